From an optimization exercise on the open Yosys and OpenROAD flow, aimed at small area, a short achievable clock period and few clock cycles per item; shortcuts taken in it are not production practice.
Only simulation tests tie the RTL to the original design; equivalence was not proved.
Runs are listed by start time; runs that overlapped did not see each other's results, and the first one shown may already differ from the original design.
The series may have gaps, and a smaller design here may also do less where the tests do not look.
No activity file was given, so power comes from the tool's default toggle rates.

==> design.v <==
module cla(A, B, c_in, sum, G, P);
    input [7:0] A, B;
    input c_in;
    output [7:0] sum;
    output G, P;
    wire g_0, p_0;
    and g0 (g_0, A[0], B[0]);
    or p0 (p_0, A[0], B[0]);
    wire g_1, p_1;
    and g1( g_1, A[1], B[1]);
    or p1( p_1, A[1], B[1]);
    wire g_2, p_2;
    and g2( g_2, A[2], B[2]);
    or p2( p_2, A[2], B[2]);
    wire g_3, p_3;
    and g3( g_3, A[3], B[3]);
    or p3( p_3, A[3], B[3]);
    wire g_4, p_4;
    and g4( g_4, A[4], B[4]);
    or p4( p_4, A[4], B[4]);
    wire g_5, p_5;
    and g5( g_5, A[5], B[5]);
    or p5( p_5, A[5], B[5]);
    wire g_6, p_6;
    and g6( g_6, A[6], B[6]);
    or p6( p_6, A[6], B[6]);
    wire g_7, p_7;
    and g7( g_7, A[7], B[7]);
    or p7( p_7, A[7], B[7]);
    wire c_1;  
    wire w1;
    and and1 (w1, p_0, c_in);
    or or1 (c_1, g_0, w1);
    wire c_2;  
    wire w21, w22, t21;
    and and2_1 (w21, p_1, w1);  
    and and2_2 (w22, p_1, g_0);  
    or or2_1 (t21, w21, w22);
    or or2_2 (c_2, g_1, t21);
    wire c_3;  
    wire w31, w32, w33, t31, t32;
    and and3_1 (w31, p_2, w21);  
    and and3_2 (w32, p_2, w22);  
    and and3_3 (w33, p_2, g_1);  
    or or3_1 (t31, w31, w32);
    or or3_2 (t32, w33, t31);
    or or3_3 (c_3, g_2, t32);
    wire c_4;  
    wire w41, w42, w43, w44, t41, t42, t43;
    and and4_1 (w41, p_3, w31);  
    and and4_2 (w42, p_3, w32);  
    and and4_3 (w43, p_3, w33);  
    and and4_4 (w44, p_3, g_2);  
    or or4_1 (t41, w41, w42);
    or or4_2 (t42, w43, t41);
    or or4_3 (t43, w44, t42);
    or or4_4 (c_4, g_3, t43);
    wire c_5;  
    wire w51, w52, w53, w54, w55, t51, t52, t53, t54;
    and and5_1 (w51, p_4, w41);  
    and and5_2 (w52, p_4, w42);  
    and and5_3 (w53, p_4, w43);  
    and and5_4 (w54, p_4, w44);  
    and and5_5 (w55, p_4, g_3);  
    or or5_1 (t51, w51, w52);
    or or5_2 (t52, w53, t51);
    or or5_3 (t53, w54, t52);
    or or5_4 (t54, w55, t53);
    or or5_5 (c_5, g_4, t54);
    wire c_6;  
    wire w61, w62, w63, w64, w65, w66, t61, t62, t63, t64, t65;
    and and6_1 (w61, p_5, w51);  
    and and6_2 (w62, p_5, w52);  
    and and6_3 (w63, p_5, w53);  
    and and6_4 (w64, p_5, w54);  
    and and6_5 (w65, p_5, w55);  
    and and6_6 (w66, p_5, g_4);  
    or or6_1 (t61, w61, w62);
    or or6_2 (t62, w63, t61);
    or or6_3 (t63, w64, t62);
    or or6_4 (t64, w65, t63);
    or or6_5 (t65, w66, t64);
    or or6_6 (c_6, g_5, t65);
    wire c_7;  
    wire w71, w72, w73, w74, w75, w76, w77, t71, t72, t73, t74, t75, t76;
    and and7_1 (w71, p_6, w61);  
    and and7_2 (w72, p_6, w62);  
    and and7_3 (w73, p_6, w63);  
    and and7_4 (w74, p_6, w64);  
    and and7_5 (w75, p_6, w65);  
    and and7_6 (w76, p_6, w66);  
    and and7_7 (w77, p_6, g_5);  
    or or7_1 (t71, w71, w72);
    or or7_2 (t72, w73, t71);
    or or7_3 (t73, w74, t72);
    or or7_4 (t74, w75, t73);
    or or7_5 (t75, w76, t74);
    or or7_6 (t76, w77, t75);
    or or7_7 (c_7, g_6, t76);
    wire ptemp1, ptemp2, ptemp3, ptemp4, ptemp5, ptemp6, ptemp7;
    and and_p1 (ptemp1, p_1, p_0);
    and and_p2 (ptemp2, p_2, ptemp1);
    and and_p3 (ptemp3, p_3, ptemp2);
    and and_p4 (ptemp4, p_4, ptemp3);
    and and_p5 (ptemp5, p_5, ptemp4);
    and and_p6 (ptemp6, p_6, ptemp5);
    and and_p7 (P, p_7, ptemp6);
    wire gand1, gand2, gand3, gand4, gand5, gand6, gand7;
    wire intermediate1, intermediate2, intermediate3, intermediate4, intermediate5, intermediate6;
    and and_g1 (gand1, p_7, g_6);  
    and and_g2_1 (intermediate1, p_7, p_6);
    and and_g2_2 (gand2, g_5, intermediate1);  
    and and_g3_1 (intermediate2, p_5, intermediate1);
    and and_g3_2 (gand3, g_4, intermediate2);  
    and and_g4_1 (intermediate3, p_4, intermediate2);
    and and_g4_2 (gand4, g_3, intermediate3);  
    and and_g5_1 (intermediate4, p_3, intermediate3);
    and and_g5_2 (gand5, g_2, intermediate4);  
    and and_g6_1 (intermediate5, p_2, intermediate4);
    and and_g6_2 (gand6, g_1, intermediate5);  
    and and_g7_1 (intermediate6, p_1, intermediate5);
    and and_g7_2 (gand7, g_0, intermediate6);  
    wire gor1, gor2, gor3, gor4, gor5, gor6, gor7;
    or or_g1 (gor1, gand1, g_7);
    or or_g2 (gor2, gand2, gor1);
    or or_g3 (gor3, gand3, gor2);
    or or_g4 (gor4, gand4, gor3);
    or or_g5 (gor5, gand5, gor4);
    or or_g6 (gor6, gand6, gor5);
    or or_g7 (G, gand7, gor6);
    wire x_0, x_1, x_2, x_3, x_4, x_5, x_6, x_7;
    xor xor0_1 (x_0, A[0], B[0]);
    xor xor0_2 (sum[0], c_in, x_0);
    xor xor1_1 (x_1, A[1], B[1]);
    xor xor1_2 (sum[1], c_1, x_1);
    xor xor2_1 (x_2, A[2], B[2]);
    xor xor2_2 (sum[2], c_2, x_2);
    xor xor3_1 (x_3, A[3], B[3]);
    xor xor3_2 (sum[3], c_3, x_3);
    xor xor4_1 (x_4, A[4], B[4]);
    xor xor4_2 (sum[4], c_4, x_4);
    xor xor5_1 (x_5, A[5], B[5]);
    xor xor5_2 (sum[5], c_5, x_5);
    xor xor6_1 (x_6, A[6], B[6]);
    xor xor6_2 (sum[6], c_6, x_6);
    xor xor7_1 (x_7, A[7], B[7]);
    xor xor7_2 (sum[7], c_7, x_7);
endmodule
module alu_adder(data_operandA, data_operandB, c_0, data_result);
    input [31:0] data_operandA, data_operandB;
    input c_0;
    output [31:0] data_result;
    wire G_0, P_0, G_1, P_1, G_2, P_2, G_3, P_3;
    wire c_8, c_16, c_24, c_32;
    cla block_0 (data_operandA[7:0], data_operandB[7:0], c_0, data_result[7:0], G_0, P_0);
    wire w0;
    and and8 (w0, P_0, c_0);
    or or8 (c_8, G_0, w0);
    cla block_1 (data_operandA[15:8], data_operandB[15:8], c_8, data_result[15:8], G_1, P_1);
    wire w11, w12, t11;
    and and16_1 (w11, P_1, w0);
    and and16_2 (w12, P_1, G_0);
    or or16_1 (t11, w11, w12);
    or or16_2 (c_16, G_1, t11);
    cla block_2 (data_operandA[23:16], data_operandB[23:16], c_16, data_result[23:16], G_2, P_2);
    wire w21, w22, w23, t21, t22;
    and and24_1 (w21, P_2, w11);
    and and24_2 (w22, P_2, w12);
    and and24_3 (w23, P_2, G_1);
    or or24_1 (t21, w21, w22);
    or or24_2 (t22, w23, t21);
    or or24_3 (c_24, G_2, t22);
    cla block_3 (data_operandA[31:24], data_operandB[31:24], c_24, data_result[31:24], G_3, P_3);
    wire w31, w32, w33, w34, t31, t32, t33;
    wire c_out;
    and and32_1 (w31, P_3, w21);
    and and32_2 (w32, P_3, w22);
    and and32_3 (w33, P_3, w23);
    and and32_4 (w34, P_3, G_2);
    or or32_1 (t31, w31, w32);
    or or32_2 (t32, w33, t31);
    or or32_3 (t33, w34, t32);
    or or32_4 (c_out, G_3, t33);
endmodule
module right_rotate(in, out, rotate_amt);
    input [31:0] in;
    input [4:0] rotate_amt;
    output [31:0] out;
    wire [31:0] r1, r2, r4, r8, r16;
    wire [31:0] mux1, mux2, mux3, mux4;
    rotate_16 first_rotate(.in(in), .out(r16));
    assign mux1 = rotate_amt[4] ? r16 : in;
    rotate_8 second_rotate(.in(mux1), .out(r8));
    assign mux2 = rotate_amt[3] ? r8 : mux1;
    rotate_4 third_rotate(.in(mux2), .out(r4));
    assign mux3 = rotate_amt[2] ? r4 : mux2;
    rotate_2 fourth_rotate(.in(mux3), .out(r2));
    assign mux4 = rotate_amt[1] ? r2 : mux3;
    rotate_1 fifth_rotate(.in(mux4), .out(r1));
    assign out = rotate_amt[0] ? r1 : mux4;
endmodule
module rotate_1(in, out);
    input[31:0] in;
    output[31:0] out;
    wire [30:0] body;
    assign body = in[31:1];
    assign out[30:0] = body;
    assign out[31] = in[0];
endmodule
module rotate_2(in, out);
    input[31:0] in;
    output[31:0] out;
    wire [31:0] r1;
    rotate_1 first (in, r1);
    rotate_1 second (r1, out);
endmodule
module rotate_4(in, out);
    input [31:0] in;
    output [31:0] out;
    wire [31:0] r2;
    rotate_2 first (in, r2);
    rotate_2 second (r2, out);
endmodule
module rotate_8(in, out);
    input [31:0] in;
    output [31:0] out;
    wire [31:0] r4;
    rotate_4 first (in, r4);
    rotate_4 second (r4, out);
endmodule
module rotate_16(in, out);
    input [31:0] in;
    output [31:0] out;
    wire [31:0] r8;
    rotate_8 first (in, r8);
    rotate_8 second (r8, out);
endmodule
module alu(data_operandA, data_operandB, ctrl_ALUopcode,
			ctrl_shiftamt, data_result, isNotEqual, isLessThan, overflow);
	input [31:0] data_operandA, data_operandB;
	input [4:0] ctrl_ALUopcode, ctrl_shiftamt;
	output [31:0] data_result;
	output isNotEqual, isLessThan, overflow;
	wire signed[31:0] inner_A, inner_B;
	reg signed[31:0] inner_result;
	reg inner_cout;
	assign inner_A = data_operandA;
	assign inner_B = data_operandB;
	assign isNotEqual = data_operandA != data_operandB;
	assign isLessThan = data_operandA < data_operandB;
	assign overflow = inner_cout != inner_result[31];
	wire [31:0] rotr_result;
	right_rotate ROTR (inner_A, rotr_result, ctrl_shiftamt);
	assign data_result = (ctrl_ALUopcode == 5'b01001) ? rotr_result : inner_result;
	always @(*)
		begin
			case (ctrl_ALUopcode)
				0 : {inner_cout, inner_result} = inner_A + inner_B;      
				1 : {inner_cout, inner_result} = inner_A - inner_B;	     
				2 : begin 
						inner_result = inner_A & inner_B;  			     
						inner_cout = inner_result[31];
					end
				3 : begin 
						inner_result = inner_A | inner_B;  			     
						inner_cout = inner_result[31];
					end
				4 : begin 
						inner_result = inner_A << ctrl_shiftamt;		 
						inner_cout = inner_result[31];
					end
				5 : begin 
						inner_result = inner_A >>> ctrl_shiftamt;	     
						inner_cout = inner_result[31];
					end
				8 : begin
						inner_result = inner_A ^ inner_B;                
						inner_cout = inner_result[31];
					end
				9 : begin
						inner_result = rotr_result;                      
						inner_cout = inner_result[31];
					end
				10 : begin
						inner_result = data_operandA + data_operandB;	 
					 	inner_cout = inner_result[31];
					 end
				11 : begin
						inner_result = inner_A >> ctrl_shiftamt;	     
					 	inner_cout = inner_result[31];
					 end
				default : begin
						inner_result = 32'b0;                            
						inner_cout = 1'b0;
					 end
			endcase
		end
endmodule
module control (instruction, opcode, rd, rs, rt, shamt, ALUop, imm);
    input [31:0] instruction;
    output [4:0] opcode, rd, rs, rt, shamt, ALUop;
    output [31:0] imm;
    wire [4:0] opcode;
    assign opcode = instruction[31:27];
    wire r_type, i_type, ji_type, jii_type;
    assign r_type = ~opcode[4] && ~opcode[3] && ~opcode[2] && ~opcode[1] && ~opcode[0];
    assign i_type = (~opcode[4] && ~opcode[3] && opcode[2] && ~opcode[1] && opcode[0]) ||
                    (~opcode[4] && ~opcode[3] && opcode[2] && opcode[1] && opcode[0]) ||
                    (~opcode[4] && opcode[3] && ~opcode[2] && ~opcode[1] && ~opcode[0]) ||
                    (~opcode[4] && ~opcode[3] && ~opcode[2] && opcode[1] && ~opcode[0]) || 
                    (~opcode[4] && ~opcode[3] && opcode[2] && opcode[1] && ~opcode[0]);
    assign ji_type = (~opcode[4] && ~opcode[3] && ~opcode[2] && ~opcode[1] && opcode[0]) ||
                     (~opcode[4] && ~opcode[3] && ~opcode[2] && opcode[1] && opcode[0]) ||
                     (opcode[4] && ~opcode[3] && opcode[2] && opcode[1] && ~opcode[0]) ||
                     (opcode[4] && ~opcode[3] && opcode[2] && ~opcode[1] && opcode[0]);
    assign jii_type = ~opcode[4] && ~opcode[3] && opcode[2] && ~opcode[1] && ~opcode[0];
    wire [31:0] i_imm;  
    assign i_imm[16:0] = instruction[16:0];
    wire sign;
    assign sign = i_imm[16];
    wire [15:0] ones, zeros;
    assign ones = 15'b111111111111111;
    assign zeros = 15'b0;
    assign i_imm[31:17] = sign ? ones : zeros;
    wire [31:0] ji_imm;
    wire [26:0] target;
    assign target = instruction[26:0];  
    assign ji_imm[26:0] = target;
    assign ji_imm[31:27] = 5'b0;
    assign imm = i_type ? i_imm : ji_imm;
    wire is_sw, is_lw, is_bne, is_blt, is_bex, is_setx, is_jal;
    assign is_sw = opcode == 5'b00111;
    assign is_lw = opcode == 5'b01000;
    assign is_bne = opcode == 5'b00010;
    assign is_blt = opcode == 5'b00110;
    assign is_bex = opcode == 5'b10110;
    assign is_setx = opcode == 5'b10101;
    assign is_jal = opcode == 5'b00011;
    wire is_rotr, is_sla;
    assign is_rotr = opcode == 5'b11101;
    assign is_sla = ALUop == 5'b01011;
    wire [4:0] shamt_if_rotr;
    assign shamt_if_rotr = is_rotr ? imm : instruction[11:7];
    assign shamt = is_sla ? rt : shamt_if_rotr;
    wire [4:0] ALUop_if_I, ALUop_if_branch;
    assign ALUop_if_I = (i_type) ? 5'b00000 : instruction[6:2];
    assign ALUop_if_branch = (is_blt || is_bne || is_bex) ? 5'b00001 : ALUop_if_I;
    assign ALUop = is_rotr ? 5'b01001 : ALUop_if_branch;
    wire [4:0] rd_if_setx;
    assign rd_if_setx = is_setx ? 5'b11110 : instruction[26:22];
    assign rd = is_jal ? 5'b11111 : rd_if_setx;
    wire [4:0] rs_if_bne_or_blt;
    assign rs_if_bne_or_blt = (is_bne || is_blt || (opcode == 5'b00100)) ? instruction[26:22] : instruction[21:17];
    assign rs = is_bex ? 5'b11110 : rs_if_bne_or_blt;
    wire [4:0] rt_if_I_not_addi, rt_if_bex;
    assign rt_if_I_not_addi = (is_lw || is_bne || is_blt) ? instruction[21:17] : instruction[16:12];
    assign rt_if_bex = is_bex ? 5'b0 : rt_if_I_not_addi;
    assign rt = is_sw ? instruction[26:22] : rt_if_bex;
endmodule
module dffe_ref (q, d, clk, en, clr);
   input d, clk, en, clr;
   wire clr;
   output q;
   reg q;
   always @(posedge clk or posedge clr) begin
       if (clr) begin
           q <= 1'b0;
       end else if (en) begin
           q <= d;
       end
   end
endmodule
module register (clock, ctrl_reset, input_enable, input_data, output_data);
    input clock, ctrl_reset, input_enable;
    input [31:0] input_data;
	output [31:0] output_data;
    dffe_ref dff0(output_data[0], input_data[0], clock, input_enable, ctrl_reset);
    dffe_ref dff1(output_data[1], input_data[1], clock, input_enable, ctrl_reset);
    dffe_ref dff2(output_data[2], input_data[2], clock, input_enable, ctrl_reset);
    dffe_ref dff3(output_data[3], input_data[3], clock, input_enable, ctrl_reset);
    dffe_ref dff4(output_data[4], input_data[4], clock, input_enable, ctrl_reset);
    dffe_ref dff5(output_data[5], input_data[5], clock, input_enable, ctrl_reset);
    dffe_ref dff6(output_data[6], input_data[6], clock, input_enable, ctrl_reset);
    dffe_ref dff7(output_data[7], input_data[7], clock, input_enable, ctrl_reset);
    dffe_ref dff8(output_data[8], input_data[8], clock, input_enable, ctrl_reset);
    dffe_ref dff9(output_data[9], input_data[9], clock, input_enable, ctrl_reset);
    dffe_ref dff10(output_data[10], input_data[10], clock, input_enable, ctrl_reset);
    dffe_ref dff11(output_data[11], input_data[11], clock, input_enable, ctrl_reset);
    dffe_ref dff12(output_data[12], input_data[12], clock, input_enable, ctrl_reset);
    dffe_ref dff13(output_data[13], input_data[13], clock, input_enable, ctrl_reset);
    dffe_ref dff14(output_data[14], input_data[14], clock, input_enable, ctrl_reset);
    dffe_ref dff15(output_data[15], input_data[15], clock, input_enable, ctrl_reset);
    dffe_ref dff16(output_data[16], input_data[16], clock, input_enable, ctrl_reset);
    dffe_ref dff17(output_data[17], input_data[17], clock, input_enable, ctrl_reset);
    dffe_ref dff18(output_data[18], input_data[18], clock, input_enable, ctrl_reset);
    dffe_ref dff19(output_data[19], input_data[19], clock, input_enable, ctrl_reset);
    dffe_ref dff20(output_data[20], input_data[20], clock, input_enable, ctrl_reset);
    dffe_ref dff21(output_data[21], input_data[21], clock, input_enable, ctrl_reset);
    dffe_ref dff22(output_data[22], input_data[22], clock, input_enable, ctrl_reset);
    dffe_ref dff23(output_data[23], input_data[23], clock, input_enable, ctrl_reset);
    dffe_ref dff24(output_data[24], input_data[24], clock, input_enable, ctrl_reset);
    dffe_ref dff25(output_data[25], input_data[25], clock, input_enable, ctrl_reset);
    dffe_ref dff26(output_data[26], input_data[26], clock, input_enable, ctrl_reset);
    dffe_ref dff27(output_data[27], input_data[27], clock, input_enable, ctrl_reset);
    dffe_ref dff28(output_data[28], input_data[28], clock, input_enable, ctrl_reset);
    dffe_ref dff29(output_data[29], input_data[29], clock, input_enable, ctrl_reset);
    dffe_ref dff30(output_data[30], input_data[30], clock, input_enable, ctrl_reset);
    dffe_ref dff31(output_data[31], input_data[31], clock, input_enable, ctrl_reset);
endmodule
module decoder (out, select, enable);
    input [4:0] select;
    input enable;
    output [31:0] out;
    wire [31:0] en;
    assign en[0] = enable;
    assign en[1] = 1'b0;
    assign en[2] = 1'b0;
    assign en[3] = 1'b0;
    assign en[4] = 1'b0;
    assign en[5] = 1'b0;
    assign en[6] = 1'b0;
    assign en[7] = 1'b0;
    assign en[8] = 1'b0;
    assign en[9] = 1'b0;
    assign en[10] = 1'b0;
    assign en[11] = 1'b0;
    assign en[12] = 1'b0;
    assign en[13] = 1'b0;
    assign en[14] = 1'b0;
    assign en[15] = 1'b0;
    assign en[16] = 1'b0;
    assign en[17] = 1'b0;
    assign en[18] = 1'b0;
    assign en[19] = 1'b0;
    assign en[20] = 1'b0;
    assign en[21] = 1'b0;
    assign en[22] = 1'b0;
    assign en[23] = 1'b0;
    assign en[24] = 1'b0;
    assign en[25] = 1'b0;
    assign en[26] = 1'b0;
    assign en[27] = 1'b0;
    assign en[28] = 1'b0;
    assign en[29] = 1'b0;
    assign en[30] = 1'b0;
    assign en[31] = 1'b0;
    assign out = en << select;
endmodule
module fd_latch(
    in_ir, in_pc,
    out_ir, out_pc,
    clock, ctrl_reset, input_enable);
    input clock, ctrl_reset, input_enable;
    input [31:0] in_ir, in_pc;
    output [31:0] out_ir, out_pc;
    register pc (clock, ctrl_reset, input_enable, in_pc, out_pc);
    register ir (clock, ctrl_reset, input_enable, in_ir, out_ir);
endmodule
module dx_latch(
    in_A, in_B, in_ir, in_pc,
    out_A, out_B, out_ir, out_pc,
    clock, ctrl_reset, input_enable);
    input clock, ctrl_reset, input_enable;
    input [31:0] in_A, in_B, in_ir, in_pc;
    output [31:0] out_A, out_B, out_ir, out_pc;
    register pc (clock, ctrl_reset, input_enable, in_pc, out_pc);
    register A (clock, ctrl_reset, input_enable, in_A, out_A);
    register B (clock, ctrl_reset, input_enable, in_B, out_B);    
    register ir (clock, ctrl_reset, input_enable, in_ir, out_ir);
endmodule
module xm_latch(
    in_O, in_B, in_ir, 
    out_O, out_B, out_ir, 
    clock, ctrl_reset, input_enable);
    input clock, ctrl_reset, input_enable;
    input [31:0] in_O, in_B, in_ir;
    output [31:0] out_O, out_B, out_ir;
    register O (clock, ctrl_reset, input_enable, in_O, out_O);
    register B (clock, ctrl_reset, input_enable, in_B, out_B);    
    register ir (clock, ctrl_reset, input_enable, in_ir, out_ir);
endmodule
module mw_latch(
    in_O, in_D, in_ir, 
    out_O, out_D, out_ir, 
    clock, ctrl_reset, input_enable);
    input clock, ctrl_reset, input_enable;
    input [31:0] in_O, in_D, in_ir;
    output [31:0] out_O, out_D, out_ir;
    register O (clock, ctrl_reset, input_enable, in_O, out_O);
    register D (clock, ctrl_reset, input_enable, in_D, out_D);    
    register ir (clock, ctrl_reset, input_enable, in_ir, out_ir);
endmodule
module regfile (
	clock,
	ctrl_writeEnable, ctrl_reset, ctrl_writeReg,
	ctrl_readRegA, ctrl_readRegB, data_writeReg,
	data_readRegA, data_readRegB
);
	input clock, ctrl_writeEnable, ctrl_reset;
	input [4:0] ctrl_writeReg, ctrl_readRegA, ctrl_readRegB;
	input [31:0] data_writeReg;
	output [31:0] data_readRegA, data_readRegB;
	wire [31:0] reg_in_enable;
	wire reg0_in_enable, reg1_in_enable, reg2_in_enable, reg3_in_enable, reg4_in_enable, reg5_in_enable, reg6_in_enable, reg7_in_enable, reg8_in_enable, reg9_in_enable, reg10_in_enable, reg11_in_enable, reg12_in_enable, reg13_in_enable, reg14_in_enable, reg15_in_enable, reg16_in_enable, reg17_in_enable, reg18_in_enable, reg19_in_enable, reg20_in_enable, reg21_in_enable, reg22_in_enable, reg23_in_enable, reg24_in_enable, reg25_in_enable, reg26_in_enable, reg27_in_enable, reg28_in_enable, reg29_in_enable, reg30_in_enable, reg31_in_enable;
	decoder decode_writeReg (reg_in_enable, ctrl_writeReg, ctrl_writeEnable);
	and and0(reg0_in_enable, ctrl_writeEnable, reg_in_enable[0]);
	and and1(reg1_in_enable, ctrl_writeEnable, reg_in_enable[1]);
	and and2(reg2_in_enable, ctrl_writeEnable, reg_in_enable[2]);
	and and3(reg3_in_enable, ctrl_writeEnable, reg_in_enable[3]);
	and and4(reg4_in_enable, ctrl_writeEnable, reg_in_enable[4]);
	and and5(reg5_in_enable, ctrl_writeEnable, reg_in_enable[5]);
	and and6(reg6_in_enable, ctrl_writeEnable, reg_in_enable[6]);
	and and7(reg7_in_enable, ctrl_writeEnable, reg_in_enable[7]);
	and and8(reg8_in_enable, ctrl_writeEnable, reg_in_enable[8]);
	and and9(reg9_in_enable, ctrl_writeEnable, reg_in_enable[9]);
	and and10(reg10_in_enable, ctrl_writeEnable, reg_in_enable[10]);
	and and11(reg11_in_enable, ctrl_writeEnable, reg_in_enable[11]);
	and and12(reg12_in_enable, ctrl_writeEnable, reg_in_enable[12]);
	and and13(reg13_in_enable, ctrl_writeEnable, reg_in_enable[13]);
	and and14(reg14_in_enable, ctrl_writeEnable, reg_in_enable[14]);
	and and15(reg15_in_enable, ctrl_writeEnable, reg_in_enable[15]);
	and and16(reg16_in_enable, ctrl_writeEnable, reg_in_enable[16]);
	and and17(reg17_in_enable, ctrl_writeEnable, reg_in_enable[17]);
	and and18(reg18_in_enable, ctrl_writeEnable, reg_in_enable[18]);
	and and19(reg19_in_enable, ctrl_writeEnable, reg_in_enable[19]);
	and and20(reg20_in_enable, ctrl_writeEnable, reg_in_enable[20]);
	and and21(reg21_in_enable, ctrl_writeEnable, reg_in_enable[21]);
	and and22(reg22_in_enable, ctrl_writeEnable, reg_in_enable[22]);
	and and23(reg23_in_enable, ctrl_writeEnable, reg_in_enable[23]);
	and and24(reg24_in_enable, ctrl_writeEnable, reg_in_enable[24]);
	and and25(reg25_in_enable, ctrl_writeEnable, reg_in_enable[25]);
	and and26(reg26_in_enable, ctrl_writeEnable, reg_in_enable[26]);
	and and27(reg27_in_enable, ctrl_writeEnable, reg_in_enable[27]);
	and and28(reg28_in_enable, ctrl_writeEnable, reg_in_enable[28]);
	and and29(reg29_in_enable, ctrl_writeEnable, reg_in_enable[29]);
	and and30(reg30_in_enable, ctrl_writeEnable, reg_in_enable[30]);
	and and31(reg31_in_enable, ctrl_writeEnable, reg_in_enable[31]);	
	wire reg_clock;
	assign reg_clock = clock;  
	wire [31:0] reg0_result, reg1_result, reg2_result, reg3_result, reg4_result, reg5_result, reg6_result, reg7_result, reg8_result, reg9_result, reg10_result, reg11_result, reg12_result, reg13_result, reg14_result, reg15_result, reg16_result, reg17_result, reg18_result, reg19_result, reg20_result, reg21_result, reg22_result, reg23_result, reg24_result, reg25_result, reg26_result, reg27_result, reg28_result, reg29_result, reg30_result, reg31_result;
	register reg0(reg_clock, ctrl_reset, 1'b0, data_writeReg, reg0_result);
	register reg1(reg_clock, ctrl_reset, reg1_in_enable, data_writeReg, reg1_result);
	register reg2(reg_clock, ctrl_reset, reg2_in_enable, data_writeReg, reg2_result);
	register reg3(reg_clock, ctrl_reset, reg3_in_enable, data_writeReg, reg3_result);
	register reg4(reg_clock, ctrl_reset, reg4_in_enable, data_writeReg, reg4_result);
	register reg5(reg_clock, ctrl_reset, reg5_in_enable, data_writeReg, reg5_result);
	register reg6(reg_clock, ctrl_reset, reg6_in_enable, data_writeReg, reg6_result);
	register reg7(reg_clock, ctrl_reset, reg7_in_enable, data_writeReg, reg7_result);
	register reg8(reg_clock, ctrl_reset, reg8_in_enable, data_writeReg, reg8_result);
	register reg9(reg_clock, ctrl_reset, reg9_in_enable, data_writeReg, reg9_result);
	register reg10(reg_clock, ctrl_reset, reg10_in_enable, data_writeReg, reg10_result);
	register reg11(reg_clock, ctrl_reset, reg11_in_enable, data_writeReg, reg11_result);
	register reg12(reg_clock, ctrl_reset, reg12_in_enable, data_writeReg, reg12_result);
	register reg13(reg_clock, ctrl_reset, reg13_in_enable, data_writeReg, reg13_result);
	register reg14(reg_clock, ctrl_reset, reg14_in_enable, data_writeReg, reg14_result);
	register reg15(reg_clock, ctrl_reset, reg15_in_enable, data_writeReg, reg15_result);
	register reg16(reg_clock, ctrl_reset, reg16_in_enable, data_writeReg, reg16_result);
	register reg17(reg_clock, ctrl_reset, reg17_in_enable, data_writeReg, reg17_result);
	register reg18(reg_clock, ctrl_reset, reg18_in_enable, data_writeReg, reg18_result);
	register reg19(reg_clock, ctrl_reset, reg19_in_enable, data_writeReg, reg19_result);
	register reg20(reg_clock, ctrl_reset, reg20_in_enable, data_writeReg, reg20_result);
	register reg21(reg_clock, ctrl_reset, reg21_in_enable, data_writeReg, reg21_result);
	register reg22(reg_clock, ctrl_reset, reg22_in_enable, data_writeReg, reg22_result);
	register reg23(reg_clock, ctrl_reset, reg23_in_enable, data_writeReg, reg23_result);
	register reg24(reg_clock, ctrl_reset, reg24_in_enable, data_writeReg, reg24_result);
	register reg25(reg_clock, ctrl_reset, reg25_in_enable, data_writeReg, reg25_result);
	register reg26(reg_clock, ctrl_reset, reg26_in_enable, data_writeReg, reg26_result);
	register reg27(reg_clock, ctrl_reset, reg27_in_enable, data_writeReg, reg27_result);
	register reg28(reg_clock, ctrl_reset, reg28_in_enable, data_writeReg, reg28_result);
	register reg29(reg_clock, ctrl_reset, reg29_in_enable, data_writeReg, reg29_result);
	register reg30(reg_clock, ctrl_reset, reg30_in_enable, data_writeReg, reg30_result);
	register reg31(reg_clock, ctrl_reset, reg31_in_enable, data_writeReg, reg31_result);
	wire [1023:0] all_regs;
	assign all_regs = {reg31_result, reg30_result, reg29_result, reg28_result, reg27_result, reg26_result, reg25_result, reg24_result, reg23_result, reg22_result, reg21_result, reg20_result, reg19_result, reg18_result, reg17_result, reg16_result, reg15_result, reg14_result, reg13_result, reg12_result, reg11_result, reg10_result, reg9_result, reg8_result, reg7_result, reg6_result, reg5_result, reg4_result, reg3_result, reg2_result, reg1_result, reg0_result};
	wire [31:0] raw_readRegA, raw_readRegB;
	assign raw_readRegA = all_regs[ctrl_readRegA*32 +: 32];
	assign raw_readRegB = all_regs[ctrl_readRegB*32 +: 32];
	assign data_readRegA = (ctrl_writeEnable && (ctrl_writeReg == ctrl_readRegA) && (ctrl_readRegA != 5'b00000))
	                       ? data_writeReg : raw_readRegA;
	assign data_readRegB = (ctrl_writeEnable && (ctrl_writeReg == ctrl_readRegB) && (ctrl_readRegB != 5'b00000))
	                       ? data_writeReg : raw_readRegB;
endmodule
module processor(
    clock,                           
    reset,                           
    address_imem,                    
    q_imem,                          
    address_dmem,                    
    data,                            
    wren,                            
    q_dmem,                          
    ctrl_writeEnable,                
    ctrl_writeReg,                   
    ctrl_readRegA,                   
    ctrl_readRegB,                   
    data_writeReg,                   
    data_readRegA,                   
    data_readRegB,                   
    hashOutput,                      
    isHashDone                       
	);
	input clock, reset;
    output [31:0] address_imem;
	input [31:0] q_imem;
	output [31:0] address_dmem, data;
	output wren;
	input [31:0] q_dmem;
	output ctrl_writeEnable;
	output [4:0] ctrl_writeReg, ctrl_readRegA, ctrl_readRegB;
	output [31:0] data_writeReg;
	input [31:0] data_readRegA, data_readRegB;
    output [255:0] hashOutput;
    output isHashDone;
    wire stall;
    wire input_enable;
    assign input_enable = 1'b1;
    wire [31:0] nop;
    assign nop = 32'b0;
    wire [31:0] in_pc, out_pc;
    register pc (clock, reset, input_enable, in_pc, out_pc);
    wire [31:0] fd_in_ir, fd_in_pc;
    wire [31:0] fd_out_ir, fd_out_pc;
    fd_latch fd (fd_in_ir, fd_in_pc, fd_out_ir, fd_out_pc, clock, reset, input_enable);
    wire [31:0] dx_in_A, dx_in_B, dx_in_ir, dx_in_pc;
    wire [31:0] dx_out_A, dx_out_B, dx_out_ir, dx_out_pc;
    dx_latch dx (dx_in_A, dx_in_B, dx_in_ir, dx_in_pc, 
                 dx_out_A, dx_out_B, dx_out_ir, dx_out_pc,
                 clock, reset, input_enable);
    wire [31:0] xm_in_O, xm_in_B, xm_in_ir;
    wire [31:0] xm_out_O, xm_out_B, xm_out_ir;
    xm_latch xm (xm_in_O, xm_in_B, xm_in_ir, 
                 xm_out_O, xm_out_B, xm_out_ir, 
                 clock, reset, input_enable);
    wire [31:0] mw_in_O, mw_in_D, mw_in_ir;
    wire [31:0] mw_out_O, mw_out_D, mw_out_ir;
    mw_latch mw (mw_in_O, mw_in_D, mw_in_ir, 
                 mw_out_O, mw_out_D, mw_out_ir, 
                 clock, reset, input_enable);
    wire [4:0] d_opcode, d_rd, d_rs, d_rt, d_shamt, d_ALUop;
    wire [31:0] d_imm;
    control decode_control(fd_out_ir, d_opcode, d_rd, d_rs, d_rt, d_shamt, d_ALUop, d_imm);
    wire [4:0] x_opcode, x_rd, x_rs, x_rt, x_shamt, x_ALUop;
    wire [31:0] x_imm;
    control execute_control(dx_out_ir, x_opcode, x_rd, x_rs, x_rt, x_shamt, x_ALUop, x_imm);
    wire [4:0] m_opcode, m_rd, m_rs, m_rt, m_shamt, m_ALUop;
    wire [31:0] m_imm;
    control memory_control(xm_out_ir, m_opcode, m_rd, m_rs, m_rt, m_shamt, m_ALUop, m_imm);
    wire [4:0] w_opcode, w_rd, w_rs, w_rt, w_shamt, w_ALUop;
    wire [31:0] w_imm;
    control writeback_control(mw_out_ir, w_opcode, w_rd, w_rs, w_rt, w_shamt, w_ALUop, w_imm);
    wire h_ctrl_reset, h_input_enable;
    assign h_ctrl_reset = reset;
    assign h_input_enable = 1'b1;
    wire [31:0] h0_in, h1_in, h2_in, h3_in, h4_in, h5_in, h6_in, h7_in;
    wire [31:0] h0_out, h1_out, h2_out, h3_out, h4_out, h5_out, h6_out, h7_out;
    register h_0 (clock, h_ctrl_reset, h_input_enable, h0_in, h0_out);
    register h_1 (clock, h_ctrl_reset, h_input_enable, h1_in, h1_out);
    register h_2 (clock, h_ctrl_reset, h_input_enable, h2_in, h2_out);
    register h_3 (clock, h_ctrl_reset, h_input_enable, h3_in, h3_out);
    register h_4 (clock, h_ctrl_reset, h_input_enable, h4_in, h4_out);
    register h_5 (clock, h_ctrl_reset, h_input_enable, h5_in, h5_out);
    register h_6 (clock, h_ctrl_reset, h_input_enable, h6_in, h6_out);
    register h_7 (clock, h_ctrl_reset, h_input_enable, h7_in, h7_out);
    assign h0_in = (m_opcode == 5'b11110 && m_rd == 5'b00000) ? xm_out_O : h0_out;
    assign h1_in = (m_opcode == 5'b11110 && m_rd == 5'b00001) ? xm_out_O : h1_out;
    assign h2_in = (m_opcode == 5'b11110 && m_rd == 5'b00010) ? xm_out_O : h2_out;
    assign h3_in = (m_opcode == 5'b11110 && m_rd == 5'b00011) ? xm_out_O : h3_out;
    assign h4_in = (m_opcode == 5'b11110 && m_rd == 5'b00100) ? xm_out_O : h4_out;
    assign h5_in = (m_opcode == 5'b11110 && m_rd == 5'b00101) ? xm_out_O : h5_out;
    assign h6_in = (m_opcode == 5'b11110 && m_rd == 5'b00110) ? xm_out_O : h6_out;
    assign h7_in = (m_opcode == 5'b11110 && m_rd == 5'b00111) ? xm_out_O : h7_out;
    assign hashOutput[31:0] = h7_out;
    assign hashOutput[63:32] = h6_out;
    assign hashOutput[95:64] = h5_out;
    assign hashOutput[127:96] = h4_out;
    assign hashOutput[159:128] = h3_out;
    assign hashOutput[191:160] = h2_out;
    assign hashOutput[223:192] = h1_out;
    assign hashOutput[255:224] = h0_out;
    assign isHashDone = (m_opcode == 5'b11111) ? 1'b1 : 1'b0;
    wire [31:0] pc_select_1, pc_select_2;
    wire [31:0] new_pc;
    wire pc_jump;
    assign pc_jump = pc_branch || pc_imm || pc_rd;
    assign pc_select_1 = pc_branch ? pc_plus_imm : pc_plus_1;
    assign pc_select_2 = pc_imm ? x_imm : pc_select_1;
    assign new_pc = pc_rd ? ALU_in_A : pc_select_2;
    assign in_pc = stall ? out_pc : new_pc;
    wire [31:0] pc_plus_1, new_pc_plus_1;
    wire [31:0] one;
    assign one = 32'b00000000000000000000000000000001;
    alu_adder pc_add_1 (out_pc, one, 1'b0, pc_plus_1);
    alu_adder new_pc_add_1 (new_pc, one, 1'b0, new_pc_plus_1);
    assign address_imem = in_pc;
    assign fd_in_pc = pc_jump ? new_pc_plus_1 : (stall ? fd_out_pc : pc_plus_1);
    wire [31:0] fd_stall;
    assign fd_stall = stall ? fd_out_ir : q_imem;
    assign fd_in_ir = pc_jump ? nop : fd_stall;
    assign ctrl_readRegA = d_rs;
    assign ctrl_readRegB = d_rt;
    assign dx_in_A = (stall || pc_jump) ? 32'b0 : data_readRegA;
    assign dx_in_B = (stall || pc_jump) ? 32'b0 : data_readRegB;
    assign dx_in_pc = fd_out_pc;
    assign dx_in_ir = (stall || pc_jump) ? nop : fd_out_ir;
    wire [31:0] ALU_in_A, ALU_in_B;
    wire xm_no_bypass, mw_no_bypass;
    assign xm_no_bypass = ~((m_opcode == 5'b00000) || (m_opcode == 5'b00101) || (m_opcode == 5'b01000) ||
                            (m_opcode == 5'b00011) || (m_opcode == 5'b10101) || (m_opcode == 5'b11101));
    assign mw_no_bypass = ~((w_opcode == 5'b00000) || (w_opcode == 5'b00101) || (w_opcode == 5'b01000) ||
                            (w_opcode == 5'b00011) || (w_opcode == 5'b10101) || (w_opcode == 5'b11101));
    wire [31:0] A_bypass_1, A_bypass_2;
    wire A_xm_bypass, A_mw_bypass, A_no_bypass;
    assign A_xm_bypass = x_rs == m_rd;
    assign A_mw_bypass = x_rs == w_rd;
    assign A_bypass_1 = (A_xm_bypass && ~xm_no_bypass)      
                        ? xm_out_O : data_writeReg;         
    assign A_bypass_2 = ((A_xm_bypass && ~xm_no_bypass) ||  
                        (A_mw_bypass && ~mw_no_bypass))     
                        ? A_bypass_1 : dx_out_A;  
    assign ALU_in_A = (x_rs == 5'b00000) ? dx_out_A : A_bypass_2;
    wire [31:0] B_choice, B_bypass_1, B_bypass_2;
    wire B_xm_bypass, B_mw_bypass, B_no_bypass;
    assign B_xm_bypass = x_rt == m_rd; 
    assign B_mw_bypass = x_rt == w_rd;
    assign B_bypass_1 = (B_xm_bypass && ~xm_no_bypass)      
                        ? xm_out_O : data_writeReg;         
    assign B_bypass_2 = ((B_xm_bypass && ~xm_no_bypass) ||  
                        (B_mw_bypass && ~mw_no_bypass))     
                        ? B_bypass_1 : dx_out_B;  
    assign B_choice = (x_rt == 5'b00000) ? dx_out_B : B_bypass_2;
    assign ALU_in_B = ((x_opcode == 5'b00101) ||  
                      (x_opcode == 5'b00111) ||   
                      (x_opcode == 5'b01000))     
                      ? x_imm : B_choice;         
    wire isNotEqual, isLessThan, alu_overflow;
    wire [31:0] alu_out;
    alu ALU (ALU_in_A, ALU_in_B, x_ALUop, x_shamt, alu_out, isNotEqual, isLessThan, alu_overflow);
    wire overflow, is_add, is_sub, is_addi;
    assign is_add = (x_opcode == 5'b00000) && (x_ALUop == 5'b00000);
    assign is_sub = (x_opcode == 5'b00000) && (x_ALUop == 5'b00001);
    assign is_addi = (x_opcode == 5'b00101);
    assign overflow = alu_overflow && (is_add || is_sub || is_addi);
    wire [31:0] rstatus_val;
    assign rstatus_val = is_sub ? 32'd3 : (is_addi ? 32'd2 : 32'd1);
    wire [31:0] overflow_inst;  
    assign overflow_inst[31:27] = x_opcode; 
    assign overflow_inst[26:22] = 5'b11110;  
    assign overflow_inst[21:0] = dx_out_ir[21:0];
    assign xm_in_ir = overflow ? overflow_inst : dx_out_ir;
    wire [31:0] xm_in_O_if_jal, xm_in_O_if_setx;
    assign xm_in_O_if_jal = (x_opcode == 5'b00011) ? dx_out_pc : alu_out;
    wire [31:0] xm_in_O_if_swhash;
    assign xm_in_O_if_setx = (x_opcode == 5'b10101) ? x_imm : xm_in_O_if_jal;
    assign xm_in_O_if_swhash = (x_opcode == 5'b11110) ? ALU_in_A : xm_in_O_if_setx;  
    assign xm_in_O = overflow ? rstatus_val : xm_in_O_if_swhash;
    assign xm_in_B = B_choice;
    wire [31:0] pc_plus_imm;
    alu_adder pc_add_imm (dx_out_pc, x_imm, 1'b0, pc_plus_imm);  
    wire pc_branch, pc_imm, pc_rd;
    assign pc_branch = ((x_opcode == 5'b00010) && isNotEqual) ||  
                       ((x_opcode == 5'b00110) && isLessThan);    
    assign pc_imm = (x_opcode == 5'b00001) ||                     
                    (x_opcode == 5'b00011) ||                     
                    ((x_opcode == 5'b10110) && isNotEqual);       
    assign pc_rd = (x_opcode == 5'b00100);                        
    assign address_dmem = xm_out_O;
    assign wren = (m_opcode == 5'b00111) ? 1'b1 : 1'b0;  
    wire mem_bypass_select;                               
    assign mem_bypass_select = (m_opcode == 5'b00111) &&  
                               (w_opcode == 5'b01000) &&  
                               (m_rd == w_rd) &&          
                               (w_rd != 5'b00000);        
    wire mem_no_bypass;  
    assign mem_no_bypass = ((w_opcode == 5'b00111) ||  
                           (w_opcode == 5'b00010) ||   
                           (w_opcode == 5'b00110) ||   
                           (w_opcode == 5'b00100)) &&  
                           (m_rd == w_rd);
    assign data = (mem_bypass_select && ~mem_no_bypass) ? data_writeReg : xm_out_B;
    assign mw_in_O = xm_out_O;
    assign mw_in_D = q_dmem;
    assign mw_in_ir = xm_out_ir;
    assign ctrl_writeReg = w_rd;
    assign data_writeReg = (w_opcode == 5'b01000) ? q_dmem : mw_out_O;
    assign ctrl_writeEnable = (w_opcode == 5'b00000) ||  
                              (w_opcode == 5'b00101) ||  
                              (w_opcode == 5'b01000) ||  
                              (w_opcode == 5'b00011) ||  
                              (w_opcode == 5'b10101) ||  
                              (w_opcode == 5'b11101);    
    assign stall = ((x_opcode == 5'b01000) && ((d_rs == x_rd) || ((d_rt == x_rd) && (d_opcode != 5'b00111))));
endmodule
module sha_cpu (
    input          clock,
    input          reset,
    output [11:0]  address_imem,
    input  [31:0]  q_imem,
    output [11:0]  address_dmem,
    output [31:0]  data,
    output         wren,
    input  [31:0]  q_dmem,
    output [255:0] hashOutput,
    output         isHashDone
);
    wire        rwe;
    wire [4:0]  rd, rs1, rs2;
    wire [31:0] rData, regA, regB;
    wire [31:0] instAddr, memAddr;
    processor CPU(.clock(clock), .reset(reset),
        .address_imem(instAddr), .q_imem(q_imem),
        .ctrl_writeEnable(rwe), .ctrl_writeReg(rd),
        .ctrl_readRegA(rs1), .ctrl_readRegB(rs2),
        .data_writeReg(rData), .data_readRegA(regA), .data_readRegB(regB),
        .wren(wren), .address_dmem(memAddr),
        .data(data), .q_dmem(q_dmem),
        .hashOutput(hashOutput), .isHashDone(isHashDone));
    regfile RegisterFile(.clock(clock),
        .ctrl_writeEnable(rwe), .ctrl_reset(reset),
        .ctrl_writeReg(rd),
        .ctrl_readRegA(rs1), .ctrl_readRegB(rs2),
        .data_writeReg(rData), .data_readRegA(regA), .data_readRegB(regB));
    assign address_imem = instAddr[11:0];
    assign address_dmem = memAddr[11:0];
endmodule
==> run.sh <==
#!/bin/bash
# synth_recipe.tcl (not shown) runs the flow's synth.tcl, then flattens the netlist and writes it again
# the make line also repeats each setting of config.mk as NAME=value (left out here)
make -C /OpenROAD-flow-scripts/flow DESIGN_CONFIG=/design/flow/config.mk WORK_HOME=/design/flow/orfs CLKGATE_MAP_FILE= SYNTH_SCRIPT=/design/flow/synth_recipe.tcl finish
==> config.mk <==
export PLATFORM = sky130hd
export DESIGN_NAME = sha_cpu
export DESIGN_NICKNAME = sha_cpu
export VERILOG_FILES = /design/flow/design.v
export SDC_FILE = /design/flow/constraint.sdc
export NUM_CORES = 4
export LEC_CHECK = 0
export CAP_MARGIN = 20
export CORE_MARGIN = 2
export CORE_UTILIZATION = 40
export SLEW_MARGIN = 20
==> constraint.sdc <==
create_clock -name core_clock -period 12.0 [get_ports {clock}]
set_input_delay 2.4000 -clock core_clock [delete_from_list [all_inputs] [get_ports {clock}]]
set_output_delay 2.4000 -clock core_clock [all_outputs]
set_load 0.01 [all_outputs]
==> results of run 1 <==
## metal layers
metal | share of wire | wire (um) | vias to the layer above
li1 | - | - | 42124
met1 | 0.38 | 212000 | 48931
met2 | 0.42 | 234000 | 6681
met3 | 0.097 | 53600 | 1712
met4 | 0.095 | 52100 | 14
met5 | 0.00013 | 72 | -
## worst register-to-register path, delay by kind of cell (launching register included)
kind | cells | cell delay, ns
simple gates | 12 | 3.33
flops | 1 | 0.40
compound gates | 9 | 2.87
fa+ha+maj | 8 | 1.91
buf+inv | 10 | 1.95
## through the flow
stage | util | cell area [sq um] | worst slack, ns
3_5_place_dp | 0.429 | 104000 | 0.948
6_report | 0.456 | 111000 | 0.288
3_3_place_gp | 0.428 | 104000 | 0.940
2_1_floorplan | - | 97300 | -12.40
5_1_grt | 0.456 | 111000 | 0.0167
4_1_cts | 0.455 | 110000 | 0.445
## kinds of logic after synthesis
logic type               synth area share
XOR/XNOR                          0.00702
multiplexers                       0.0501
flip-flops                          0.408
buffers and inverters              0.0732
adder cells (fa/ha/maj)            0.0286
AO/OA/AOI/OAI                       0.210
AND/OR/NAND/NOR                     0.223
## placed cells by master (no fill, tap or decap), drive strengths merged, types with 25 or more instances in the layout
| cell type | instances |
|---|---|
| a221oi | 57 |
| nand2b | 26 |
| a21o | 25 |
| nand2 | 2890 |
| mux2i | 116 |
| clkinv | 52 |
| o211ai | 72 |
| clkbuf | 256 |
| clkdlybuf4s50 | 379 |
| a21oi | 903 |
| xnor2 | 57 |
| nor3 | 92 |
| mux2 | 308 |
| and2 | 58 |
| o21a | 36 |
| a2111oi | 50 |
| or2 | 26 |
| o21ai | 862 |
| a311oi | 282 |
| o22ai | 53 |
| diode | 35 |
| dfrtp | 1588 |
| nand4 | 25 |
| nor4 | 36 |
| a32oi | 58 |
| nand3 | 901 |
| a22oi | 75 |
| o221ai | 37 |
| nor2 | 864 |
| a211oi | 253 |
| buf | 505 |
| a31oi | 225 |
| inv | 214 |
| ha | 213 |
| and3 | 139 |
| a22o | 38 |
## how the worst max path moves through the flow
stage | endpoint | slack, ns | start | depth (start not counted)
final | address_imem[3] | 0.29 | CPU.dx.ir.dff30.q | 27
after detailed placement | address_imem[11] | 0.95 | q_dmem[25] | 21
after global placement | address_imem[11] | 0.94 | q_dmem[25] | 21
after CTS | address_imem[11] | 0.44 | CPU.dx.ir.dff31.q | 28
after floorplan | CPU.dx.A.dff0.q | -12.40 | reset | 1
after global routing | address_imem[3] | 0.02 | CPU.dx.ir.dff27.q | 27
## final cells by class
| class | instances | area share |
|---|---|---|
| diodes | 35 | 0.000792 |
| clock buffers | 256 | 0.0482 |
| clock inverters | 84 | 0.0103 |
| inverters | 206 | 0.00702 |
| multi-input cells | 9068 | 0.466 |
| flip-flops and latches | 1588 | 0.359 |
| well taps | 3202 | 0.0362 |
| repair buffers | 884 | 0.0716 |
## what timing repair did
item,CTS,global route
setup buffers,0,4
hold endpoints to repair,0,0
setup endpoints to repair,0,5
resized for setup,0,1
==> results.sh, run 1 <==
export IMPL_tightest_slew_ns=1.40
export IMPL_dp_cells=14943
export IMPL_yosysTopAreaCell="dfrtp_1"
export IMPL_io_buffers=379
export IMPL_grt_max_degree=168
export IMPL_gp_congestion=1.11
export IMPL_slowest_delay_ns=0.66
export IMPL_hp_start="CPU.fd.pc.dff27.q"
export IMPL_synth_avg_cell_area_sq_um=7.95
export IMPL_nets=12217
export IMPL_reg2reg_from="CPU.dx.ir.dff30.q"
export IMPL_track_usage=0.432
export IMPL_yosysSeqAreaShare=0.408
export IMPL_synth_area_top_cells="dfrtp_1 41%, nand2_1 11%, a21oi_1 4.6%, nand3_1 4.6%, o21ai_0 4.4%"
export IMPL_path_buf_inv=9
export IMPL_clock_sinks=1588
export IMPL_hold_buffers=0
export IMPL_vias=99462
export IMPL_drive_above_1_share=0.114
export IMPL_routedWlPerCell_um=36.0
export IMPL_met2_usage=0.636
export IMPL_syn_cell_area_sq_um=97300
export IMPL_first_global_vias=93173
export IMPL_cp_required_ns=9.60
export IMPL_synthDistinctLibCells=109
export IMPL_synth_common_cells="2,883 x nand2_1, 1,588 x dfrtp_1, 932 x clkbuf_1, 901 x a21oi_1, 901 x nand3_1"
export IMPL_synth_top_flop_cell="dfrtp_1"
export IMPL_antenna_found_initial=57
export IMPL_cts_buffers=184
export IMPL_clockBufferDepth=3
export IMPL_r2r_slack_ns=1.35
export IMPL_cap_violations=0
export IMPL_finalMaxSlewViolations=0
export IMPL_hold_end="CPU.dx.pc.dff27.q"
export IMPL_cp_top_family="compound AO/OA/AOI/OAI gates"
export IMPL_drt_wl_total_mm=551
export IMPL_min_path_cells=0
export IMPL_clk_transition_reported_paths_ns=0.06
export IMPL_cp_end_kind="output pin"
export IMPL_cts_tree="done"
export IMPL_timing_final_crit_share=0.976
export IMPL_yosysMostFrequentCell="nand2_1"
export IMPL_die_area_sq_um=247000
export IMPL_grtUsageMet3=0.101
export IMPL_core_region_area_sq_um=243000
export IMPL_setup_viol=0
export IMPL_synth_seq_cells=1588
export IMPL_register_area_sq_um=39700
export IMPL_rr_worst_depth=39
export IMPL_syn_nets=12520
export IMPL_area_delta_synth_final_pct=13.7
export IMPL_first_iter_violations=13546
export IMPL_yosys_warnings=2
export IMPL_met1_usage=0.545
export IMPL_busiest_layer="met2"
export IMPL_clock_skew_final_ns=0.122
export IMPL_min_period_ns=11.71
export IMPL_die_w_um=497
export IMPL_overflow=0
export IMPL_post_dp_hpwl_mm=386
export IMPL_die_y_um=497
export IMPL_detail_route_first_pass_iterations=7
export IMPL_initial_utilization=0.401
export IMPL_cts_root_buf="clkbuf_16"
export IMPL_status="finished clean"
export IMPL_core_rowCount=181
export IMPL_worstSkewPairLatency_ns=0.92
export IMPL_via_per_inst=6.49
export IMPL_path_class="reg2out"
export IMPL_synthArstFlopShare=1.00
export IMPL_worstSetupStartpointType="flip-flop"
export IMPL_final_cells=15323
export IMPL_hold_class="reg2reg"
export IMPL_htreeDepth=4
export IMPL_crit_arrival_ns=9.31
export IMPL_final_fill_count=23598
export IMPL_setup_tns_ns=0
export IMPL_ios=380
export IMPL_multi_input_area_sq_um=51600
export IMPL_clock_fmax_mhz=85.4
export IMPL_rsz0062_at_grt="false"
export IMPL_remaining_drc_errors=0
export IMPL_slew_headroom=0.0650
export IMPL_timing_rr_end="CPU.fd.pc.dff31.q"
export IMPL_ant_nets=0
export IMPL_crit_fanout=25
export IMPL_cp_slowest_cell="a31oi_1"
export IMPL_cpMostUsedCell="buf_4"
export IMPL_synth_top_area_frac=0.408
export IMPL_hold_viol=0
export IMPL_synthCells=12235
export IMPL_whs_ns=0.344
export IMPL_grt_first_pass_wirelength_mm=759
export IMPL_synth_edf_count=0
Testbench counts, summed over its fixed seeds: cycles 136,260, items 18.
Power of run 1 is not shown: the default activity estimate is doubtful for this run.
==> run 2, diff against run 1 <==
==> design.v (replaced) <==
module alu (
    input  [31:0] A,
    input  [31:0] B,
    input         cin,
    input         r_and,
    input         r_or,
    input         r_xor,
    input         r_sh,
    input  [4:0]  rot,
    input  [4:0]  msk,
    input         shl,
    input         shr,
    input         sar,
    output [31:0] sum,    
    output [31:0] oth     
);
    wire [32:0] s0 = {A, 1'b1} + {B, cin};
    assign sum = s0[32:1];
    wire [63:0] aa = {A, A} >> rot;
    wire [31:0] r = aa[31:0];
    wire [31:0] mr = 32'hffffffff >> msk;
    wire [31:0] ml = 32'hffffffff << msk;
    wire [31:0] keep = shr ? mr : (shl ? ml : 32'hffffffff);
    wire [31:0] sh = (r & keep) | (~keep & {32{sar & A[31]}});
    assign oth = ({32{r_and}} & (A & B)) |
                 ({32{r_or}}  & (A | B)) |
                 ({32{r_xor}} & (A ^ B)) |
                 ({32{r_sh}}  & sh);
endmodule
module regfile (
    input             clock,
    input             clear,
    input             we,
    input      [4:0]  wdest,
    input      [31:0] wdata,
    input      [31:1] sa,      
    input      [4:0]  rb,
    input             fb,      
    output     [31:0] da,
    output     [31:0] db
);
    wire [31:0] q [0:31];
    assign q[0] = 32'b0;
    wire [31:0] wd = clear ? 32'b0 : wdata;
    genvar i;
    generate
        for (i = 1; i < 32; i = i + 1) begin : r
            reg [31:0] d;
            always @(posedge clock)
                if (clear | (we & (wdest == i))) d <= wd;
            assign q[i] = d;
        end
    endgenerate
    reg [31:0] ta, tb;
    integer k;
    always @(*) begin
        ta = 32'b0;
        tb = 32'b0;
        for (k = 1; k < 32; k = k + 1) begin
            ta = ta | (q[k] & {32{sa[k]}});
            tb = tb | (q[k] & {32{(rb == k) & ~fb}});
        end
    end
    assign da = ta;
    assign db = tb;
endmodule
module sha_cpu (
    input          clock,
    input          reset,
    output [11:0]  address_imem,
    input  [31:0]  q_imem,
    output [11:0]  address_dmem,
    output [31:0]  data,
    output         wren,
    input  [31:0]  q_dmem,
    output [255:0] hashOutput,
    output         isHashDone
);
    localparam OP_R    = 5'b00000, OP_J    = 5'b00001, OP_BNE  = 5'b00010,
               OP_JAL  = 5'b00011, OP_JR   = 5'b00100, OP_ADDI = 5'b00101,
               OP_BLT  = 5'b00110, OP_SW   = 5'b00111, OP_LW   = 5'b01000,
               OP_SETX = 5'b10101, OP_BEX  = 5'b10110, OP_ROTR = 5'b11101,
               OP_SWH  = 5'b11110, OP_HD   = 5'b11111;
    reg  [11:0] pc;           
    reg         btb_v;        
    reg  [11:0] btb_pc, btb_tg;
    reg         f_valid;      
    reg         f_btb;        
    reg  [11:0] f_pc;
    reg         d_valid;      
    reg  [1:0]  d_cnt;        
    reg  [31:0] d_ir;
    reg  [4:0]  d_ia, d_ib;   
    reg  [11:0] d_alt;        
    reg         d_pt;         
    reg  [11:0] d_pc, d_tgt;  
    reg         d_new;        
    reg         d_fix;        
    reg  [31:1] d_sa;         
    reg         x_valid;      
    reg  [31:0] x_a, x_b;
    reg         x_ba, x_bb;   
    reg         x_la, x_lb;   
    reg         x_sub, x_radd, x_rand, x_ror, x_rxor, x_rsh;
    reg  [4:0]  x_rot, x_msk;
    reg         x_shl, x_shr, x_sar;
    reg  [4:0]  x_dst;
    reg         x_wr, x_ld, x_ovf;
    reg  [1:0]  x_code;
    reg         x_bne, x_blt, x_bex, x_jr, x_pt;
    reg  [11:0] x_alt;
    reg         x_swh;
    reg  [2:0]  x_hidx;
    reg         x_sw;
    reg  [11:0] x_sa;         
    reg         w_we, w_ld, w_ovc;  
    reg         w_a31, w_b31, w_s31;    
    reg  [1:0]  w_code;
    reg         wt_a, wt_b;   
    reg  [4:0]  w_dst;
    reg  [31:0] w_sum, w_oth;    
    reg         w_isadd;
    reg  [11:0] w_alt;
    reg  [11:0] m_addr;       
    reg  [31:0] m_data;
    reg         m_wren;
    reg         qv;           
    reg  [11:0] qa;
    reg  [31:0] qd;
    reg         done, hd_pend;
    wire [31:0] w_val = w_isadd ? w_sum : w_oth;
    wire ovf_w = w_ovc & (w_a31 == w_b31) & (w_s31 != w_a31);
    wire [31:0] wdata = w_ld ? q_dmem : (ovf_w ? {30'b0, w_code} : w_val);
    wire [31:0] rf_a, rf_b;
    regfile RF (.clock(clock), .clear(reset),
                .we(w_we | ovf_w), .wdest(ovf_w ? 5'd30 : w_dst), .wdata(wdata),
                .sa(d_sa), .rb(d_ib), .fb(wt_b), .da(rf_a), .db(rf_b));
    wire [31:0] Ab = x_ba ? w_val : x_a;    
    wire [31:0] Bb = x_bb ? w_val : x_b;
    wire [31:0] A = x_la ? q_dmem : Ab;
    wire [31:0] B = x_lb ? q_dmem : (Bb ^ {32{x_sub}});
    wire [31:0] alu_sum, alu_oth;
    alu ALU (.A(A), .B(B), .cin(x_sub),
             .r_and(x_rand), .r_or(x_ror), .r_xor(x_rxor), .r_sh(x_rsh),
             .rot(x_rot), .msk(x_msk), .shl(x_shl), .shr(x_shr), .sar(x_sar),
             .sum(alu_sum), .oth(alu_oth));
    wire wflush = ovf_w;
    wire br_ne = Ab != Bb;
    wire br_lt = Ab < Bb;
    wire ldconf = x_ld & qv & (qa == m_addr);    
    wire xflush = x_valid & ((((x_bne | x_bex) & br_ne) ^ ((x_bne | x_bex) & x_pt)) |
                             ((x_blt & br_lt) ^ (x_blt & x_pt)) | x_jr | ldconf);
    wire flush = wflush | xflush;
    wire [11:0] redirect = wflush ? w_alt : (x_jr ? Ab[11:0] : x_alt);
    wire x_live = x_valid & ~wflush;
    wire [4:0] f_op = q_imem[31:27];
    wire [4:0] f_rd = q_imem[26:22];
    wire [4:0] f_rs = q_imem[21:17];
    wire [4:0] f_rt = q_imem[16:12];
    wire [4:0] f_fn = q_imem[6:2];
    wire f_isr  = f_op == OP_R;
    wire f_j    = f_op == OP_J;
    wire f_jal  = f_op == OP_JAL;
    wire f_bne  = f_op == OP_BNE;
    wire f_blt  = f_op == OP_BLT;
    wire f_jr   = f_op == OP_JR;
    wire f_bex  = f_op == OP_BEX;
    wire f_sw   = f_op == OP_SW;
    wire f_lw   = f_op == OP_LW;
    wire [4:0] f_ia = (f_bne | f_blt | f_jr) ? f_rd : (f_bex ? 5'd30 : f_rs);
    wire [4:0] f_ib = f_isr ? f_rt : ((f_bne | f_blt) ? f_rs : f_rd);
    wire f_mem = f_lw | f_sw;                       
    wire [4:0] d_op = d_ir[31:27];
    wire d_isr  = d_op == OP_R;
    wire d_addi = d_op == OP_ADDI;
    wire d_lw   = d_op == OP_LW;
    wire d_sw   = d_op == OP_SW;
    wire d_jal  = d_op == OP_JAL;
    wire d_setx = d_op == OP_SETX;
    wire d_rotr = d_op == OP_ROTR;
    wire [4:0] d_fn = d_ir[6:2];
    wire [4:0] d_dst = d_jal ? 5'd31 : (d_setx ? 5'd30 : d_ir[26:22]);
    wire d_wr  = (d_isr | d_addi | d_lw | d_jal | d_setx | d_rotr) & (d_dst != 5'd0);
    wire d_ovf = d_addi | (d_isr & (d_fn == 5'd0 || d_fn == 5'd1));
    wire dw  = d_valid & d_wr;
    wire dl  = dw & d_lw;
    wire e_rd = d_dst == f_rd;
    wire e_rs = d_dst == f_rs;
    wire e_rt = d_dst == f_rt;
    wire e_30 = d_dst == 5'd30;
    wire xl_rs = x_valid & x_ld & x_wr & (x_dst == f_rs);
    wire g2 = dl & f_mem & e_rs;
    wire g1 = (dl & (((f_bne | f_blt | f_jr) & e_rd) | ((f_bne | f_blt) & e_rs) | (f_bex & e_30) |
                     (f_isr & (f_fn == 5'd1) & e_rt))) |
              (dw & f_mem & e_rs) | (f_mem & xl_rs);
    wire [1:0] g = g2 ? 2'd2 : (g1 ? 2'd1 : 2'd0);
    wire fixD = d_valid & d_new & d_fix & ~flush;
    wire fv = f_valid & ~fixD;
    wire [1:0] cnt_n = flush ? 2'd0 :
                       (fv ? g : ((d_cnt != 2'd0) ? d_cnt - 2'd1 : 2'd0));
    wire hold = ~flush & (fv ? g1 : d_cnt[1]);
    wire pt = f_j | f_jal | ((f_bne | f_blt) & q_imem[16]);
    wire [11:0] f_pc1 = f_pc + 12'd1;
    wire [11:0] tgt = (f_j | f_jal | f_bex) ? q_imem[11:0] : (f_pc1 + q_imem[11:0]);
    wire hit = btb_v & (btb_pc == pc);
    always @(posedge clock or posedge reset)
        if (reset) begin
            pc <= 12'd5;
            f_valid <= 1'b0;
            f_btb <= 1'b0;
            btb_v <= 1'b0;
        end else begin
            pc <= flush ? redirect :
                  fixD  ? (d_pt ? d_tgt : d_pc + 12'd1) :
                  hold  ? pc :
                  hit   ? btb_tg : pc + 12'd1;
            f_valid <= ~flush & ~fixD & ~hold;
            f_btb <= hit;
            if (fixD & d_pt) btb_v <= 1'b1;
        end
    always @(posedge clock) begin
        f_pc <= pc;
        if (fixD & d_pt) begin
            btb_pc <= d_pc;
            btb_tg <= d_tgt;
        end
    end
    assign address_imem = pc;
    wire d_go = d_valid & (d_cnt == 2'd0) & ~flush;   
    always @(posedge clock or posedge reset)
        if (reset) begin
            d_valid <= 1'b0;
            d_cnt <= 2'd0;
        end else begin
            d_valid <= ~flush & (fv | (d_valid & (d_cnt != 2'd0)));
            d_cnt <= cnt_n;
        end
    always @(posedge clock) begin
        d_new <= fv;
        if (fv) begin
            d_ir <= q_imem;
            d_ia <= f_ia;
            d_ib <= f_ib;
            d_alt <= f_lw ? f_pc : ((pt | ~(f_bne | f_blt | f_bex)) ? f_pc1 : tgt);
            d_pt <= pt;
            d_pc <= f_pc;
            d_tgt <= tgt;
            d_fix <= pt ^ f_btb;
        end
    end
    wire d_bne  = d_op == OP_BNE;
    wire d_blt  = d_op == OP_BLT;
    wire d_jr   = d_op == OP_JR;
    wire d_bex  = d_op == OP_BEX;
    wire d_swh  = d_op == OP_SWH;
    wire d_hd   = d_op == OP_HD;
    wire [4:0] d_sh = d_ir[11:7];
    wire d_rt_used = d_isr & (d_fn == 5'd0 || d_fn == 5'd1 || d_fn == 5'd2 ||
                              d_fn == 5'd3 || d_fn == 5'd8 || d_fn == 5'd10);
    wire d_ua_alu = d_isr | d_addi | d_rotr | d_swh;
    wire d_ua = d_ua_alu | d_bne | d_blt | d_jr | d_bex;
    wire d_ub = d_rt_used | d_bne | d_blt;
    wire [31:0] ra = rf_a | ({32{wt_a}} & wdata);    
    wire [31:0] rb = rf_b | ({32{wt_b}} & wdata);
    wire x_wr_nl = x_valid & x_wr & ~x_ld;
    wire x_wr_l  = x_valid & x_wr & x_ld;
    wire fa_rd = x_wr_nl & (x_dst == d_ia);
    wire fb_rd = x_wr_nl & (x_dst == d_ib);
    wire la_rd = x_wr_l & (x_dst == d_ia);
    wire lb_rd = x_wr_l & (x_dst == d_ib);
    wire [31:0] d_simm = {{15{d_ir[16]}}, d_ir[16:0]};
    always @(posedge clock or posedge reset)
        if (reset) x_valid <= 1'b0;
        else x_valid <= d_go;
    always @(posedge clock) begin
        x_a <= (d_setx | d_jal) ? 32'b0 : ra;
        x_b <= d_addi ? d_simm :
               d_setx ? {5'b0, d_ir[26:0]} :
               d_jal  ? {20'b0, d_alt} :
               d_bex  ? 32'b0 : rb;
        x_ba <= d_ua & fa_rd;
        x_bb <= (d_ub | d_sw) & fb_rd;
        x_la <= d_ua_alu & la_rd;
        x_lb <= (d_rt_used | d_sw) & lb_rd;
        x_sub  <= d_isr & d_fn == 5'd1;
        x_radd <= d_addi | (d_isr & (d_fn == 5'd0 || d_fn == 5'd1 || d_fn == 5'd10));
        x_rand <= d_isr & d_fn == 5'd2;
        x_ror  <= (d_isr & d_fn == 5'd3) | d_setx | d_jal;
        x_rxor <= d_isr & d_fn == 5'd8;
        x_rsh  <= d_rotr | (d_isr & (d_fn == 5'd4 || d_fn == 5'd5 || d_fn == 5'd9 || d_fn == 5'd11));
        x_rot  <= d_rotr ? d_ir[4:0] :
                  (d_isr & d_fn == 5'd11) ? d_ir[16:12] :
                  (d_isr & d_fn == 5'd4) ? (5'd0 - d_sh) : d_sh;
        x_msk  <= (d_isr & d_fn == 5'd11) ? d_ir[16:12] : d_sh;
        x_shl  <= d_isr & d_fn == 5'd4;
        x_shr  <= d_isr & (d_fn == 5'd5 || d_fn == 5'd11);
        x_sar  <= d_isr & d_fn == 5'd5;
        x_dst  <= d_dst;
        x_wr   <= d_wr;
        x_ld   <= d_lw;
        x_ovf  <= d_ovf;
        x_code <= d_addi ? 2'd2 : ((d_fn == 5'd1) ? 2'd3 : 2'd1);
        x_bne  <= d_bne;
        x_blt  <= d_blt;
        x_bex  <= d_bex;
        x_jr   <= d_jr;
        x_pt   <= d_pt;
        x_alt  <= d_alt;
        x_swh  <= d_swh & (d_ir[26:25] == 2'b00);
        x_hidx <= d_ir[24:22];
        x_sw   <= d_sw;
        x_sa   <= agu;
    end
    wire [31:0] base = rf_a | ({32{wt_a}} & w_val);   
    wire [11:0] im = d_ir[11:0];
    wire [4:0] ag_l  = {1'b0, base[3:0]} + {1'b0, im[3:0]};
    wire [5:0] ag_m0 = {1'b0, base[7:4], 1'b0} + {1'b0, im[7:4], 1'b0};
    wire [5:0] ag_m1 = {1'b0, base[7:4], 1'b1} + {1'b0, im[7:4], 1'b1};
    wire [4:0] ag_h0 = {base[11:8], 1'b0} + {im[11:8], 1'b0};
    wire [4:0] ag_h1 = {base[11:8], 1'b1} + {im[11:8], 1'b1};
    wire ag_c4 = ag_l[4];
    wire ag_c8 = ag_c4 ? ag_m1[5] : ag_m0[5];
    wire [11:0] agu = {ag_c8 ? ag_h1[4:1] : ag_h0[4:1],
                       ag_c4 ? ag_m1[4:1] : ag_m0[4:1], ag_l[3:0]};
    wire ld_next = d_valid & d_lw & (d_cnt == 2'd0);
    wire newst = x_live & x_sw;                
    wire qv_n = ld_next ? (qv | newst) : (qv & newst);
    wire hdr = (d_go & d_hd) | hd_pend;         
    always @(posedge clock) begin
        m_addr <= ld_next ? agu : (qv ? qa : x_sa);
        m_data <= qv ? qd : B;
        if (newst & (ld_next | qv)) begin
            qa <= x_sa;
            qd <= B;
        end
    end
    always @(posedge clock or posedge reset)
        if (reset) begin
            m_wren <= 1'b0;
            qv <= 1'b0;
            done <= 1'b0;
            hd_pend <= 1'b0;
        end else begin
            m_wren <= ~ld_next & (qv | newst);
            qv <= qv_n;
            done <= hdr & ~qv_n;
            hd_pend <= hdr & qv_n;
        end
    assign address_dmem = m_addr;
    assign data = m_data;
    assign wren = m_wren;
    assign isHashDone = done;
    wire w_we_n = x_live & ~ldconf & x_wr;
    wire fv0 = f_valid & ~(d_valid & d_new & d_fix);
    wire [4:0] ia_n = fv0 ? f_ia : d_ia;
    wire [4:0] ib_n = fv0 ? f_ib : d_ib;
    wire wt_a_n = x_valid & x_wr & (x_dst == ia_n);
    wire wt_b_n = x_valid & x_wr & (x_dst == ib_n);
    integer j;
    always @(posedge clock or posedge reset)
        if (reset) begin
            w_we <= 1'b0;
            w_ovc <= 1'b0;
            wt_a <= 1'b0;
            wt_b <= 1'b0;
        end else begin
            w_we <= w_we_n;
            w_ovc <= x_live & x_ovf;
            wt_a <= wt_a_n;
            wt_b <= wt_b_n;
        end
    always @(posedge clock) begin
        for (j = 1; j < 32; j = j + 1)
            d_sa[j] <= (ia_n == j) & ~wt_a_n;
        w_ld <= x_ld;
        w_dst <= x_dst;
        w_sum <= alu_sum;
        w_oth <= alu_oth;
        w_isadd <= x_radd;
        w_a31 <= A[31];
        w_b31 <= B[31];
        w_s31 <= alu_sum[31];
        w_code <= x_code;
        w_alt <= x_alt;
    end
    wire [31:0] hd = reset ? 32'b0 : A;
    wire [31:0] h [0:7];
    genvar hi;
    generate
        for (hi = 0; hi < 8; hi = hi + 1) begin : hr
            reg [31:0] q;
            always @(posedge clock)
                if (reset | (x_live & x_swh & (x_hidx == hi))) q <= hd;
            assign h[hi] = q;
        end
    endgenerate
    assign hashOutput = {h[0], h[1], h[2], h[3], h[4], h[5], h[6], h[7]};
endmodule
==> flow/run.sh (new file) <==
#!/bin/bash
set -o pipefail
bash standard.sh SETUP_SLACK_MARGIN=8.2 "BUFFER_PORTS_ARGS=-buffer_cell sky130_fd_sc_hd__buf_2" finish > standard_flow.log 2>&1
==> standard.sh (new file) <==
#!/bin/bash
# synth_recipe.tcl (not shown) runs the flow's synth.tcl, then flattens the netlist and writes it again
# the make line also repeats each setting of config.mk as NAME=value (left out here)
make -C /OpenROAD-flow-scripts/flow DESIGN_CONFIG=/design/flow/config.mk WORK_HOME=/design/flow/orfs CLKGATE_MAP_FILE= SYNTH_SCRIPT=/design/flow/synth_recipe.tcl "${@:-finish}"
--- a/config.mk
+++ b/config.mk
@@ -7,5 +7,6 @@
 export LEC_CHECK = 0
+export ABC_CLOCK_PERIOD_IN_PS = 2500
 export CAP_MARGIN = 20
 export CORE_MARGIN = 2
-export CORE_UTILIZATION = 40
+export CORE_UTILIZATION = 60
 export SLEW_MARGIN = 20
removed: run.sh
==> results.sh, run 2 <==
export IMPL_synth_avg_cell_area_sq_um=12.9
export IMPL_cts_buffers=171
export IMPL_cap_violations=2
export IMPL_largest_register_ffs=992
export IMPL_rsz0062_at_grt="true"
export IMPL_grt_first_pass_wirelength_mm=452
export IMPL_min_period_ns=4.26
export IMPL_rr_worst_depth=16
export IMPL_synth_common_cells="1,396 x edfxtp_1, 704 x a22oi_1, 477 x nand2_1, 308 x nor2_1, 306 x dfxtp_1"
export IMPL_status="failed layout checks"
export IMPL_post_dp_hpwl_mm=190
export IMPL_track_usage=0.500
export IMPL_htreeDepth=4
export IMPL_initial_utilization=0.604
export IMPL_die_y_um=360
export IMPL_timing_final_crit_share=0.355
export IMPL_first_iter_violations=13376
export IMPL_cts_root_buf="clkbuf_16"
export IMPL_ir_worst_vdd_mv=0.171
export IMPL_synthCells=5885
export IMPL_ios=380
export IMPL_yosysSeqAreaShare=0.642
export IMPL_reg_largest_list="RF.r.d (992), hr.q (256)"
export IMPL_syn_nets=6082
export IMPL_drive_above_1_share=0.231
export IMPL_io_buffers=379
export IMPL_core_region_area_sq_um=126000
export IMPL_synth_top_area_frac=0.553
export IMPL_so_violations="capacitance limit, slew limit"
export IMPL_top_layer="met5"
export IMPL_die_w_um=360
export IMPL_leakagePower_nw=33.9
export IMPL_setup_slack_ns=7.74
export IMPL_hold_buffers=0
export IMPL_vias=63515
export IMPL_nets=6581
export IMPL_hp_start="x_radd"
export IMPL_gp_congestion=1.00
export IMPL_synth_edf_count=1396
export IMPL_grt_max_degree=78
export IMPL_yosys_warnings=2
export IMPL_wl_met2_mm=135
export IMPL_synth_area_top_cells="edfxtp_1 55%, dfxtp_1 8.1%, a22oi_1 7.0%, nand2_1 2.4%, mux2i_1 2.2%"
export IMPL_met3RoutedLength_mm=60.5
export IMPL_fin_util=0.723
export IMPL_r2r_slack_ns=7.74
export IMPL_area_delta_synth_final_pct=19.6
export IMPL_clock_fmax_mhz=234
export IMPL_worstSetupStartpointType="primary input"
export IMPL_clock_skew_final_ns=0.0472
export IMPL_cp_required_ns=12.70
export IMPL_crit_fanout=7
export IMPL_synthArstFlopShare=0.0156
export IMPL_layout_commonest_cell="edfxtp_1"
export IMPL_yosysMostFrequentCell="edfxtp_1"
export IMPL_yosysTopAreaCell="edfxtp_1"
export IMPL_hold_end="w_isadd"
export IMPL_remaining_drc_errors=0
export IMPL_p_per_area_nw_per_um2=263
export IMPL_via_per_inst=7.75
export IMPL_ant_nets=0
export IMPL_slew_headroom=-0.0699
export IMPL_core_rowCount=130
export IMPL_drt_wl_total_mm=334
export IMPL_worstSkewPairLatency_ns=0.84
export IMPL_power_w=0.0238
export IMPL_pre_cts_ws_ns=6.23
export IMPL_synth_top_flop_cell="edfxtp_1"
export IMPL_wl_met1_mm=107
export IMPL_cts_tree="done"
export IMPL_finalMaxSlewViolations=2
export IMPL_die_area_sq_um=129000
export IMPL_clock_sinks=1729
export IMPL_crit_start="q_dmem[6]"
export IMPL_first_global_vias=58356
export IMPL_hold_viol=0
export IMPL_whs_ns=0.334
export IMPL_top_register="RF.r.d"
export IMPL_tightest_slew_ns=1.56
export IMPL_min_path_cells=0
export IMPL_crit_arrival_ns=4.97
export IMPL_most_common_layout_cells="1,396 x edfxtp_1, 699 x a22oi_1, 453 x nand2_1"
export IMPL_hold_class="reg2reg"
export IMPL_cp_end_kind="flip-flop"
export IMPL_antenna_found_initial=24
export IMPL_syn_cell_area_sq_um=75900
export IMPL_reg2reg_from="d_sa[31]"
export IMPL_synthDistinctLibCells=87
export IMPL_setup_viol=0
export IMPL_clockBufferDepth=3
export IMPL_setup_tns_ns=0
export IMPL_detail_route_first_pass_iterations=15
export IMPL_synth_seq_cells=1729
export IMPL_path_class="in2reg"
export IMPL_routedWlPerCell_um=40.7
export IMPL_overflow=0
export IMPL_clk_transition_reported_paths_ns=0.07
export IMPL_timing_rr_end="m_addr[11]"
-- run 2: metrics by stage --
| stage | instance area (sq um) | std cells |
|---|---|---|
| 6_report | 90700 | 8198 |
| 5_1_grt | 90700 | 8183 |
| 4_1_cts | 89400 | 8116 |
| 3_5_place_dp | 80500 | 7642 |
| 3_3_place_gp | 80500 | 7642 |
| 2_1_floorplan | 76800 | 5885 |
-- run 2: cells by family after synthesis --
logic type / Yosys count / synth area share
AOI/OAI and AO/OA: 1739 / 0.166
xor gates and xnor gates: 169 / 0.0195
adders and majority gates: 131 / 0.0223
buffers and inverters: 530 / 0.0277
DFF: 1729 / 0.642
muxes: 239 / 0.0384
and+or+nand+nor: 1348 / 0.0842
-- run 2: final cells by class --
type                            count  area, sq um
Timing Repair inverter              1         7.51
Timing Repair Buffer              727         5740
Clock inverter                     97          953
Fill cell                        8449        34800
Clock buffer                      221         4730
Tap cell                         1650         2060
Sequential cell                  1729        48800
Inverter                          125          485
Antenna cell                       19         47.5
Multi-Input combinational cell   3629        27900
-- run 2: worst max path at each step --
stage,to,cells after the start,slack (ns)
2_1_floorplan,w_sum[29],12,7.24
3_3_place_gp,d_pc[9],13,6.46
3_5_place_dp,d_tgt[9],13,6.23
4_1_cts,w_sum[29],13,7.77
5_1_grt,w_sum[29],13,7.65
6_report,w_sum[29],13,7.74
-- run 2: metal layers --
metal | global-route usage | vias to the layer above
li1 | - | 24311
met1 | 0.615 | 30353
met2 | 0.704 | 6722
met3 | 0.244 | 2095
met4 | 0.317 | 34
met5 | 0.0159 | -
-- run 2: timing repair --
item | CTS | global route
gates resized for setup | 380 | 167
pin swaps | 85 | 93
setup endpoints to repair | 1741 | 393
hold endpoints to repair | 0 | 0
gates cloned | 14 | 2
setup buffers | 142 | 60
-- run 2: worst max-delay path, stage by stage --
cell	delay, ns
buf_2	0.15
mux2i_4	0.30
inv_1	0.09
ha_1	0.26
a21oi_2	0.21
o21bai_1	0.11
a41o_4	0.28
a2111oi_4	0.42
o31a_1	0.27
o21ai_2	0.10
nand3_2	0.10
a32oi_2	0.12
xor2_1	0.16
-- run 2: report_power, final --
part,internal [W],switching [W]
logic,0.00329,0.00589
registers,0.00806,0.00110
clock network,0.00314,0.00237
Testbench counts for the RTL of run 2, summed over its fixed seeds: cycles 110,952, items 18.
==> run 3, diff against run 2 <==
--- a/design.v
+++ b/design.v
@@ -1,66 +1,21 @@
-module alu (
-    input  [31:0] A,
-    input  [31:0] B,
-    input         cin,
-    input         r_and,
-    input         r_or,
-    input         r_xor,
-    input         r_sh,
-    input  [4:0]  rot,
-    input  [4:0]  msk,
-    input         shl,
-    input         shr,
-    input         sar,
-    output [31:0] sum,    
-    output [31:0] oth     
+module opadd (
+    input  [31:0] q,
+    input         la,
+    input         lb,
+    input  [31:0] ra,
+    input  [31:0] rb,
+    output [31:0] a,
+    output [31:0] b,
+    output [31:0] s
 );
-    wire [32:0] s0 = {A, 1'b1} + {B, cin};
-    assign sum = s0[32:1];
-    wire [63:0] aa = {A, A} >> rot;
-    wire [31:0] r = aa[31:0];
-    wire [31:0] mr = 32'hffffffff >> msk;
-    wire [31:0] ml = 32'hffffffff << msk;
-    wire [31:0] keep = shr ? mr : (shl ? ml : 32'hffffffff);
-    wire [31:0] sh = (r & keep) | (~keep & {32{sar & A[31]}});
-    assign oth = ({32{r_and}} & (A & B)) |
-                 ({32{r_or}}  & (A | B)) |
-                 ({32{r_xor}} & (A ^ B)) |
-                 ({32{r_sh}}  & sh);
+    assign a = la ? q : ra;
+    assign b = lb ? q : rb;
+    assign s = a + b;
 endmodule
-module regfile (
-    input             clock,
-    input             clear,
-    input             we,
-    input      [4:0]  wdest,
-    input      [31:0] wdata,
-    input      [31:1] sa,      
-    input      [4:0]  rb,
-    input             fb,      
-    output     [31:0] da,
-    output     [31:0] db
+module agu (
+    input  [11:0] base,
+    input  [11:0] imm,
+    output [11:0] addr
 );
-    wire [31:0] q [0:31];
-    assign q[0] = 32'b0;
-    wire [31:0] wd = clear ? 32'b0 : wdata;
-    genvar i;
-    generate
-        for (i = 1; i < 32; i = i + 1) begin : r
-            reg [31:0] d;
-            always @(posedge clock)
-                if (clear | (we & (wdest == i))) d <= wd;
-            assign q[i] = d;
-        end
-    endgenerate
-    reg [31:0] ta, tb;
-    integer k;
-    always @(*) begin
-        ta = 32'b0;
-        tb = 32'b0;
-        for (k = 1; k < 32; k = k + 1) begin
-            ta = ta | (q[k] & {32{sa[k]}});
-            tb = tb | (q[k] & {32{(rb == k) & ~fb}});
-        end
-    end
-    assign da = ta;
-    assign db = tb;
+    assign addr = base + imm;
 endmodule
@@ -93,3 +48,2 @@
     reg  [4:0]  d_ia, d_ib;   
-    reg  [11:0] d_alt;        
     reg         d_pt;         
@@ -98,3 +52,2 @@
     reg         d_fix;        
-    reg  [31:1] d_sa;         
     reg         x_valid;      
@@ -115,2 +68,3 @@
     reg  [11:0] x_sa;         
+    wire [11:0] ag_addr;      
     reg         w_we, w_ld, w_ovc;  
@@ -121,3 +75,3 @@
     reg  [31:0] w_sum, w_oth;    
-    reg         w_isadd;
+    reg         w_isadd, w_sub;
     reg  [11:0] w_alt;
@@ -130,18 +84,44 @@
     reg         done, hd_pend;
-    wire [31:0] w_val = w_isadd ? w_sum : w_oth;
-    wire ovf_w = w_ovc & (w_a31 == w_b31) & (w_s31 != w_a31);
+    wire [31:0] w_val = w_isadd ? (w_sum ^ {32{w_sub}}) : w_oth;
+    wire ovf_w = w_ovc & (w_a31 == w_b31) & ((w_s31 ^ w_sub) != w_a31);
     wire [31:0] wdata = w_ld ? q_dmem : (ovf_w ? {30'b0, w_code} : w_val);
-    wire [31:0] rf_a, rf_b;
-    regfile RF (.clock(clock), .clear(reset),
-                .we(w_we | ovf_w), .wdest(ovf_w ? 5'd30 : w_dst), .wdata(wdata),
-                .sa(d_sa), .rb(d_ib), .fb(wt_b), .da(rf_a), .db(rf_b));
+    wire [31:0] rq [0:31];
+    assign rq[0] = 32'b0;
+    wire [31:0] rwd = reset ? 32'b0 : wdata;
+    wire rwe = w_we | ovf_w;
+    wire [4:0] rwdst = ovf_w ? 5'd30 : w_dst;
+    genvar ri;
+    generate
+        for (ri = 1; ri < 32; ri = ri + 1) begin : r
+            reg [31:0] d;
+            always @(posedge clock)
+                if (reset | (rwe & (rwdst == ri))) d <= rwd;
+            assign rq[ri] = d;
+        end
+    endgenerate
+    reg [31:0] rf_a, rf_b;
+    integer rk;
+    always @(*) begin
+        rf_a = 32'b0;
+        rf_b = 32'b0;
+        for (rk = 1; rk < 32; rk = rk + 1) begin
+            rf_a = rf_a | (rq[rk] & {32{(d_ia == rk) & ~wt_a}});
+            rf_b = rf_b | (rq[rk] & {32{(d_ib == rk) & ~wt_b}});
+        end
+    end
     wire [31:0] Ab = x_ba ? w_val : x_a;    
     wire [31:0] Bb = x_bb ? w_val : x_b;
-    wire [31:0] A = x_la ? q_dmem : Ab;
-    wire [31:0] B = x_lb ? q_dmem : (Bb ^ {32{x_sub}});
-    wire [31:0] alu_sum, alu_oth;
-    alu ALU (.A(A), .B(B), .cin(x_sub),
-             .r_and(x_rand), .r_or(x_ror), .r_xor(x_rxor), .r_sh(x_rsh),
-             .rot(x_rot), .msk(x_msk), .shl(x_shl), .shr(x_shr), .sar(x_sar),
-             .sum(alu_sum), .oth(alu_oth));
+    wire [31:0] A, B;       
+    wire [31:0] alu_sum;
+    opadd ADD (.q(q_dmem), .la(x_la), .lb(x_lb), .ra(Ab), .rb(Bb),
+               .a(A), .b(B), .s(alu_sum));
+    wire [63:0] sh_aa = {A, A} >> x_rot;
+    wire [31:0] sh_mr = 32'hffffffff >> x_msk;
+    wire [31:0] sh_ml = 32'hffffffff << x_msk;
+    wire [31:0] sh_keep = x_shr ? sh_mr : (x_shl ? sh_ml : 32'hffffffff);
+    wire [31:0] sh_res = (sh_aa[31:0] & sh_keep) | (~sh_keep & {32{x_sar & A[31]}});
+    wire [31:0] alu_oth = ({32{x_rand}} & (A & B)) |
+                          ({32{x_ror}}  & (A | B)) |
+                          ({32{x_rxor}} & (A ^ B)) |
+                          ({32{x_rsh}}  & sh_res);
     wire wflush = ovf_w;
@@ -192,7 +172,7 @@
     wire g2 = dl & f_mem & e_rs;
-    wire g1 = (dl & (((f_bne | f_blt | f_jr) & e_rd) | ((f_bne | f_blt) & e_rs) | (f_bex & e_30) |
-                     (f_isr & (f_fn == 5'd1) & e_rt))) |
+    wire g1 = (dl & (((f_bne | f_blt | f_jr) & e_rd) | ((f_bne | f_blt) & e_rs) | (f_bex & e_30))) |
+              (dw & f_isr & (f_fn == 5'd1) & (e_rt | e_rs)) |
               (dw & f_mem & e_rs) | (f_mem & xl_rs);
     wire [1:0] g = g2 ? 2'd2 : (g1 ? 2'd1 : 2'd0);
-    wire fixD = d_valid & d_new & d_fix & ~flush;
+    wire fixD = d_valid & d_new & d_fix;
     wire fv = f_valid & ~fixD;
@@ -243,3 +223,2 @@
             d_ib <= f_ib;
-            d_alt <= f_lw ? f_pc : ((pt | ~(f_bne | f_blt | f_bex)) ? f_pc1 : tgt);
             d_pt <= pt;
@@ -254,2 +233,3 @@
     wire d_bex  = d_op == OP_BEX;
+    wire [11:0] d_alt = d_lw ? d_pc : ((d_pt | ~(d_bne | d_blt | d_bex)) ? d_pc + 12'd1 : d_tgt);
     wire d_swh  = d_op == OP_SWH;
@@ -262,3 +242,3 @@
     wire d_ub = d_rt_used | d_bne | d_blt;
-    wire [31:0] ra = rf_a | ({32{wt_a}} & wdata);    
+    wire [31:0] ra = rf_a | ({32{wt_a}} & wdata);
     wire [31:0] rb = rf_b | ({32{wt_b}} & wdata);
@@ -275,3 +255,3 @@
     always @(posedge clock) begin
-        x_a <= (d_setx | d_jal) ? 32'b0 : ra;
+        x_a <= (d_setx | d_jal) ? 32'b0 : (ra ^ {32{d_isr & (d_fn == 5'd1)}});
         x_b <= d_addi ? d_simm :
@@ -311,15 +291,6 @@
         x_sw   <= d_sw;
-        x_sa   <= agu;
+        x_sa   <= ag_addr;
     end
     wire [31:0] base = rf_a | ({32{wt_a}} & w_val);   
-    wire [11:0] im = d_ir[11:0];
-    wire [4:0] ag_l  = {1'b0, base[3:0]} + {1'b0, im[3:0]};
-    wire [5:0] ag_m0 = {1'b0, base[7:4], 1'b0} + {1'b0, im[7:4], 1'b0};
-    wire [5:0] ag_m1 = {1'b0, base[7:4], 1'b1} + {1'b0, im[7:4], 1'b1};
-    wire [4:0] ag_h0 = {base[11:8], 1'b0} + {im[11:8], 1'b0};
-    wire [4:0] ag_h1 = {base[11:8], 1'b1} + {im[11:8], 1'b1};
-    wire ag_c4 = ag_l[4];
-    wire ag_c8 = ag_c4 ? ag_m1[5] : ag_m0[5];
-    wire [11:0] agu = {ag_c8 ? ag_h1[4:1] : ag_h0[4:1],
-                       ag_c4 ? ag_m1[4:1] : ag_m0[4:1], ag_l[3:0]};
+    agu AGU (.base(base[11:0]), .imm(d_ir[11:0]), .addr(ag_addr));
     wire ld_next = d_valid & d_lw & (d_cnt == 2'd0);
@@ -329,3 +300,3 @@
     always @(posedge clock) begin
-        m_addr <= ld_next ? agu : (qv ? qa : x_sa);
+        m_addr <= ld_next ? ag_addr : (qv ? qa : x_sa);
         m_data <= qv ? qd : B;
@@ -353,8 +324,6 @@
     wire w_we_n = x_live & ~ldconf & x_wr;
-    wire fv0 = f_valid & ~(d_valid & d_new & d_fix);
-    wire [4:0] ia_n = fv0 ? f_ia : d_ia;
-    wire [4:0] ib_n = fv0 ? f_ib : d_ib;
+    wire [4:0] ia_n = fv ? f_ia : d_ia;
+    wire [4:0] ib_n = fv ? f_ib : d_ib;
     wire wt_a_n = x_valid & x_wr & (x_dst == ia_n);
     wire wt_b_n = x_valid & x_wr & (x_dst == ib_n);
-    integer j;
     always @(posedge clock or posedge reset)
@@ -372,4 +341,2 @@
     always @(posedge clock) begin
-        for (j = 1; j < 32; j = j + 1)
-            d_sa[j] <= (ia_n == j) & ~wt_a_n;
         w_ld <= x_ld;
@@ -379,4 +346,5 @@
         w_isadd <= x_radd;
-        w_a31 <= A[31];
-        w_b31 <= B[31];
+        w_sub <= x_sub;
+        w_a31 <= x_la ? q_dmem[31] : (Ab[31] ^ x_sub);  
+        w_b31 <= x_lb ? q_dmem[31] : (Bb[31] ^ x_sub);  
         w_s31 <= alu_sum[31];
--- a/config.mk
+++ b/config.mk
@@ -7,6 +7,6 @@
 export LEC_CHECK = 0
-export ABC_CLOCK_PERIOD_IN_PS = 2500
-export CAP_MARGIN = 20
+export CAP_MARGIN = 40
 export CORE_MARGIN = 2
 export CORE_UTILIZATION = 60
-export SLEW_MARGIN = 20
+export SLEW_MARGIN = 40
+export SYNTH_HIERARCHICAL = 1
==> results.sh, run 3 <==
export IMPL_cts_root_buf="clkbuf_16"
export IMPL_hold_class="reg2reg"
export IMPL_synth_top_flop_cell="edfxtp_1"
export IMPL_final_fill_count=8388
export IMPL_finalMaxSlewViolations=0
export IMPL_cpMostUsedCell="buf_4"
export IMPL_vias=63916
export IMPL_core_region_area_sq_um=125000
export IMPL_slew_headroom=0.311
export IMPL_synth_edf_count=1374
export IMPL_routedWlPerCell_um=39.4
export IMPL_ios=380
export IMPL_die_w_um=359
export IMPL_timing_final_crit_share=0.344
export IMPL_yosysMostFrequentCell="edfxtp_1"
export IMPL_detail_route_first_pass_iterations=15
export IMPL_remaining_drc_errors=0
export IMPL_clock_fmax_mhz=242
export IMPL_cp_slowest_cell="nor2_4"
export IMPL_io_buffers=379
export IMPL_area_delta_synth_final_pct=20.2
export IMPL_synth_avg_cell_area_sq_um=12.5
export IMPL_worstSetupStartpointType="flip-flop"
export IMPL_die_y_um=359
export IMPL_leakagePower_nw=33.7
export IMPL_status="finished clean"
export IMPL_fin_area_sq_um=91100
export IMPL_largest_register_ffs=992
export IMPL_worstSkewPairLatency_ns=0.83
export IMPL_setup_viol=0
export IMPL_cts_tree="done"
export IMPL_die_area_sq_um=129000
export IMPL_track_usage=0.492
export IMPL_core_rowCount=130
export IMPL_hold_viol=0
export IMPL_yosysTopAreaCell="edfxtp_1"
export IMPL_ant_nets=0
export IMPL_path_class="reg2reg"
export IMPL_crit_fanout=20
export IMPL_cts_buffers=169
export IMPL_p_per_area_nw_per_um2=266
export IMPL_fin_util=0.726
export IMPL_overflow=0
export IMPL_tightest_slew_ns=1.03
export IMPL_crit_arrival_ns=4.81
export IMPL_yosys_warnings=7
export IMPL_slowest_delay_ns=0.90
export IMPL_via_per_inst=7.66
export IMPL_synthCells=6046
export IMPL_clk_transition_reported_paths_ns=0.06
export IMPL_synth_top_area_frac=0.545
export IMPL_most_common_layout_cells="1,374 x edfxtp_1, 872 x a22oi_1, 479 x nand2_1"
export IMPL_path_cells="buf_4, nand4bb_1, nor2_4, buf_4, a222oi_1, nand3_1, nor3_1, nand2_1, a21oi_1, a2bb2oi_1, o21ai_0"
export IMPL_cp_end_kind="flip-flop"
export IMPL_grt_first_pass_wirelength_mm=446
export IMPL_drive_above_1_share=0.245
export IMPL_yosysSeqAreaShare=0.629
export IMPL_syn_cell_area_sq_um=75800
export IMPL_first_global_vias=58431
export IMPL_synth_common_cells="1,374 x edfxtp_1, 880 x a22oi_1, 532 x nand2_1, 353 x nor2_1, 297 x clkbuf_1"
export IMPL_clockBufferDepth=3
export IMPL_cap_violations=0
export IMPL_rsz0062_at_grt="true"
export IMPL_min_path_cells=0
export IMPL_synthArstFlopShare=0.0160
export IMPL_top_register="r.d"
export IMPL_post_dp_hpwl_mm=193
export IMPL_postPlaceCellArea_sq_um=81000
export IMPL_cp_required_ns=12.69
export IMPL_initial_utilization=0.604
export IMPL_synthDistinctLibCells=91
export IMPL_layout_commonest_cell="edfxtp_1"
export IMPL_first_iter_violations=14951
export IMPL_ir_worst_vdd_mv=0.194
export IMPL_rr_worst_depth=11
export IMPL_hold_buffers=0
export IMPL_syn_nets=6267
export IMPL_clock_skew_final_ns=0.0536
export IMPL_setup_tns_ns=0
export IMPL_reg_largest_list="r.d (992), hr.q (256)"
export IMPL_antenna_found_initial=28
export IMPL_gp_congestion=0.995
export IMPL_min_period_ns=4.13
export IMPL_clock_sinks=1687
export IMPL_nets=6760
export IMPL_synth_area_top_cells="edfxtp_1 54%, a22oi_1 8.7%, dfxtp_1 7.6%, nand2_1 2.6%, ha_1 2.5%"
export IMPL_multi_input_area_sq_um=29600
export IMPL_grt_max_degree=81
export IMPL_synth_seq_cells=1687
export IMPL_drt_wl_total_mm=329
export IMPL_register_area_sq_um=47700
export IMPL_htreeDepth=4
==> run 3: changes by cell type in the layout (fill, tap and decap cells not counted), sizes merged, moves of 56 or more <==
cell	previous run	this run
a221oi	113	13
a22o	111	10
a22oi	704	880
inv	131	192
mux2	32	126
o21ai	221	297
xnor2	83	139
==> run 3: timing repair <==
| item | 4_1_cts | 5_1_grt |
|---|---|---|
| cloned | 10 | 1 |
| setup endpoints to repair | 474 | 372 |
| gates resized for setup | 336 | 187 |
| pin swaps | 80 | 76 |
| setup buffers | 146 | 50 |
==> run 3: Yosys stat by module (local to each module, per instance) <==
module | flip-flops and latches | cell area, sq um | copies in the design
agu | 0 | 503 | 1
opadd | 0 | 2620 | 1
sha_cpu | 1687 | 72600 | 1
==> run 3: cells by family (layout without fill, tap and decap cells) <==
group,Yosys count,after routing,synth area share
fa+ha+maj,155,155,0.0259
flops,1687,1687,0.629
compound gates,1707,1707,0.158
xor+xnor,194,194,0.0224
other cells,0,17,0
mux,299,299,0.0469
simple gates,1433,1433,0.0878
buf+inv,571,1203,0.0298
==> run 3: worst max-delay path, delay by kind of cell (launching register included) <==
| family | cells | cell delay (ns) |
|---|---|---|
| buffers and inverters | 2 | 0.89 |
| AND/OR/NAND/NOR | 5 | 1.87 |
| flip-flops | 1 | 0.37 |
| AO/OA/AOI/OAI | 4 | 0.82 |
==> run 3: power by group <==
group | switching, W | internal (W)
clock | 0.00236 | 0.00298
sequential | 0.000998 | 0.00789
combinational | 0.00640 | 0.00360
total | 0.00975 | 0.0145
==> run 3: worst paths after layout <==
path / from / endpoint / slack (ns)
min in group asynchronous: reset / w_we / 1.80
max reg2reg: wt_b / x_b[1] / 7.87
max: wt_b / x_b[1] / 7.87
max in group asynchronous: reset / pc[3] / 9.22
min: x_code[1] / w_code[1] / 0.33
min reg2reg: x_code[1] / w_code[1] / 0.33
==> run 3: through the flow <==
stage,setup slack [ns],instances,hold slack [ns],power [W]
global route,7.82,8330,0.343,0.0247
global placement,6.82,7808,0.311,0.0168
floorplan,7.47,6046,0.310,0.0134
finish,7.87,8345,0.334,0.0242
detailed placement,6.87,7809,0.314,0.0169
CTS,7.98,8275,0.328,0.0229
==> run 3: area by class of cell <==
class,instances,area share
Sequential cell,1687,0.524
Multi-Input combinational cell,3788,0.325
Timing Repair Buffer,715,0.0606
Clock buffer,219,0.0499
Tap cell,1650,0.0227
Clock inverter,91,0.0103
Inverter,178,0.00764
Antenna cell,17,0.000467
==> run 3: layer usage <==
metal  wire [um]  global-route usage  share of wire  vias up
met3       57100               0.227           0.17     2009
met2      135000               0.693           0.41     6979
met4       28800               0.314          0.088       32
met1      108000               0.612           0.33    30277
met5         460             0.00851         0.0014        -
li1            -                   -              -    24619
Testbench counts for the RTL of run 3, summed over its fixed seeds: cycles 110,952, items 18.
==> run 4, diff against run 3 <==
--- a/design.v
+++ b/design.v
@@ -49,3 +49,3 @@
     reg         d_pt;         
-    reg  [11:0] d_pc, d_tgt;  
+    reg  [11:0] d_pc;         
     reg         d_new;        
@@ -160,2 +160,4 @@
     wire d_rotr = d_op == OP_ROTR;
+    wire [11:0] d_pc1 = d_pc + 12'd1;
+    wire [11:0] d_tgt = (d_op == OP_J || d_op == OP_JAL || d_op == OP_BEX) ? d_ir[11:0] : (d_pc1 + d_ir[11:0]);
     wire [4:0] d_fn = d_ir[6:2];
@@ -182,4 +184,2 @@
     wire pt = f_j | f_jal | ((f_bne | f_blt) & q_imem[16]);
-    wire [11:0] f_pc1 = f_pc + 12'd1;
-    wire [11:0] tgt = (f_j | f_jal | f_bex) ? q_imem[11:0] : (f_pc1 + q_imem[11:0]);
     wire hit = btb_v & (btb_pc == pc);
@@ -193,3 +193,3 @@
             pc <= flush ? redirect :
-                  fixD  ? (d_pt ? d_tgt : d_pc + 12'd1) :
+                  fixD  ? (d_pt ? d_tgt : d_pc1) :
                   hold  ? pc :
@@ -225,3 +225,2 @@
             d_pc <= f_pc;
-            d_tgt <= tgt;
             d_fix <= pt ^ f_btb;
@@ -233,3 +232,3 @@
     wire d_bex  = d_op == OP_BEX;
-    wire [11:0] d_alt = d_lw ? d_pc : ((d_pt | ~(d_bne | d_blt | d_bex)) ? d_pc + 12'd1 : d_tgt);
+    wire [11:0] d_alt = d_lw ? d_pc : ((d_pt | ~(d_bne | d_blt | d_bex)) ? d_pc1 : d_tgt);
     wire d_swh  = d_op == OP_SWH;
--- a/config.mk
+++ b/config.mk
@@ -10,3 +10,6 @@
 export CORE_UTILIZATION = 60
+export CTS_CLUSTER_DIAMETER = 100
+export CTS_CLUSTER_SIZE = 30
 export SLEW_MARGIN = 40
 export SYNTH_HIERARCHICAL = 1
+export TNS_END_PERCENT = 20
==> results.sh, run 4 <==
export IMPL_nets=6632
export IMPL_clock_fmax_mhz=239
export IMPL_power_w=0.0214
export IMPL_yosysSeqAreaShare=0.625
export IMPL_detail_route_first_pass_iterations=15
export IMPL_reg_largest_list="r.d (992), hr.q (256)"
export IMPL_synth_common_cells="1,362 x edfxtp_1, 807 x a22oi_1, 474 x nand2_1, 359 x nor2_1, 304 x clkbuf_1"
export IMPL_synthArstFlopShare=0.0161
export IMPL_synth_xor_area_share=0.0218
export IMPL_finalMaxSlewViolations=0
export IMPL_synth_top_family_by_area="compound AO/OA/AOI/OAI gates"
export IMPL_cts_tree="done"
export IMPL_antenna_found_initial=26
export IMPL_timing_final_crit_share=0.348
export IMPL_cp_top_family="compound AO/OA/AOI/OAI gates"
export IMPL_synth_seq_cells=1675
export IMPL_cp_slowest_cell="fa_2"
export IMPL_syn_cell_area_sq_um=75600
export IMPL_grt_max_degree=54
export IMPL_gp_congestion=1.03
export IMPL_die_area_sq_um=129000
export IMPL_status="finished clean"
export IMPL_ant_nets=0
export IMPL_clock_sinks=1675
export IMPL_core_rowCount=130
export IMPL_cpMostUsedCell="a21o_1"
export IMPL_register_area_sq_um=47400
export IMPL_synth_edf_count=1362
export IMPL_yosysMostFrequentCell="edfxtp_1"
export IMPL_synth_avg_cell_area_sq_um=12.6
export IMPL_layout_commonest_cell="edfxtp_1"
export IMPL_path_class="in2reg"
export IMPL_hold_buffers=0
export IMPL_remaining_drc_errors=0
export IMPL_path_buf_inv=1
export IMPL_synth_area_top_cells="edfxtp_1 54%, a22oi_1 8.0%, dfxtp_1 7.6%, ha_1 2.5%, nand2_1 2.4%"
export IMPL_synthDistinctLibCells=94
export IMPL_top_register="r.d"
export IMPL_setup_tns_ns=0
export IMPL_cp_end_kind="flip-flop"
export IMPL_fin_util=0.687
export IMPL_area_delta_synth_final_pct=14.0
export IMPL_cp_required_ns=12.63
export IMPL_slowest_delay_ns=0.36
export IMPL_rsz0062_at_grt="true"
export IMPL_p_per_area_nw_per_um2=248
export IMPL_htreeDepth=3
export IMPL_slew_headroom=0.289
export IMPL_track_usage=0.486
export IMPL_clockBufferDepth=3
export IMPL_whs_ns=0.335
export IMPL_synthMuxAreaShare=0.0444
export IMPL_crit_arrival_ns=4.81
export IMPL_path_cells="buf_12, mux2_4, ha_4, fa_2, a21o_1, a311o_1, a211oi_4, nor2_2, a21o_1, a311oi_1"
export IMPL_ios=380
export IMPL_drt_wl_total_mm=325
export IMPL_syn_nets=6247
export IMPL_core_region_area_sq_um=125000
export IMPL_postPlaceCellArea_sq_um=80200
export IMPL_worstSetupStartpointType="primary input"
export IMPL_synth_top_area_frac=0.541
export IMPL_crit_fanout=3
export IMPL_vias=63102
export IMPL_synthCells=6026
export IMPL_cts_buffers=68
export IMPL_first_global_vias=57485
export IMPL_synthAdderAreaFrac=0.0259
export IMPL_drive_above_1_share=0.212
export IMPL_setup_viol=0
export IMPL_yosysTopAreaCell="edfxtp_1"
export IMPL_min_period_ns=4.18
export IMPL_synth_top_flop_cell="edfxtp_1"
export IMPL_leakagePower_nw=31.6
export IMPL_ir_worst_vdd_mv=0.182
export IMPL_routedWlPerCell_um=40.1
export IMPL_synth_compound_area_frac=0.165
export IMPL_fin_area_sq_um=86200
export IMPL_hold_viol=0
export IMPL_yosys_warnings=7
export IMPL_die_y_um=359
export IMPL_via_per_inst=7.78
export IMPL_most_common_layout_cells="1,362 x edfxtp_1, 799 x a22oi_1, 430 x nand2_1"
export IMPL_hold_class="reg2reg"
export IMPL_initial_utilization=0.603
export IMPL_largest_register_ffs=992
export IMPL_yosys_area_share_simple=0.0875
export IMPL_first_iter_violations=14066
export IMPL_multi_input_area_sq_um=28700
export IMPL_die_w_um=359
export IMPL_cap_violations=0
export IMPL_cts_root_buf="clkbuf_16"
export IMPL_final_fill_count=8913
export IMPL_grt_first_pass_wirelength_mm=442
export IMPL_clk_transition_reported_paths_ns=0.12
export IMPL_worstSkewPairLatency_ns=0.76
export IMPL_clock_skew_final_ns=0.0395
export IMPL_post_dp_hpwl_mm=192
export IMPL_overflow=0
export IMPL_tightest_slew_ns=1.07
export IMPL_io_buffers=379
## run 4: modules after synthesis (local to each module, per instance)
module	copies in the design	area [sq um]	cells
agu	1	503	59
opadd	1	2620	349
sha_cpu	1	72500	5618
## run 4: path summary, 6_finish.rpt
| kind | start | cells past startpoint | to | slack (ns) |
|---|---|---|---|---|
| worst max-delay path | q_dmem[0] | 10 | w_sum[26] | 7.82 |
| worst min-delay path | x_radd | 0 | w_isadd | 0.33 |
| worst max register to register | wt_a | 17 | m_addr[11] | 7.83 |
| worst min register to register | x_radd | 0 | w_isadd | 0.33 |
| max in group asynchronous | reset | 3 | pc[2] | 9.63 |
| min in group asynchronous | reset | 2 | w_ovc | 1.73 |
## run 4: logic make-up (layout without fill, tap and decap cells)
logic type,count (synthesis),after routing
other,0,15
muxes,279,279
adders and majority gates,155,155
DFF,1675,1675
buffers and inverters,577,989
AOI/OAI and AO/OA,1747,1750
and+or+nand+nor,1405,1405
xor gates and xnor gates,188,188
## run 4: final cells by class
type / count / share of cell area
diodes: 15 / 0.000435
clock buffers: 88 / 0.0213
clock inverters: 12 / 0.00187
inverters: 182 / 0.00808
multi-input cells: 3777 / 0.333
flip-flops and latches: 1675 / 0.549
well taps: 1650 / 0.0239
repair buffers: 707 / 0.0625
## run 4: layer usage
layer / global-route usage / up-vias / wire [um] / share of wire
met5: 0.00629 / - / 395 / 0.0012
met4: 0.310 / 30 / 29200 / 0.090
met3: 0.213 / 1988 / 56200 / 0.17
met2: 0.698 / 6776 / 135000 / 0.41
met1: 0.601 / 30016 / 105000 / 0.32
li1: - / 24292 / - / -
## run 4: where the power goes
part | switching, W | total (W) | internal (W) | leakage, nW
logic | 0.00628 | 0.00963 | 0.00335 | 13.9
clock network | 0.00185 | 0.00297 | 0.00112 | 0.970
registers | 0.00101 | 0.00878 | 0.00776 | 16.7
## run 4: metrics by stage
step | setup WS (ns) | std cells
CTS | 7.85 | 8042
global placement | 6.55 | 7826
global route | 7.78 | 8096
detailed placement | 6.59 | 7830
finish | 7.82 | 8106
floorplan | 7.47 | 6026
## run 4: what timing repair did
item                       in CTS  in global routing
resized for setup             235                257
pin swaps                      72                 64
setup buffers                 102                 42
cloned                         10                  5
setup endpoints to repair    1134                205
Testbench counts for the RTL of run 4, summed over its fixed seeds: cycles 110,952, items 18.
==> run 5, diff against run 4 <==
--- a/config.mk
+++ b/config.mk
@@ -10,6 +10,6 @@
 export CORE_UTILIZATION = 60
-export CTS_CLUSTER_DIAMETER = 100
-export CTS_CLUSTER_SIZE = 30
+export CTS_CLUSTER_DIAMETER = 80
+export CTS_CLUSTER_SIZE = 25
 export SLEW_MARGIN = 40
 export SYNTH_HIERARCHICAL = 1
-export TNS_END_PERCENT = 20
+export TNS_END_PERCENT = 10
==> results.sh, run 5 <==
export IMPL_status="finished clean"
export IMPL_rsz0062_at_grt="true"
export IMPL_core_rowCount=130
export IMPL_min_period_ns=4.38
export IMPL_hold_buffers=0
export IMPL_antenna_found_initial=27
export IMPL_ir_worst_vdd_mv=0.163
export IMPL_clock_skew_final_ns=0.0556
export IMPL_timing_rr_end="x_b[5]"
export IMPL_routedWlPerCell_um=40.5
export IMPL_yosysTopAreaCell="edfxtp_1"
export IMPL_synth_top_family_by_area="compound AO/OA/AOI/OAI gates"
export IMPL_p_clk_frac=0.154
export IMPL_p_seq_frac=0.401
export IMPL_yosys_area_share_simple=0.0875
export IMPL_setup_viol=0
export IMPL_rr_worst_depth=10
export IMPL_hold_viol=0
export IMPL_post_dp_hpwl_mm=198
export IMPL_timing_final_crit_share=0.365
export IMPL_clk_transition_reported_paths_ns=0.10
export IMPL_clockBufferDepth=3
export IMPL_gp_congestion=1.05
export IMPL_synth_compound_area_frac=0.165
export IMPL_clock_fmax_mhz=228
export IMPL_track_usage=0.496
export IMPL_via_per_inst=7.82
export IMPL_clock_sinks=1675
export IMPL_hold_end="w_code[0]"
export IMPL_grt_max_degree=79
export IMPL_synth_top_area_frac=0.541
export IMPL_synth_area_top_cells="edfxtp_1 54%, a22oi_1 8.0%, dfxtp_1 7.6%, ha_1 2.5%, nand2_1 2.4%"
export IMPL_tightest_slew_ns=1.05
export IMPL_drt_wl_total_mm=331
export IMPL_synthAdderAreaFrac=0.0259
export IMPL_cts_buffers=84
export IMPL_cts_tree="done"
export IMPL_cpMostUsedCell="buf_4"
export IMPL_leakagePower_nw=32.0
export IMPL_nets=6663
export IMPL_path_buf_inv=2
export IMPL_core_region_area_sq_um=125000
export IMPL_synthArstFlopShare=0.0161
export IMPL_comb_power_share=0.444
export IMPL_yosys_warnings=7
export IMPL_finalMaxSlewViolations=0
export IMPL_worstSetupStartpointType="flip-flop"
export IMPL_cp_end_kind="flip-flop"
export IMPL_largest_register_ffs=992
export IMPL_synth_common_cells="1,362 x edfxtp_1, 807 x a22oi_1, 474 x nand2_1, 359 x nor2_1, 304 x clkbuf_1"
export IMPL_cp_required_ns=12.68
export IMPL_cap_violations=0
export IMPL_layout_commonest_cell="edfxtp_1"
export IMPL_hp_start="x_code[0]"
export IMPL_cp_slowest_cell="or4b_2"
export IMPL_min_path_cells=0
export IMPL_area_delta_synth_final_pct=15.1
export IMPL_fin_util=0.694
export IMPL_pre_cts_ws_ns=6.52
export IMPL_most_common_layout_cells="1,362 x edfxtp_1, 802 x a22oi_1, 428 x nand2_1"
export IMPL_io_buffers=379
export IMPL_overflow=0
export IMPL_yosysSeqAreaShare=0.625
export IMPL_reg2reg_from="wt_b"
export IMPL_drive_above_1_share=0.218
export IMPL_path_class="reg2reg"
export IMPL_yosysMostFrequentCell="edfxtp_1"
export IMPL_ant_nets=0
export IMPL_p_per_area_nw_per_um2=251
export IMPL_first_iter_violations=14049
export IMPL_syn_nets=6247
export IMPL_htreeDepth=3
export IMPL_reg_largest_list="r.d (992), hr.q (256)"
export IMPL_setup_tns_ns=0
export IMPL_remaining_drc_errors=0
export IMPL_cp_top_family="simple AND/OR/NAND/NOR gates"
export IMPL_top_register="r.d"
export IMPL_initial_utilization=0.603
export IMPL_cts_root_buf="clkbuf_16"
export IMPL_synthMuxAreaShare=0.0444
export IMPL_die_y_um=359
export IMPL_synthCells=6026
export IMPL_hold_class="reg2reg"
export IMPL_r2r_slack_ns=7.62
export IMPL_p_int_w=0.0126
export IMPL_switching_share=0.425
export IMPL_syn_cell_area_sq_um=75600
export IMPL_ios=380
export IMPL_final_fill_count=8810
export IMPL_crit_arrival_ns=5.06
export IMPL_synth_edf_count=1362
export IMPL_die_area_sq_um=129000
export IMPL_synth_top_flop_cell="edfxtp_1"
export IMPL_grt_first_pass_wirelength_mm=450
export IMPL_setup_slack_ns=7.62
export IMPL_synth_xor_area_share=0.0218
export IMPL_path_cells="buf_4, or4b_2, nor2_4, buf_4, a22oi_1, nand4_1, a2111oi_0, a21oi_1, nor2_1, o2bb2ai_1"
export IMPL_crit_fanout=19
export IMPL_detail_route_first_pass_iterations=22
export IMPL_die_w_um=359
export IMPL_synthDistinctLibCells=94
export IMPL_vias=63840
export IMPL_slowest_delay_ns=0.84
export IMPL_synth_avg_cell_area_sq_um=12.6
export IMPL_p_switching_w=0.00929
export IMPL_synth_seq_cells=1675
export IMPL_slew_headroom=0.299
export IMPL_worstSkewPairLatency_ns=0.77
export IMPL_first_global_vias=58427
run 5: cell count changes in the layout (fill, tap and decap cells not counted), sizes merged:
cell	before	now
clkinv	5	16
diode	15	27
inv	188	192
buf	694	709
bufinv	0	2
clkinvlp	1	3
bufbuf	6	10
clkbuf	95	106
run 5: final cells by class:
cell class                 instances  area [sq um]  area share
multi-input combinational       3777         28700       0.330
clock buffer                     103          2190      0.0252
sequential                      1675         47400       0.544
clock inverter                    31           413     0.00474
tap                             1650          2060      0.0237
inverter                         182           704     0.00809
timing repair buffer             722          5550      0.0638
antenna                           27          67.6    0.000776
run 5: worst max path at each step:
stage	depth (start not counted)	endpoint	slack, ns	start
after floorplan	9	w_sum[26]	7.47	q_dmem[0]
after global placement	5	r[23].d[3]	6.61	reset
after detailed placement	5	r[23].d[3]	6.52	reset
after CTS	9	w_sum[27]	7.85	q_dmem[6]
after global routing	10	w_sum[26]	7.81	q_dmem[0]
final	10	x_b[5]	7.62	wt_b
run 5: cell families (layout without fill, tap and decap cells):
family / Yosys count / in the layout
other: 0 / 27
muxes: 279 / 279
DFF: 1675 / 1675
xor gates and xnor gates: 188 / 188
and+or+nand+nor: 1405 / 1405
AOI/OAI and AO/OA: 1747 / 1750
adders and majority gates: 155 / 155
buffers and inverters: 577 / 1038
run 5: metal layers:
layer / track usage / part of all wire / vias up
li1: - / - / 24446
met1: 0.608 / 0.32 / 30449
met2: 0.697 / 0.41 / 6793
met3: 0.217 / 0.17 / 2124
met4: 0.360 / 0.098 / 28
met5: 0.0226 / 0.0021 / -
run 5: power by group through the flow:
| stage | registers, W | clock network (W) | logic, W |
|---|---|---|---|
| after global placement | 0.00877 | 0 | 0.00791 |
| after floorplan | 0.00839 | 0 | 0.00483 |
| final | 0.00877 | 0.00337 | 0.00971 |
| after CTS | 0.00868 | 0.00334 | 0.00866 |
| after detailed placement | 0.00878 | 0 | 0.00804 |
| after global routing | 0.00882 | 0.00355 | 0.00995 |
run 5: per-stage QoR:
| step | total power (W) | cells | hold WS [ns] | cell area, sq um |
|---|---|---|---|---|
| after detailed placement | 0.0168 | 7827 | 0.314 | 80300 |
| after global placement | 0.0167 | 7817 | 0.311 | 80000 |
| after CTS | 0.0207 | 8098 | 0.338 | 85600 |
| after floorplan | 0.0132 | 6026 | 0.310 | 75800 |
| final | 0.0219 | 8167 | 0.340 | 87100 |
| after global routing | 0.0223 | 8147 | 0.345 | 87000 |
run 5: timing repair:
action / 4_1_cts / 5_1_grt
cloned: 14 / 1
buffers inserted: 123 / 38
resized for setup: 280 / 223
pin swaps: 85 / 53
setup endpoints to repair: 1352 / 243
run 5: Yosys stat by module, one instance, submodules excluded:
module / cell area, sq um / flops+latches / cells / times used
sha_cpu: 72500 / 1675 / 5618 / 1
opadd: 2620 / 0 / 349 / 1
agu: 503 / 0 / 59 / 1
==> run 6, diff against run 5 <==
--- a/config.mk
+++ b/config.mk
@@ -11,5 +11,5 @@
 export CTS_CLUSTER_DIAMETER = 80
-export CTS_CLUSTER_SIZE = 25
+export CTS_CLUSTER_SIZE = 30
 export SLEW_MARGIN = 40
 export SYNTH_HIERARCHICAL = 1
-export TNS_END_PERCENT = 10
+export TNS_END_PERCENT = 20
==> results.sh, run 6 <==
export IMPL_largest_register_ffs=992
export IMPL_worstSetupStartpointType="primary input"
export IMPL_overflow=0
export IMPL_drive_above_1_share=0.229
export IMPL_synth_top_flop_cell="edfxtp_1"
export IMPL_yosysSeqAreaShare=0.625
export IMPL_status="finished clean"
export IMPL_multi_input_area_sq_um=29100
export IMPL_ant_nets=0
export IMPL_cp_end_kind="flip-flop"
export IMPL_final_fill_count=8748
export IMPL_vias=63444
export IMPL_grt_first_pass_wirelength_mm=444
export IMPL_cp_top_family="compound AO/OA/AOI/OAI gates"
export IMPL_antenna_found_initial=24
export IMPL_yosysTopAreaCell="edfxtp_1"
export IMPL_whs_ns=0.333
export IMPL_synthCells=6026
export IMPL_hold_class="reg2reg"
export IMPL_ios=380
export IMPL_clockBufferDepth=3
export IMPL_slew_headroom=0.295
export IMPL_clock_sinks=1675
export IMPL_detail_route_first_pass_iterations=12
export IMPL_hold_viol=0
export IMPL_finalMaxSlewViolations=0
export IMPL_synth_area_top_cells="edfxtp_1 54%, a22oi_1 8.0%, dfxtp_1 7.6%, ha_1 2.5%, nand2_1 2.4%"
export IMPL_io_buffers=379
export IMPL_layout_commonest_cell="edfxtp_1"
export IMPL_worstSkewPairLatency_ns=0.77
export IMPL_routedWlPerCell_um=40.0
export IMPL_die_y_um=359
export IMPL_cpMostUsedCell="a21o_1"
export IMPL_setup_viol=0
export IMPL_setup_tns_ns=0
export IMPL_ir_worst_vdd_mv=0.150
export IMPL_first_iter_violations=14448
export IMPL_yosys_warnings=7
export IMPL_synth_top_area_frac=0.541
export IMPL_core_rowCount=130
export IMPL_grt_max_degree=54
export IMPL_tightest_slew_ns=1.06
export IMPL_most_common_layout_cells="1,362 x edfxtp_1, 799 x a22oi_1, 429 x nand2_1"
export IMPL_crit_arrival_ns=4.86
export IMPL_cts_buffers=78
export IMPL_synth_edf_count=1362
export IMPL_p_per_area_nw_per_um2=252
export IMPL_register_area_sq_um=47400
export IMPL_path_class="in2reg"
export IMPL_slowest_delay_ns=0.36
export IMPL_cap_violations=0
export IMPL_yosysMostFrequentCell="edfxtp_1"
export IMPL_syn_cell_area_sq_um=75600
export IMPL_cts_tree="done"
export IMPL_nets=6685
export IMPL_reg_largest_list="r.d (992), hr.q (256)"
export IMPL_min_period_ns=4.25
export IMPL_remaining_drc_errors=0
export IMPL_track_usage=0.489
export IMPL_synthArstFlopShare=0.0161
export IMPL_timing_final_crit_share=0.354
export IMPL_path_buf_inv=1
export IMPL_via_per_inst=7.76
export IMPL_area_delta_synth_final_pct=15.9
export IMPL_synth_avg_cell_area_sq_um=12.6
export IMPL_top_register="r.d"
export IMPL_htreeDepth=3
export IMPL_gp_congestion=1.03
export IMPL_rsz0062_at_grt="true"
export IMPL_core_region_area_sq_um=125000
export IMPL_syn_nets=6247
export IMPL_die_area_sq_um=129000
export IMPL_clk_transition_reported_paths_ns=0.12
export IMPL_synth_seq_cells=1675
export IMPL_path_cells="buf_12, mux2_4, ha_4, fa_2, a21o_1, a311o_1, a211oi_4, nor2_2, a21o_1, a311oi_1"
export IMPL_post_dp_hpwl_mm=192
export IMPL_cts_root_buf="clkbuf_16"
export IMPL_leakagePower_nw=32.2
export IMPL_synthDistinctLibCells=94
export IMPL_clock_fmax_mhz=235
export IMPL_drt_wl_total_mm=327
export IMPL_first_global_vias=57772
export IMPL_initial_utilization=0.603
export IMPL_crit_fanout=3
export IMPL_cp_slowest_cell="fa_2"
export IMPL_die_w_um=359
export IMPL_synth_common_cells="1,362 x edfxtp_1, 807 x a22oi_1, 474 x nand2_1, 359 x nor2_1, 304 x clkbuf_1"
export IMPL_clock_skew_final_ns=0.0646
export IMPL_cp_required_ns=12.61
[run 6: cell counts after synthesis]
Identical to the previous run, type by type.
[run 6: worst register-to-register path: cells and delay by family, from the launching register on]
kind | cells | cell delay, ns
buffers and inverters | 2 | 0.88
and+or+nand+nor | 6 | 1.66
AOI/OAI and AO/OA | 3 | 0.89
DFF | 1 | 0.62
[run 6: through the flow]
stage / cell area, sq um / total power [W] / worst slack (ns) / util / std cells
after floorplan: 75800 / 0.0132 / 7.47 / - / 6026
after global placement: 80100 / 0.0167 / 6.55 / 0.639 / 7826
after detailed placement: 80200 / 0.0168 / 6.59 / 0.640 / 7830
after CTS: 85500 / 0.0206 / 7.84 / 0.681 / 8092
after global routing: 87600 / 0.0226 / 7.74 / 0.699 / 8168
final: 87700 / 0.0221 / 7.75 / 0.699 / 8180
[run 6: area by class of cell]
cell class,instances,share of cell area
antenna,16,0.000457
clock buffer,95,0.0236
clock inverter,35,0.00579
inverter,182,0.00795
multi-input combinational,3777,0.332
sequential,1675,0.540
tap,1650,0.0235
timing repair buffer,750,0.0668
[run 6: path summary, 6_finish.rpt]
check                          start        end  slack, ns  depth (start not counted)
max in group asynchronous      reset      pc[2]       9.61                          3
min reg2reg                x_code[0]  w_code[0]       0.33                          0
max                        q_dmem[0]  w_sum[26]       7.75                         10
max reg2reg                     wt_b     x_b[6]       7.91                         11
min                        x_code[0]  w_code[0]       0.33                          0
min in group asynchronous      reset      w_ovc       1.73                          2
[run 6: modules after synthesis, one instance, submodules excluded]
module	area [sq um]	times used
sha_cpu	72500	1
opadd	2620	1
agu	503	1
[run 6: metal layers]
metal | track usage | part of all wire | up-vias
li1 | - | - | 24435
met1 | 0.603 | 0.33 | 30215
met2 | 0.697 | 0.41 | 6739
met3 | 0.212 | 0.17 | 2021
met4 | 0.328 | 0.091 | 34
met5 | 0.0111 | 0.0014 | -
[run 6: cells by family (layout without fill, tap and decap cells)]
kind of cell	count (synthesis)	count (layout)	synth area share
DFF	1675	1675	0.625
AOI/OAI and AO/OA	1747	1750	0.165
and+or+nand+nor	1405	1405	0.0875
other	0	16	0
adders and majority gates	155	155	0.0259
muxes	279	279	0.0444
xor gates and xnor gates	188	188	0.0218
buffers and inverters	577	1062	0.0297
[run 6: repair_timing]
| action | in CTS | in global routing |
|---|---|---|
| gates cloned | 15 | 1 |
| resized for setup | 257 | 393 |
| setup endpoints to repair | 1133 | 330 |
| buffers inserted | 117 | 71 |
| hold buffers | 0 | 0 |
| pin swaps | 69 | 95 |
| hold endpoints to repair | 0 | 0 |
[run 6: where the power goes]
group	leakage [nW]	switching (W)	internal, W
registers	16.7	0.00102	0.00776
clock network	1.23	0.00202	0.00133
logic	14.3	0.00643	0.00356

## port drivers added, routing unchanged
Ports are ideal in the flow. The routed layouts listed here were re-timed in OpenROAD. Step 1 (the two cells are an assumption about what drives the block):
set clk [get_ports {clock}]
set_driving_cell -lib_cell sky130_fd_sc_hd__clkbuf_16 $clk
set_driving_cell -lib_cell sky130_fd_sc_hd__buf_2 [delete_from_list [all_inputs] $clk]
Step 2, shift: input delay + t, output delay - t, t = (earliest + latest rising clock arrival at the registers) / 2. This alone moves slack from input paths to output paths. Slacks: ideal ports / drivers / drivers and shift; pairs: ideal ports / drivers.
| run | shift t [ns] | setup slack, ns | pins driven straight from the clock port |
|---|---|---|---|
| run 1 | 0.963 | 0.288 / 0.181 / 0.739 | 1 |
| run 2 | 0.898 | 7.735 / 7.737 / 6.847 | 1 |
| run 3 | 0.881 | 7.875 / 7.875 / 7.088 | 1 |
| run 4 | 0.817 | 7.820 / 7.830 / 7.037 | 1 |
| run 5 | 0.820 | 7.622 / 7.622 / 6.960 | 1 |
| run 6 | 0.817 | 7.748 / 7.783 / 6.967 | 1 |
For run 2, which loses most, drivers alone change the setup slack by +0.002 ns; drivers and shift together by -0.888 ns.
